From an optimization exercise on the open Yosys and OpenROAD flow, aimed at small area; shortcuts taken in it are not production practice. The RTL was checked by simulation tests, not by an equivalence proof against the original design. Runs are listed by start time; runs that overlapped did not see each other's results, and the first one shown may already differ from the original design. Not every run is shown, and edits may drop behaviour that the tests do not exercise. Power and IR drop assume default switching activity.

==> flow/design.v <==
`timescale 1ns / 1ps
module button(
    input clk,
    input rst,
    input debounce_clk,
    input button,
    output reg pressed
    );
	reg [1:0] step;
	always @(posedge clk) begin
		if (rst) begin
			step <= 2'b0;
			pressed <= 0;
		end
		else begin
			if (debounce_clk) begin
				step <= {button, step[1]};
			end
			pressed <= step[1] & ~step[0] & debounce_clk;
		end
	end
endmodule
`timescale 1ns / 1ps
module switch(
    input clk,
    input rst,
    input debounce_clk,
    input switch,
    output reg state
    );
	reg [1:0] step;
	always @(posedge clk) begin
		if(rst) begin
			step <= 2'b0;
			state <= 0;
		end
		else begin
		if(debounce_clk) begin
			step <= {switch, step[1]};
		end
		if(step[1] && !step[0] && debounce_clk) begin
			state <= 1;
		end
		else if(!step[1] && step[0] && debounce_clk) begin
			state <= 0;
		end
		end
	end
endmodule
`timescale 1ns / 1ps
module debouncer(
    input clk,
    input rst,
    input debounce_clk,
    input increase_button,
    input decrease_button,
    input [7:0] sw,
    output increase,
    output decrease,
    output [7:0] color
    );
	 button inc(clk, rst, debounce_clk, increase_button, increase);
	 button dec(clk, rst, debounce_clk, decrease_button, decrease);
	 genvar i;
	 generate
	 for(i = 0; i < 8; i = i + 1) begin : switch_instantiation
		switch s(clk, rst, debounce_clk, sw[i], color[7-i]);
	 end
	 endgenerate
endmodule
`timescale 1ns / 1ps
module clock(
    input clk,
    input rst,
    output reg divided_clk
    );
	 parameter DIVIDER = 0;
	 reg [31:0] counter;
	always @(posedge clk) begin
		if(rst) begin
			counter <= 32'b0;
			divided_clk <= 0;
		end
		else if(counter + 32'b1 == DIVIDER) begin
			counter <= 32'b0;
			divided_clk <= 1;
		end
		else begin
			counter <= counter + 32'b1;
			divided_clk <= 0;
		end
	end
endmodule
`timescale 1ns / 1ps
module spi(
    input clk,
    input rst,
    input divided_clk,
    input miso,
    output reg ss,
    output reg mosi,
    output reg sck,
	 output reg valid,
	 output reg [39:0] data
    );
	 localparam IDLE = 3'd0;
	 localparam START = 3'd1;
	 localparam BYTE = 3'd2;
	 localparam STOP = 3'd3;
	 localparam END = 3'd4;
	 reg [2:0] state;
	 reg [2:0] byte_counter;
	 reg [4:0] counter;
	 always @(posedge clk) begin
		if(rst) begin
			ss <= 1;
			mosi <= 1;
			sck <= 0;
			valid <= 0;
			state <= IDLE;
			byte_counter <= 0;
			counter <= 0;
		end
		else if(divided_clk) begin
			case(state)
				IDLE: begin
					ss <= 0;
					sck <= 0;
					state <= START;
				end
				START: begin
					if(counter == 5'd30) begin
						state <= BYTE;
						counter <= 0;
					end
					else begin
						counter <= counter + 5'd1;
					end
				end
				BYTE: begin
					if(sck) begin
						sck <= 0;
						data <= {data[38:0], miso};
						if(counter == 5'd7) begin
							counter <= 0;
							state <= STOP;
						end
						else begin
							counter <= counter + 5'd1;
						end
					end
					else begin
						sck <= 1;
					end
				end
				STOP: begin
					if(counter == 5'd20) begin
						counter <= 0;
						if(byte_counter == 3'd4) begin
							state <= END;
							byte_counter <= 0;
							valid <= 1;
						end
						else begin
							byte_counter <= byte_counter + 3'd1;
							state <= BYTE;
						end
					end
					else begin
						counter <= counter + 5'd1;
					end
				end
				END: begin
					ss <= 1;
					state <= IDLE;
					valid <= 0;
				end
				default: begin
				end
			endcase
		end
	 end
endmodule
`timescale 1ns / 1ps
module joystick(
    input clk,
    input rst,
	 input valid,
	 input [39:0] data,
    output reg [4:0] x,
    output reg [4:0] y,
    output reg button
    );
	 parameter MAX_X = 16'd65535;
	 parameter MAX_Y = 16'd65535;
	 parameter SCREEN_WIDTH = MAX_X;
	 parameter SCREEN_HEIGHT = MAX_Y;
	 parameter SCALING_FACTOR = 0;
	 reg [9:0] x_reading;
	 reg [9:0] y_reading;
	 reg [2:0] buttons;
	 reg [9:0] v_x;
	 reg [9:0] v_y;
	 reg x_sign;
	 reg y_sign;
	 reg [17:0] internal_x;
	 reg [17:0] internal_y;
	 always @* begin
		x_reading = {data[25:24], data[39:32]};
		y_reading = {data[9:8], data[23:16]};
		buttons = data[2:0];
		v_x = (x_reading >= 10'd512) ? (x_reading - 10'd512) / 10'd128 : (10'd511 - x_reading) / 10'd128;
		v_y = (y_reading >= 10'd512) ? (y_reading - 10'd512) / 10'd128 : (10'd511 - y_reading) / 10'd128;
		x_sign = x_reading < 10'd512;
		y_sign = y_reading < 10'd512;
	 end
	 always @(posedge clk) begin
		if(rst) begin
			button <= 0;
			internal_x <= 0;
			internal_y <= 0;
			x <= 0;
			y <= 0;
		end
		else if(valid) begin
			button <= buttons[1];
			if(x_sign) begin
				internal_x <= (internal_x >= v_x) ? internal_x - v_x : 11'd0;
			end
			else begin
				internal_x <= (internal_x <= MAX_X - v_x - 4*SCALING_FACTOR) ? internal_x + v_x : MAX_X;
			end
			if(!y_sign) begin
				internal_y <= (internal_y >= v_y) ? internal_y - v_y : 11'd0;
			end
			else begin
				internal_y <= (internal_y <= MAX_Y - v_y - 4*SCALING_FACTOR) ? internal_y + v_y : MAX_Y;
			end
		end
		else begin
			x <= internal_x / (MAX_X / SCREEN_WIDTH);
			y <= internal_y / (MAX_X / SCREEN_HEIGHT);
		end
	 end
endmodule
`timescale 1ns / 1ps
module vga(
    input clk,  
    input rst,
	 input divided_clk,
	 input [2399:0] image,
    output hsync,
    output vsync,
    output reg [2:0] red,
    output reg [2:0] green,
    output reg [1:0] blue
    );
parameter hpixels = 800; 
parameter vlines = 521;  
parameter hpulse = 96; 	 
parameter vpulse = 2; 	 
parameter hbp = 144; 	 
parameter hfp = 784; 	 
parameter vbp = 31; 		 
parameter vfp = 511; 	 
localparam SCREEN_WIDTH = 20;
localparam SCALING_FACTOR = 640 / SCREEN_WIDTH;
reg [9:0] hc;
reg [9:0] vc;
always @(posedge clk)
begin
	if(rst) begin
		hc <= 0;
		vc <= 0;
	end
	else if(divided_clk) begin
		if (hc < hpixels - 1)
			hc <= hc + 10'd1;
		else
		begin
			hc <= 0;
			if (vc < vlines - 1)
				vc <= vc + 10'd1;
			else
				vc <= 0;
		end
	end
end
assign hsync = (hc < hpulse) ? 1'b0:1'b1;
assign vsync = (vc < vpulse) ? 1'b0:1'b1;
reg [7:0] pixel;
always @(*)
begin
	pixel = 8'd0;
	if (vc >= vbp && vc < vfp)
	begin
		if (hc >= hbp && hc < hfp)
		begin
			pixel = image[8*((vc-vbp)/SCALING_FACTOR*SCREEN_WIDTH+(hc-hbp)/SCALING_FACTOR)+:8];
			red = pixel[2:0];
			green = pixel[5:3];
			blue = pixel[7:6];
		end
		else
		begin
			red = 0;
			green = 0;
			blue = 0;
		end
	end
	else
	begin
		red = 0;
		green = 0;
		blue = 0;
	end
end
endmodule
`timescale 1ns / 1ps
module radius(
    input clk,
    input rst,
    input increase,
    input decrease,
    output reg [4:0] radius
    );
	 parameter MAX_RADIUS = 10;
	 always @(posedge clk) begin
		if(rst) begin
			radius <= 0;
		end
		else if(increase && !decrease && radius < MAX_RADIUS) begin
			radius <= radius + 4'd1;
		end
		else if(decrease && !increase && radius > 0) begin
			radius <= radius - 4'd1;
		end
	 end
endmodule
`timescale 1ns / 1ps
module image(
    clk,
    rst,
    draw,
    draw_image,
	 image
    );
localparam SCREEN_WIDTH = 20;
localparam SCREEN_HEIGHT = 15;
localparam SCREEN_SIZE = SCREEN_WIDTH * SCREEN_HEIGHT;
	 parameter WIDTH = SCREEN_SIZE*8;
	 input clk;
	 input rst;
	 input draw;
	 input [WIDTH-1:0] draw_image;
    output reg [WIDTH-1:0] image;
	 always @(posedge clk) begin
		if(rst) begin
			image <= 0;
		end
		else if(draw) begin
			image <= draw_image;
		end
	 end
endmodule
`timescale 1ns / 1ps
module draw(
		image,
		x,
		y,
		radius,
		color,
		output_image
    );
	 parameter WIDTH = 40;
	 parameter HEIGHT = 30;
    input [WIDTH*HEIGHT*8-1:0] image;
    input [4:0] x;
    input [4:0] y;
    input [4:0] radius;
	 input [7:0] color;
    output reg [WIDTH*HEIGHT*8-1:0] output_image;
	 reg [4:0] i;
	 reg [4:0] j;
	 reg [4:0] x_dist;
	 reg [4:0] y_dist;
	 always @* begin
		for(i = 0; i < HEIGHT; i = i + 1) begin
			for(j = 0; j < WIDTH; j = j + 1) begin
				x_dist = (x > j) ? x - j : j - x;
				y_dist = (y > i) ? y - i : i - y;
				if(x_dist <= radius && y_dist <= radius) begin
					output_image[(i*WIDTH+j)*8+:8] = color;
				end
				else begin
					output_image[(i*WIDTH+j)*8+:8] = image[(i*WIDTH+j)*8+:8];
				end
			end
		end
	 end
endmodule
`timescale 1ns / 1ps
module extra_sketchy(
    input clk,
	 input rst,
	 input [7:0] sw,
	 input btnL,
	 input btnR,
	 input MISO,
	 output SS,
	 output MOSI,
	 output SCK,
	 output Hsync,
	 output Vsync,
	 output [2:0] vgaRed,
	 output [2:0] vgaGreen,
	 output [1:0] vgaBlue
    );
localparam SCREEN_WIDTH = 20;
localparam SCREEN_HEIGHT = 15;
localparam SCREEN_SIZE = SCREEN_WIDTH * SCREEN_HEIGHT;
localparam SCALING_FACTOR = 640 / SCREEN_WIDTH;
localparam MAX_X = 1920;
localparam MAX_Y = 1080;
	 wire [39:0] data;
	 wire [4:0] x;
	 wire [4:0] y;
	 wire debounce_clk;
	 wire pixel_clk;
	 wire spi_clk;
	 wire increase;
	 wire decrease;
	 wire [7:0] color;
	 wire [4:0] radius;
	 wire [SCREEN_SIZE*8-1:0] screen;
	 wire left_button;
	 wire valid;
	 wire [SCREEN_SIZE*8-1:0] draw_image;
	clock #(32'd256) divider(clk, rst, debounce_clk);
	clock #(32'd4) vga_divider(clk, rst, pixel_clk);
	clock #(32'd4) spi_divider(clk, rst, spi_clk);
	debouncer debounce(clk, rst, debounce_clk, btnL, btnR, sw, increase, decrease, color);
	spi spi_controller(clk, rst, spi_clk, MISO, SS, MOSI, SCK, valid, data);
	joystick #(18'd1023, 18'd1023, SCREEN_WIDTH, SCREEN_HEIGHT, SCALING_FACTOR) jstk(clk, rst, valid, data, x, y, left_button);
	vga vga_controller(clk, rst, pixel_clk, draw_image, Hsync, Vsync, vgaRed, vgaGreen, vgaBlue);
	radius #(10) radius_controller(clk, rst, increase, decrease, radius);
	image #(SCREEN_SIZE*8) memory(clk, rst, left_button, draw_image, screen);
	draw #(SCREEN_WIDTH, SCREEN_HEIGHT) drawer(screen, x, y, radius, color, draw_image);
endmodule
==> flow/run.sh <==
#!/bin/bash
# synth_recipe.tcl (not shown) runs the flow's synth.tcl, then flattens the netlist and writes it again
# the make line also repeats each setting of config.mk as NAME=value (left out here)
make -C /OpenROAD-flow-scripts/flow DESIGN_CONFIG=/design/flow/config.mk WORK_HOME=/design/flow/orfs CLKGATE_MAP_FILE= SYNTH_SCRIPT=/design/flow/synth_recipe.tcl finish
==> flow/config.mk <==
export PLATFORM = sky130hd
export DESIGN_NAME = extra_sketchy
export DESIGN_NICKNAME = extra_sketchy
export VERILOG_FILES = /design/flow/design.v
export SDC_FILE = /design/flow/constraint.sdc
export NUM_CORES = 8
export LEC_CHECK = 0
export CAP_MARGIN = 20
export CORE_MARGIN = 2
export CORE_UTILIZATION = 30
export SLEW_MARGIN = 20
==> flow/constraint.sdc <==
create_clock -name core_clock -period 12.0 [get_ports {clk}]
set_input_delay 2.4000 -clock core_clock [delete_from_list [all_inputs] [get_ports {clk}]]
set_output_delay 2.4000 -clock core_clock [all_outputs]
set_load 0.01 [all_outputs]
==> results of run 1 <==
==> worst paths after layout <==
| kind | end | cells past startpoint |
|---|---|---|
| max reg2reg | jstk.x[0] | 36 |
| max | vgaRed[1] | 26 |
| min reg2reg | spi_controller.data[11] | 0 |
| min | spi_controller.data[11] | 0 |
==> logic make-up (layout without fill, tap and decap cells) <==
family	count (synthesis)	count (layout)	synth area share, %
AO/OA/AOI/OAI	5072	5072	24.7
adder cells (fa/ha/maj)	239	239	2.25
flip-flops	2655	2655	39.9
multiplexers	475	475	6.12
AND/OR/NAND/NOR	7136	7136	21.4
other	1	25	0.00279
buffers and inverters	1423	991	4.02
XOR/XNOR	252	252	1.64
==> metrics by stage <==
stage               cell area, um^2  setup slack (ns)
floorplan                    134000              3.37
global placement             141000             0.677
detailed placement           141000             0.736
CTS                          151000            0.0861
global route                 151000            0.0343
finish                       151000             0.144
==> what timing repair did <==
action | in CTS | in global routing
gates resized for setup | 1 | 4
setup endpoints to repair | 1 | 6
gates cloned | 0 | 0
==> synth_stat cells, types with 62 or more instances <==
cell type                     n
sky130_fd_sc_hd__xnor2_1    172
sky130_fd_sc_hd__a222oi_1   919
sky130_fd_sc_hd__nor3_1     135
sky130_fd_sc_hd__mux2i_1    178
sky130_fd_sc_hd__dfxtp_1   2615
sky130_fd_sc_hd__o21a_1     213
sky130_fd_sc_hd__ha_1       225
sky130_fd_sc_hd__buf_1      128
sky130_fd_sc_hd__o22ai_1    112
sky130_fd_sc_hd__nand2_1   5133
sky130_fd_sc_hd__clkbuf_1  1115
sky130_fd_sc_hd__a221oi_1   118
sky130_fd_sc_hd__mux4_2     272
sky130_fd_sc_hd__nand2b_1    63
sky130_fd_sc_hd__o221ai_1   142
sky130_fd_sc_hd__a21oi_1   2760
sky130_fd_sc_hd__inv_1      159
sky130_fd_sc_hd__o21ai_0    304
sky130_fd_sc_hd__nand3_1    328
sky130_fd_sc_hd__nand4_1     62
sky130_fd_sc_hd__nor2_1    1072
sky130_fd_sc_hd__nor2b_1     98
sky130_fd_sc_hd__a31oi_1     88
sky130_fd_sc_hd__xor2_1      80
==> routing by layer <==
| layer | GRT usage [%] | share of wire, % | up-vias |
|---|---|---|---|
| met3 | 5.69 | 12 | 1587 |
| met2 | 34.2 | 42 | 8224 |
| met5 | 0 | 0.039 | - |
| met1 | 29.7 | 39 | 63732 |
| li1 | - | - | 60888 |
| met4 | 14.1 | 6.8 | 36 |
==> area by class of cell <==
class / instances / area (um^2)
clock buffer: 408 / 8440
clock inverter: 112 / 1550
multi-input combinational: 13175 / 76200
timing repair buffer: 306 / 2940
sequential: 2655 / 53600
fill: 46132 / 295000
antenna: 24 / 60.1
inverter: 165 / 624
tap: 5928 / 7420
==> flip-flops by register name (all words and copies together) (netlist names), 3 cells and up <==
signal and cells:
jstk.x 5, jstk.internal_y 18, memory.image 2400, jstk.internal_x 18, spi_divider.counter 32, divider.counter 32, vga_controller.vc 10, spi_controller.state 3
vga_controller.hc 10, debounce.switch_instantiation.s.step 16, debounce.switch_instantiation.s.state 8, jstk.y 5, spi_controller.data 40, spi_controller.counter 5, radius_controller.radius 5, vga_divider.counter 32
spi_controller.byte_counter 3
==> impl_metrics.tcl, run 1 <==
set metrics [dict create \
    global_route.usage.total_pct 23.0 \
    worst_ep_required_time_ns 9.60 \
    detail_routed_via_count_per_cell 5.90 \
    period_minus_slack_ns 11.86 \
    cts.sinks 2655 \
    instances_no_fill 22773 \
    detail_route.first_pass.iterations 17 \
    async_flop_share_pct 0 \
    cts_setup_buffers 0 \
    grt_setup_unrepaired "false" \
    maximum_clock_path_buffer_count 4 \
    cts.root.buffer_cell "sky130_fd_sc_hd__clkbuf_16" \
    mappedNetlistArea_mm2 0.134 \
    holdCritStartpoint "spi_controller.data[10]" \
    final_util_pct 33.9 \
    cts_tree "yes" \
    ys.flop_type "sky130_fd_sc_hd__dfxtp_1" \
    timing.critical_path.slowest_cell_delay_ns 0.66 \
    setup-tns-final_ns 0 \
    synth.area.top_cells "sky130_fd_sc_hd__dfxtp_1 (39%), sky130_fd_sc_hd__nand2_1 (14%), sky130_fd_sc_hd__a21oi_1 (10%), sky130_fd_sc_hd__a222oi_1 (6.9%), sky130_fd_sc_hd__mux4_2 (4.6%)" \
    fmax_ghz 0.0843 \
    die_x_um 673 \
    layout-drive-gt1-share_pct 7.45 \
    placement_rows 245 \
    dpl.cell_count 22229 \
    dr_total_vias 134467 \
    dieHeight_um 673 \
    cts_buffers 291 \
    drc 0 \
    setup-violations-final 0 \
    timing.critical_path.max_delay_family "compound AO/OA/AOI/OAI gates" \
    routed_wirelength_um 549000 \
    synthesized_instance_count 17253 \
    clk_latency_ns 0.98 \
    skew_ns 0.0915 \
    worstSetupEndpointType "primary output" \
    count_of_routing_violations_after_the_opening_detailed_route_iteration 22546 \
    final.period_utilization_pct 98.8 \
    critPathMaxFanout 16 \
    grt_start_max_net_pins 222 \
    grt-ovfl-total 0 \
    final-hold-violation-count 0 \
    reg2reg_slack_ns 0.89 \
    worstHoldPathType "flop to flop" \
    pin_count 26 \
    ctsHtreeMaxLevel 5 \
    ys_warn_count 10 \
    ant_nets 0 \
    floorplan.initialDensity_pct 30.1 \
    status "finished clean" \
    yosys.area.top_type "sky130_fd_sc_hd__dfxtp_1" \
    hold-worst-slack_ns 0.415 \
    syn-mean-instance-area_um2 7.78 \
    setup.worst_path.class "flop to primary output" \
    buffer_ports.inserted 24 \
    wire_length_of_the_first_global_routing_pass_um 805000 \
    timing_worst_slew_pin_value_ns 1.27 \
    synth_enable_flop_cells 40 \
    max_transition_margin_pct 15.0 \
    flow.area_growth_from_synthesis_pct 12.3 \
    synth.ff_latch_count 2655 \
    synth_largest_type_area_fraction_pct 39.0 \
    dieArea_mm2 0.453 \
    synth_seq_area_share_pct 39.9 \
    drv_slew 0 \
    leading_cell_type_in_the_layout_fill_and_taps_excluded "sky130_fd_sc_hd__nand2_1" \
    critical_path_start "jstk.x[3]" \
    startpoint_type "flop" \
    core_area_mm2 0.445 \
    worst-endpoint-arrival_ns 9.46 \
    drv.max_cap_violation_count 0 \
    clock_pin_slew_worst_setup_and_hold_paths_ns 0.06 \
    dpl.hpwl_um 344000 \
    synthesis.nets 17498 \
    finalWeightedCongestion 0.946 \
    net_count_reported_at_finish 16839 \
    crit_buf_inv 5 \
    reg2reg_from "jstk.internal_x[17]" \
    post_cts_hold_buffer_count 0 \
    number_of_global_route_vias_before_repair 121409 \
    antenna_found_initial 37 \
    yosysUniqueCellTypes 117 \
    leading_cell_types_in_the_layout_fill_and_taps_excluded "sky130_fd_sc_hd__nand2_1 (5123), sky130_fd_sc_hd__a21oi_1 (2758), sky130_fd_sc_hd__dfxtp_1 (2603), sky130_fd_sc_hd__nor2_1 (1070), sky130_fd_sc_hd__a222oi_1 (919)" \
    cpMaxStageDelayCell "sky130_fd_sc_hd__clkdlybuf4s50_1" \
    average_routed_wire_per_standard_cell_um 24.1 \
]
Power of run 1 is not shown: the default activity estimate is doubtful for this run.
==> inputs of run 2 (changes only) <==
==> flow/design.v (replaced) <==
`timescale 1ns / 1ps
module extra_sketchy(
    input clk,
    input rst,
    input [7:0] sw,
    input btnL,
    input btnR,
    input MISO,
    output SS,
    output MOSI,
    output SCK,
    output Hsync,
    output Vsync,
    output [2:0] vgaRed,
    output [2:0] vgaGreen,
    output [1:0] vgaBlue
    );
    reg [7:0] c8;
    reg started;             
    reg fresh;               
    always @(posedge clk) begin
        if (rst) begin
            c8 <= 8'd0;
            started <= 1'b0;
            fresh <= 1'b1;
        end
        else begin
            c8 <= c8 + 8'd1;
            started <= 1'b1;
            if (c8 == 8'd99)
                fresh <= 1'b0;
        end
    end
    wire pix = started & (c8[1:0] == 2'd0);      
    wire db = started & (c8 == 8'd0);            
    reg [1:0] bl, br;
    reg pl, pr;
    reg [7:0] s1, s0;
    always @(posedge clk) begin
        if (rst) begin
            bl <= 2'd0;
            br <= 2'd0;
            pl <= 1'b0;
            pr <= 1'b0;
            s1 <= 8'd0;
            s0 <= 8'd0;
        end
        else begin
            if (db) begin
                bl <= {btnL, bl[1]};
                br <= {btnR, br[1]};
                s1 <= sw;
                s0 <= s1;
            end
            pl <= bl[1] & ~bl[0] & db;
            pr <= br[1] & ~br[0] & db;
        end
    end
    wire [7:0] C = {s0[0], s0[1], s0[2], s0[3], s0[4], s0[5], s0[6], s0[7]};
    reg [3:0] R;
    always @(posedge clk) begin
        if (rst)
            R <= 4'd0;
        else if (pl && !pr && R < 4'd10)
            R <= R + 4'd1;
        else if (pr && !pl && R != 4'd0)
            R <= R - 4'd1;
    end
    reg [7:0] pC;
    reg [3:0] pR;
    always @(posedge clk) begin
        if (c8 == 8'd0)
            pC <= C;
        if (c8 == 8'd1)
            pR <= R;
    end
    reg [2:0] sb;
    reg [5:0] sw6;
    always @(posedge clk) begin
        if (rst) begin
            sb <= 3'd5;
            sw6 <= 6'd0;
        end
        else if (pix) begin
            if (sb == 3'd5) begin
                if (sw6 == 6'd31) begin
                    sb <= 3'd0;
                    sw6 <= 6'd0;
                end
                else
                    sw6 <= sw6 + 6'd1;
            end
            else if ((sw6 == 6'd36 && sb != 3'd4) || sw6 == 6'd37) begin
                sb <= (sb == 3'd4) ? 3'd5 : sb + 3'd1;
                sw6 <= 6'd0;
            end
            else
                sw6 <= sw6 + 6'd1;
        end
    end
    assign SS = (sb == 3'd5) && (sw6 == 6'd0);
    assign SCK = (sb != 3'd5) && (sw6 < 6'd16) && sw6[0];
    assign MOSI = 1'b1;
    reg xb7, x1, x0, yb7, y1, y0, bt;
    always @(posedge clk) begin
        if (pix) begin
            if (sb == 3'd0 && sw6 == 6'd1) xb7 <= MISO;
            if (sb == 3'd1 && sw6 == 6'd13) x1 <= MISO;
            if (sb == 3'd1 && sw6 == 6'd15) x0 <= MISO;
            if (sb == 3'd2 && sw6 == 6'd1) yb7 <= MISO;
            if (sb == 3'd3 && sw6 == 6'd13) y1 <= MISO;
            if (sb == 3'd3 && sw6 == 6'd15) y0 <= MISO;
            if (sb == 3'd4 && sw6 == 6'd13) bt <= MISO;
        end
    end
    wire b_edge = (sb == 3'd4) && (sw6 == 6'd37) && (c8[1:0] == 2'd1);
    wire p_edge = (sb == 3'd5) && (sw6 == 6'd0) && (c8[1:0] == 2'd1) && !fresh;
    reg B, pB;
    reg [6:0] aB;            
    reg [4:0] qx, pX;
    reg [5:0] rx;
    reg [3:0] qy, pY;
    reg [6:0] ry;
    wire [1:0] vx = x1 ? {x0, xb7} : ~{x0, xb7};
    wire [1:0] vy = y1 ? {y0, yb7} : ~{y0, yb7};
    wire [5:0] stx = {2'b0, vx, 2'b0};
    wire [6:0] sty = {3'b0, vy, 2'b0};
    wire [5:0] rxs = rx + stx;
    wire [6:0] rys = ry + sty;
    always @(posedge clk) begin
        if (rst) begin
            B <= 1'b0;
            aB <= 7'd127;
            qx <= 5'd0;
            rx <= 6'd0;
            qy <= 4'd0;
            ry <= 7'd0;
        end
        else begin
            if (b_edge) begin
                B <= bt;
                aB <= 7'd0;
            end
            else if (aB != 7'd127)
                aB <= aB + 7'd1;
            if (p_edge) begin
                if (!x1) begin
                    if (rx >= stx)
                        rx <= rx - stx;
                    else if (qx != 5'd0) begin
                        qx <= qx - 5'd1;
                        rx <= rx + 6'd51 - stx;
                    end
                    else
                        rx <= 6'd0;
                end
                else begin
                    if (qx < 5'd17 || (qx == 5'd17 && rxs <= 6'd28)) begin
                        if (rxs >= 6'd51) begin
                            qx <= qx + 5'd1;
                            rx <= rxs - 6'd51;
                        end
                        else
                            rx <= rxs;
                    end
                    else begin
                        qx <= 5'd20;
                        rx <= 6'd3;
                    end
                end
                if (y1) begin
                    if (ry >= sty)
                        ry <= ry - sty;
                    else if (qy != 4'd0) begin
                        qy <= qy - 4'd1;
                        ry <= ry + 7'd68 - sty;
                    end
                    else
                        ry <= 7'd0;
                end
                else begin
                    if (qy < 4'd13 || (qy == 4'd13 && rys <= 7'd11)) begin
                        if (rys >= 7'd68) begin
                            qy <= qy + 4'd1;
                            ry <= rys - 7'd68;
                        end
                        else
                            ry <= rys;
                    end
                    else begin
                        qy <= 4'd15;
                        ry <= 7'd3;
                    end
                end
            end
        end
    end
    always @(posedge clk) begin
        if (b_edge)
            pB <= B;
        if (p_edge) begin
            pX <= qx;
            pY <= qy;
        end
    end
    wire [4:0] X = qx;
    wire [3:0] Y = qy;
    function cov;
        input [4:0] a;
        input [4:0] b;
        input [3:0] r;
        reg [5:0] d;
        begin
            d = (a > b) ? a - b : b - a;
            cov = d <= {2'b0, r};
        end
    endfunction
    reg [9:0] hc, vc;
    always @(posedge clk) begin
        if (rst) begin
            hc <= 10'd0;
            vc <= 10'd0;
        end
        else if (pix) begin
            if (hc == 10'd799) begin
                hc <= 10'd0;
                vc <= (vc == 10'd520) ? 10'd0 : vc + 10'd1;
            end
            else
                hc <= hc + 10'd1;
        end
    end
    assign Hsync = !(hc < 10'd96);
    assign Vsync = !(vc < 10'd2);
    wire active = (hc >= 10'd144) && (hc < 10'd784) && (vc >= 10'd31) && (vc < 10'd511);
    wire [9:0] hx = hc - 10'd144;
    wire [9:0] vy10 = vc - 10'd31;
    wire [4:0] cc = hx[9:5];
    wire [4:0] ncc = (hc < 10'd144) ? 5'd0 : cc + 5'd1;
    wire [3:0] dr = vy10[8:5];
    wire swev = pix && (hc[4:0] == 5'd15) && (hc >= 10'd143) && (hc <= 10'd751);
    reg [4:0] hcol;
    reg [2:0] rr;
    always @(posedge clk) begin
        if (rst) begin
            hcol <= 5'd0;
            rr <= 3'd0;
        end
        else if (hcol == 5'd19) begin
            hcol <= 5'd0;
            rr <= (rr == 3'd4) ? 3'd0 : rr + 3'd1;
        end
        else
            hcol <= hcol + 5'd1;
    end
    wire [7:0] aCf = c8 - 8'd1;
    wire [6:0] aC = aCf[7] ? 7'd127 : aCf[6:0];
    wire [7:0] aC8 = {1'b0, aC};
    wire [7:0] aB8 = {1'b0, aB};
    wire eC_in = aC <= 7'd98;
    wire eC_b = (aC8 >= aB8) ? pB : B;
    wire eC_xo = (aB >= 7'd4) && (aC8 + 8'd4 >= aB8);
    wire eC_ro = aC >= 7'd1;
    wire eR_in = (aC >= 7'd1) && (aC <= 7'd99);
    wire eR_b = (aC8 > aB8) ? pB : B;
    wire eR_xo = (aB >= 7'd4) && (aC8 + 8'd4 > aB8);
    wire eB_in = aB <= 7'd98;
    wire eB_xo = aB >= 7'd4;
    wire eB_cn = !(aB8 >= aC8);
    wire eB_ro = (aC >= 7'd1) && (aC8 <= aB8 + 8'd1);
    wire eX_in = (aB >= 7'd4) && (aB <= 7'd102);
    wire eX_cn = !(aB8 > aC8 + 8'd3);
    wire eX_ro = (aC >= 7'd1) && (aB8 > aC8 + 8'd2);
    reg [3:0] G, Gn;
    integer k;
    always @* begin
        for (k = 0; k < 4; k = k + 1) begin
            G[k] = (B && k == 0)
                || (eC_in && eC_b && k == {eC_xo, eC_ro})
                || (eR_in && eR_b && k == {eR_xo, 1'b1})
                || (eB_in && pB && k == {eB_xo, eB_ro})
                || (eX_in && B && k == {1'b1, eX_ro});
            Gn[k] = (B && k == 0)
                || (eR_in && eR_b && k == {eR_xo, 1'b1})
                || (eB_in && pB && eB_cn && k == {eB_xo, eB_ro})
                || (eX_in && B && eX_cn && k == {1'b1, eX_ro});
        end
    end
    reg [799:0] ring0, ring1, ring2;
    wire [7:0] hd0 = ring0[7:0];
    wire [7:0] hd1 = ring1[7:0];
    wire [7:0] hd2 = ring2[7:0];
    reg [3:0] colK;
    reg [3:0] rowK0, rowK1, rowK2;
    always @* begin
        for (k = 0; k < 4; k = k + 1) begin
            colK[k] = cov(k[1] ? pX : X, hcol, k[0] ? pR : R);
            rowK0[k] = cov({1'b0, k[1] ? pY : Y}, {2'b0, rr}, k[0] ? pR : R);
            rowK1[k] = cov({1'b0, k[1] ? pY : Y}, {2'b0, rr} + 5'd5, k[0] ? pR : R);
            rowK2[k] = cov({1'b0, k[1] ? pY : Y}, {2'b0, rr} + 5'd10, k[0] ? pR : R);
        end
    end
    wire any0 = |(G & colK & rowK0);
    wire any1 = |(G & colK & rowK1);
    wire any2 = |(G & colK & rowK2);
    wire nw0 = |(Gn & colK & rowK0);
    wire nw1 = |(Gn & colK & rowK1);
    wire nw2 = |(Gn & colK & rowK2);
    wire [7:0] wb0 = fresh ? 8'd0 : any0 ? (nw0 ? C : pC) : hd0;
    wire [7:0] wb1 = fresh ? 8'd0 : any1 ? (nw1 ? C : pC) : hd1;
    wire [7:0] wb2 = fresh ? 8'd0 : any2 ? (nw2 ? C : pC) : hd2;
    always @(posedge clk) begin
        ring0 <= {wb0, ring0[799:8]};
        ring1 <= {wb1, ring1[799:8]};
        ring2 <= {wb2, ring2[799:8]};
    end
    wire [1:0] di = (dr < 4'd5) ? 2'd0 : (dr < 4'd10) ? 2'd1 : (dr < 4'd15) ? 2'd2 : 2'd3;
    wire [2:0] drr = (dr < 4'd5) ? dr[2:0] : (dr < 4'd10) ? dr - 4'd5 : dr - 4'd10;
    wire pmatch = (hcol == ncc) && (rr == drr) && (di != 2'd3);
    wire [7:0] wbd = (di == 2'd0) ? wb0 : (di == 2'd1) ? wb1 : wb2;
    wire rowD = cov({1'b0, Y}, {1'b0, dr}, R);
    wire covQ = rowD && cov(X, cc, R);
    wire covP = rowD && cov(X, ncc, R);
    reg [7:0] P, Q;
    wire [7:0] Pt = (B && covP) ? C : P;
    always @(posedge clk) begin
        P <= pmatch ? wbd : Pt;
        Q <= swev ? Pt : (B && covQ) ? C : Q;
    end
    wire [7:0] pixel = active ? (covQ ? C : Q) : 8'd0;
    assign vgaRed = pixel[2:0];
    assign vgaGreen = pixel[5:3];
    assign vgaBlue = pixel[7:6];
endmodule
==> run 2 against run 1 <==
Critical path type unchanged. Setup slack improved by 2.6 ns. Global-route usage decreased by 13 points. First-iteration DRC count decreased by 92%. Maximum frequency increased by 28%.
==> impl_metrics.tcl, run 2 <==
set metrics [dict create \
    status "finished clean" \
    count_of_routing_violations_after_the_opening_detailed_route_iteration 1808 \
    synthesized_instance_count 4438 \
    global_route.usage.total_pct 9.62 \
    flow.area_growth_from_synthesis_pct 17.7 \
    dieArea_mm2 0.219 \
    cpMaxStageDelayCell "sky130_fd_sc_hd__o2111a_1" \
    post_cts.resized_instances 0 \
    dieHeight_um 468 \
    ys_warn_count 1 \
    worst_r2r_path_depth 18 \
    antenna_found_initial 1 \
    timing.critical_path.slowest_cell_delay_ns 0.73 \
    average_routed_wire_per_standard_cell_um 13.7 \
    worst-endpoint-arrival_ns 6.87 \
    finalWeightedCongestion 0.822 \
    period_minus_slack_ns 9.27 \
    ant_nets 0 \
    yosys.area.top_type "sky130_fd_sc_hd__dfxtp_1" \
    clk_latency_ns 0.89 \
    maximum_clock_path_buffer_count 3 \
    power.leakage_uw 0.0302 \
    buffer_ports.inserted 24 \
    drv_slew 0 \
    grt-ovfl-total 0 \
    cts.sinks 2547 \
    largestRegisters "ring0: 800 flops, ring1: 800 flops, ring2: 800 flops" \
    cts_tree "yes" \
    critPathMaxFanout 9 \
    synth_seq_area_share_pct 79.4 \
    dpl.hpwl_um 64800 \
    synthesis.nets 4755 \
    async_flop_share_pct 0 \
    pwr_density_cell_mw_per_mm2 216 \
    pin_count 26 \
    grt_start_max_net_pins 47 \
    holdPathStages 0 \
    grt_setup_unrepaired "false" \
    number_of_global_route_vias_before_repair 30642 \
    synth_enable_flop_cells 37 \
    layout-drive-gt1-share_pct 9.20 \
    worstHoldPathType "flop to flop" \
    syn-mean-instance-area_um2 14.6 \
    synth.ff_latch_count 2547 \
    die_x_um 468 \
    startpoint_type "flop" \
    final_util_pct 35.5 \
    drc 0 \
    net_count_reported_at_finish 4949 \
    vdd.ir_drop.worst_uv 157 \
    fillerInstances 20310 \
    setup-tns-final_ns 0 \
    ys.flop_type "sky130_fd_sc_hd__dfxtp_1" \
    floorplan.initialDensity_pct 30.2 \
    max_transition_margin_pct 27.8 \
    multi_input_comb_area_mm2 0.0125 \
    detail_route.first_pass.iterations 7 \
    regArea_mm2 0.0514 \
    path_cells "ha_1, nand2_1, nor2_1, nor2_1, xor2_1, inv_1, ha_1, o21ai_0, a21oi_1, o22a_1, mux2i_1, xor2_1, ha_1, o21ai_0, nand2b_1, a21oi_1, a41oi_1, a311oi_1, o2111a_1, mux2i_1, nor2_1, clkdlybuf4s50_1" \
    timing_worst_slew_pin_value_ns 1.08 \
    synth.most_common_cell "sky130_fd_sc_hd__dfxtp_1" \
    fmax_ghz 0.108 \
    dr_total_vias 30340 \
    post_cts_hold_buffer_count 0 \
    synth.area.top_cells "sky130_fd_sc_hd__dfxtp_1 (78%), sky130_fd_sc_hd__ha_1 (5.3%), sky130_fd_sc_hd__edfxtp_1 (1.7%), sky130_fd_sc_hd__a21oi_1 (1.2%), sky130_fd_sc_hd__nor2_1 (0.99%)" \
    drv.max_cap_violation_count 0 \
    detail_routed_via_count_per_cell 3.96 \
    final.period_utilization_pct 77.2 \
    skew_ns 0.0992 \
    cts_setup_buffers 0 \
    ctsHtreeMaxLevel 4 \
    setup.worst_path.class "flop to primary output" \
    placement_rows 170 \
    worstSetupEndpointType "primary output" \
    worst_ep_required_time_ns 9.60 \
    synth_largest_type_area_fraction_pct 77.7 \
    clock_pin_slew_worst_setup_and_hold_paths_ns 0.06 \
    cts_buffers 220 \
    core_area_mm2 0.214 \
    post_synth_most_frequent_cells "sky130_fd_sc_hd__dfxtp_1 (2510), sky130_fd_sc_hd__ha_1 (276), sky130_fd_sc_hd__nor2_1 (170)" \
    cts.root.buffer_cell "sky130_fd_sc_hd__clkbuf_16" \
    final-hold-violation-count 0 \
    yosysUniqueCellTypes 83 \
    setup-violations-final 0 \
    mappedNetlistArea_mm2 0.0647 \
    leading_cell_type_in_the_layout_fill_and_taps_excluded "sky130_fd_sc_hd__dfxtp_1" \
    leading_cell_types_in_the_layout_fill_and_taps_excluded "sky130_fd_sc_hd__dfxtp_1 (2510), sky130_fd_sc_hd__ha_1 (276), sky130_fd_sc_hd__clkbuf_16 (222), sky130_fd_sc_hd__nor2_1 (170), sky130_fd_sc_hd__nand2_1 (156)" \
    wire_length_of_the_first_global_routing_pass_um 169000 \
    total_power_uw 16500 \
    routed_wirelength_um 105000 \
]
## run 2: cell types whose count changed after synthesis, moves of 197 or more
cell,before,now
sky130_fd_sc_hd__a21oi_1,2760,154
sky130_fd_sc_hd__mux4_2,272,0
sky130_fd_sc_hd__a222oi_1,919,0
sky130_fd_sc_hd__nand2_1,5133,156
sky130_fd_sc_hd__o21a_1,213,16
sky130_fd_sc_hd__nor2_1,1072,170
sky130_fd_sc_hd__clkbuf_1,1115,48
sky130_fd_sc_hd__nand3_1,328,64
## run 2: worst paths after layout
check | startpoint | endpoint | slack [ns]
worst min-delay path | ring1[220] | ring1[212] | 0.24
worst max-delay path | vc[0] | vgaRed[2] | 2.73
worst min register to register | ring1[220] | ring1[212] | 0.24
worst max register to register | qx[1] | P[4] | 5.08
## run 2: power by group
| part | total, uW | switching [uW] | internal, uW |
|---|---|---|---|
| clock | 7260 | 3090 | 4170 |
| sequential | 8540 | 43.0 | 8500 |
| combinational | 672 | 411 | 260 |
| total | 16500 | 3540 | 12900 |
## run 2: metal layers
metal / vias up / global-route usage (%) / share of wire (%)
met3: 199 / 2.31 / 4.6
met4: 0 / 3.63 / 2.6
met1: 14416 / 13.5 / 51
li1: 15196 / - / -
met2: 529 / 14.2 / 42
met5: - / 0 / 0
## run 2: stage by stage
stage	hold WS [ns]	instances	setup slack (ns)	cell area, um^2
after global routing	0.240	7663	2.09	76100
final	0.237	7665	2.73	76100
after floorplan	0.310	4438	5.13	64700
after detailed placement	0.312	7248	3.52	68300
after CTS	0.226	7662	2.62	76100
after global placement	0.310	7248	3.64	68300
## run 2: area by class of cell
class	instances	share of cell area (%)
clock buffer	308	8.27
multi-input combinational	1673	16.4
tap	2838	4.67
antenna	3	0.00987
inverter	153	0.755
timing repair buffer	37	0.437
clock inverter	106	1.97
sequential	2547	67.5
## run 2: worst max-delay path: cells and delay by family, from the launching register on
| family | cells | cell delay [ns] |
|---|---|---|
| DFF | 1 | 0.41 |
| AOI/OAI and AO/OA | 8 | 2.19 |
| muxes | 2 | 0.43 |
| xor gates and xnor gates | 2 | 0.77 |
| and+or+nand+nor | 5 | 0.66 |
| buffers and inverters | 2 | 0.87 |
| adders and majority gates | 3 | 0.75 |
## run 2: kinds of logic after synthesis
group | Yosys count | share of synthesized area, %
compound gates | 567 | 5.77
xor+xnor | 109 | 1.48
fa+ha+maj | 304 | 6.21
buf+inv | 218 | 1.32
flops | 2547 | 79.4
mux | 56 | 0.919
other cells | 1 | 0.00580
simple gates | 636 | 4.87
==> inputs of run 3 (changes only) <==
==> flow/design.v (replaced) <==
`timescale 1ns / 1ps
module button(
    input clk,
    input rst,
    input debounce_clk,
    input button,
    output reg pressed
    );
    reg [1:0] step;
    always @(posedge clk) begin
        if (rst) begin
            step <= 2'b0;
            pressed <= 1'b0;
        end
        else begin
            if (debounce_clk)
                step <= {button, step[1]};
            pressed <= step[1] & ~step[0] & debounce_clk;
        end
    end
endmodule
`timescale 1ns / 1ps
module switch(
    input clk,
    input rst,
    input debounce_clk,
    input switch,
    output state
    );
    reg [1:0] step;
    always @(posedge clk) begin
        if (rst)
            step <= 2'b0;
        else if (debounce_clk)
            step <= {switch, step[1]};
    end
    assign state = step[0];
endmodule
`timescale 1ns / 1ps
module debouncer(
    input clk,
    input rst,
    input debounce_clk,
    input increase_button,
    input decrease_button,
    input [7:0] sw,
    output increase,
    output decrease,
    output [7:0] color
    );
    button inc(clk, rst, debounce_clk, increase_button, increase);
    button dec(clk, rst, debounce_clk, decrease_button, decrease);
    genvar i;
    generate
        for (i = 0; i < 8; i = i + 1) begin : switch_instantiation
            switch s(clk, rst, debounce_clk, sw[i], color[7-i]);
        end
    endgenerate
endmodule
`timescale 1ns / 1ps
module clock(
    input clk,
    input rst,
    output reg [7:0] c8,
    output reg fresh,         
    output pix,               
    output db                 
    );
    reg started;
    always @(posedge clk) begin
        if (rst) begin
            c8 <= 8'd0;
            started <= 1'b0;
            fresh <= 1'b1;
        end
        else begin
            c8 <= c8 + 8'd1;
            started <= 1'b1;
            if (c8 == 8'd99)
                fresh <= 1'b0;
        end
    end
    assign pix = started & (c8[1:0] == 2'd0);
    assign db = started & (c8 == 8'd0);
endmodule
`timescale 1ns / 1ps
module spi(
    input clk,
    input rst,
    input tick,
    input [1:0] phase,        
    input fresh,
    input miso,
    output ss,
    output sck,
    output reg xb7, x1, x0, yb7, y1, y0, bt,
    output b_edge,            
    output p_edge             
    );
    reg [2:0] sb;
    reg [5:0] w;
    always @(posedge clk) begin
        if (rst) begin
            sb <= 3'd5;
            w <= 6'd0;
        end
        else if (tick) begin
            if (sb == 3'd5) begin
                if (w == 6'd31) begin
                    sb <= 3'd0;
                    w <= 6'd0;
                end
                else
                    w <= w + 6'd1;
            end
            else if ((w == 6'd36 && sb != 3'd4) || w == 6'd37) begin
                sb <= (sb == 3'd4) ? 3'd5 : sb + 3'd1;
                w <= 6'd0;
            end
            else
                w <= w + 6'd1;
        end
    end
    assign ss = (sb == 3'd5) && (w == 6'd0);
    assign sck = (sb != 3'd5) && (w < 6'd16) && w[0];
    always @(posedge clk) begin
        if (tick) begin
            if (sb == 3'd0 && w == 6'd1) xb7 <= miso;
            if (sb == 3'd1 && w == 6'd13) x1 <= miso;
            if (sb == 3'd1 && w == 6'd15) x0 <= miso;
            if (sb == 3'd2 && w == 6'd1) yb7 <= miso;
            if (sb == 3'd3 && w == 6'd13) y1 <= miso;
            if (sb == 3'd3 && w == 6'd15) y0 <= miso;
            if (sb == 3'd4 && w == 6'd13) bt <= miso;
        end
    end
    assign b_edge = (sb == 3'd4) && (w == 6'd37) && (phase == 2'd1);
    assign p_edge = (sb == 3'd5) && (w == 6'd0) && (phase == 2'd1) && !fresh;
endmodule
`timescale 1ns / 1ps
module joystick(
    input clk,
    input rst,
    input b_edge,
    input p_edge,
    input xb7, x1, x0, yb7, y1, y0, bt,
    output reg [4:0] x,
    output reg [3:0] y,
    output reg button,
    output reg [4:0] px,      
    output reg [3:0] py,
    output reg pbutton,       
    output reg [6:0] bage     
    );
    reg [5:0] rx;
    reg [6:0] ry;
    wire [1:0] vx = x1 ? {x0, xb7} : ~{x0, xb7};
    wire [1:0] vy = y1 ? {y0, yb7} : ~{y0, yb7};
    wire [5:0] stx = {2'b0, vx, 2'b0};
    wire [6:0] sty = {3'b0, vy, 2'b0};
    wire [5:0] rxs = rx + stx;
    wire [6:0] rys = ry + sty;
    always @(posedge clk) begin
        if (rst) begin
            button <= 1'b0;
            bage <= 7'd127;
            x <= 5'd0;
            rx <= 6'd0;
            y <= 4'd0;
            ry <= 7'd0;
        end
        else begin
            if (b_edge) begin
                button <= bt;
                bage <= 7'd1;
            end
            else if (bage != 7'd127)
                bage <= bage + 7'd1;
            if (p_edge) begin
                if (!x1) begin
                    if (rx >= stx)
                        rx <= rx - stx;
                    else if (x != 5'd0) begin
                        x <= x - 5'd1;
                        rx <= rx + 6'd51 - stx;
                    end
                    else
                        rx <= 6'd0;
                end
                else if (x < 5'd17 || (x == 5'd17 && rxs <= 6'd28)) begin
                    if (rxs >= 6'd51) begin
                        x <= x + 5'd1;
                        rx <= rxs - 6'd51;
                    end
                    else
                        rx <= rxs;
                end
                else begin
                    x <= 5'd20;
                    rx <= 6'd3;
                end
                if (y1) begin
                    if (ry >= sty)
                        ry <= ry - sty;
                    else if (y != 4'd0) begin
                        y <= y - 4'd1;
                        ry <= ry + 7'd68 - sty;
                    end
                    else
                        ry <= 7'd0;
                end
                else if (y < 4'd13 || (y == 4'd13 && rys <= 7'd11)) begin
                    if (rys >= 7'd68) begin
                        y <= y + 4'd1;
                        ry <= rys - 7'd68;
                    end
                    else
                        ry <= rys;
                end
                else begin
                    y <= 4'd15;
                    ry <= 7'd3;
                end
            end
        end
    end
    always @(posedge clk) begin
        if (b_edge)
            pbutton <= button;
        if (p_edge) begin
            px <= x;
            py <= y;
        end
    end
endmodule
`timescale 1ns / 1ps
module vga(
    input clk,
    input rst,
    input tick,
    output hsync,
    output vsync,
    output active,
    output [4:0] col,         
    output [4:0] ncol,        
    output [3:0] row,         
    output next_cell          
    );
    reg [9:0] h, v;
    always @(posedge clk) begin
        if (rst) begin
            h <= 10'd656;
            v <= 10'd490;
        end
        else if (tick) begin
            h <= (h == 10'd799) ? 10'd0 : h + 10'd1;
            if (h == 10'd655)
                v <= (v == 10'd520) ? 10'd0 : v + 10'd1;
        end
    end
    assign hsync = !(h >= 10'd656 && h < 10'd752);
    assign vsync = !(v == 10'd490 || v == 10'd491);
    assign col = h[9:5];
    assign row = v[8:5];
    assign active = (h < 10'd640) && (v < 10'd480);
    assign ncol = (col >= 5'd20) ? 5'd0 : col + 5'd1;
    assign next_cell = tick && (h[4:0] == 5'd31) && (col < 5'd19 || col == 5'd24);
endmodule
`timescale 1ns / 1ps
module radius(
    input clk,
    input rst,
    input increase,
    input decrease,
    input capture,
    output reg [3:0] radius,
    output reg [3:0] prev
    );
    parameter MAX_RADIUS = 10;
    always @(posedge clk) begin
        if (rst)
            radius <= 4'd0;
        else if (increase && !decrease && radius < MAX_RADIUS)
            radius <= radius + 4'd1;
        else if (decrease && !increase && radius != 4'd0)
            radius <= radius - 4'd1;
    end
    always @(posedge clk)
        if (capture)
            prev <= radius;
endmodule
`timescale 1ns / 1ps
module image(
    input clk,
    input rst,
    input fresh,              
    input [7:0] c8,           
    input [4:0] x, px,
    input [3:0] y, py,
    input [3:0] r, pr,
    input b, pb,
    input [6:0] bage,
    input [7:0] color, pcolor,
    output reg [4:0] hcol,
    output reg [3:0] k3,
    output [7:0] wb0, wb1, wb2
    );
    always @(posedge clk) begin
        if (rst) begin
            hcol <= 5'd0;
            k3 <= 4'd0;
        end
        else if (hcol == 5'd19) begin
            hcol <= 5'd0;
            k3 <= (k3 == 4'd12) ? 4'd0 : k3 + 4'd3;
        end
        else
            hcol <= hcol + 5'd1;
    end
    function le;
        input [5:0] a;
        input [5:0] b;
        integer i;
        reg t;
        begin
            t = 1'b1;
            for (i = 0; i < 6; i = i + 1)
                t = (~a[i] & b[i]) | (~(a[i] & ~b[i]) & t);
            le = t;
        end
    endfunction
    function ac;
        input [5:0] d;
        input [3:0] r;
        reg [5:0] a;
        begin
            a = d[5] ? -d : d;
            ac = le(a, {2'b0, r});
        end
    endfunction
    function [2:0] rw;
        input [5:0] d;
        input [3:0] r;
        reg [6:0] lo, hi;
        begin
            lo = {d[5], d} - {3'b0, r};
            hi = {d[5], d} + {3'b0, r};
            rw[0] = lo[6] | (lo == 7'd0);
            rw[1] = (lo[6] | (lo <= 7'd1)) && !hi[6] && (hi >= 7'd1);
            rw[2] = (lo[6] | (lo <= 7'd2)) && !hi[6] && (hi >= 7'd2);
            rw[0] = rw[0] && !hi[6];
        end
    endfunction
    wire c8z = c8 == 8'd0;
    wire neg = c8z | (bage < c8);                        
    wire big = !c8z && ({2'b0, bage} > {1'b0, c8} + 9'd3);
    wire xyold = bage >= 7'd5;                           
    wire rchg = c8 != 8'd1;                              
    wire mid_on = xyold && (neg || !rchg);               
    wire sR_in = (c8 >= 8'd2) && (c8 <= 8'd100);
    wire sR_g = sR_in && (neg ? pb : b);
    wire sR_oo = xyold && !big;
    wire sB_g = (bage <= 7'd99) && pb;
    wire sB_ro = rchg && !neg;
    wire sB_oo = xyold && sB_ro;
    wire sB_nn = !xyold && !sB_ro;
    wire sX_g = xyold && (bage <= 7'd103) && b;
    wire sX_ro = rchg && !neg;
    wire [2:0] G, Gn;
    assign G[0] = b | (sB_g && sB_nn);
    assign G[1] = (sR_g && sR_oo) | (sB_g && sB_oo) | (sX_g && sX_ro);
    assign G[2] = (sR_g && !sR_oo) | (sB_g && !sB_oo && !sB_nn) | (sX_g && !sX_ro);
    assign Gn[0] = b | (sB_g && sB_nn && neg);
    assign Gn[1] = (sR_g && sR_oo) | (sB_g && sB_oo && neg) | (sX_g && sX_ro && !big);
    assign Gn[2] = (sR_g && !sR_oo) | (sB_g && !sB_oo && !sB_nn && neg) | (sX_g && !sX_ro && !big);
    wire [5:0] dxn = {1'b0, x} - {1'b0, hcol};
    wire [5:0] dxo = {1'b0, px} - {1'b0, hcol};
    wire [5:0] dyn = {2'b0, y} - {2'b0, k3};
    wire [5:0] dyo = {2'b0, py} - {2'b0, k3};
    wire [5:0] dxm = mid_on ? dxo : dxn;
    wire [5:0] dym = mid_on ? dyo : dyn;
    wire [3:0] rm = mid_on ? r : pr;
    wire [2:0] colK = {ac(dxm, rm), ac(dxo, pr), ac(dxn, r)};
    wire [2:0] rn = rw(dyn, r);
    wire [2:0] ro = rw(dyo, pr);
    wire [2:0] rmm = rw(dym, rm);
    wire [2:0] rowK0 = {rmm[0], ro[0], rn[0]};
    wire [2:0] rowK1 = {rmm[1], ro[1], rn[1]};
    wire [2:0] rowK2 = {rmm[2], ro[2], rn[2]};
    wire [2:0] h0 = colK & rowK0;
    wire [2:0] h1 = colK & rowK1;
    wire [2:0] h2 = colK & rowK2;
    reg [799:0] ring0, ring1, ring2;
    assign wb0 = fresh ? 8'd0 : |(G & h0) ? (|(Gn & h0) ? color : pcolor) : ring0[7:0];
    assign wb1 = fresh ? 8'd0 : |(G & h1) ? (|(Gn & h1) ? color : pcolor) : ring1[7:0];
    assign wb2 = fresh ? 8'd0 : |(G & h2) ? (|(Gn & h2) ? color : pcolor) : ring2[7:0];
    always @(posedge clk) begin
        ring0 <= {wb0, ring0[799:8]};
        ring1 <= {wb1, ring1[799:8]};
        ring2 <= {wb2, ring2[799:8]};
    end
endmodule
`timescale 1ns / 1ps
module draw(
    input clk,
    input active,
    input [4:0] col,
    input [4:0] ncol,
    input [3:0] row,
    input next_cell,
    input [4:0] hcol,
    input [3:0] k3,
    input [7:0] wb0, wb1, wb2,
    input [4:0] x,
    input [3:0] y,
    input [3:0] r,
    input b,
    input [7:0] color,
    output [7:0] pixel
    );
    function le;
        input [5:0] a;
        input [5:0] b;
        integer i;
        reg t;
        begin
            t = 1'b1;
            for (i = 0; i < 6; i = i + 1)
                t = (~a[i] & b[i]) | (~(a[i] & ~b[i]) & t);
            le = t;
        end
    endfunction
    function ac;
        input [5:0] d;
        input [3:0] r;
        reg [5:0] a;
        begin
            a = d[5] ? -d : d;
            ac = le(a, {2'b0, r});
        end
    endfunction
    reg [1:0] ri;
    reg [3:0] rk3;
    always @* begin
        case (row)
            4'd0, 4'd3, 4'd6, 4'd9, 4'd12: ri = 2'd0;
            4'd1, 4'd4, 4'd7, 4'd10, 4'd13: ri = 2'd1;
            4'd2, 4'd5, 4'd8, 4'd11, 4'd14: ri = 2'd2;
            default: ri = 2'd3;
        endcase
        rk3 = row - {2'b0, ri};
    end
    wire pmatch = (hcol == ncol) && (k3 == rk3) && (ri != 2'd3);
    wire [7:0] wbd = (ri == 2'd0) ? wb0 : (ri == 2'd1) ? wb1 : wb2;
    wire rowc = ac({2'b0, y} - {2'b0, row}, r);
    wire covq = rowc && ac({1'b0, x} - {1'b0, col}, r);
    wire covp = rowc && ac({1'b0, x} - {1'b0, ncol}, r);
    reg [7:0] P, Q;
    wire [7:0] pt = (b && covp) ? color : P;
    always @(posedge clk) begin
        P <= pmatch ? wbd : pt;
        Q <= next_cell ? pt : (b && covq) ? color : Q;
    end
    assign pixel = active ? (covq ? color : Q) : 8'd0;
endmodule
`timescale 1ns / 1ps
module extra_sketchy(
    input clk,
    input rst,
    input [7:0] sw,
    input btnL,
    input btnR,
    input MISO,
    output SS,
    output MOSI,
    output SCK,
    output Hsync,
    output Vsync,
    output [2:0] vgaRed,
    output [2:0] vgaGreen,
    output [1:0] vgaBlue
    );
    wire [7:0] c8;
    wire fresh, pix, db;
    wire increase, decrease;
    wire [7:0] color;
    reg [7:0] pcolor;
    wire [3:0] radius, pradius;
    wire xb7, x1, x0, yb7, y1, y0, bt, b_edge, p_edge;
    wire [4:0] x, px;
    wire [3:0] y, py;
    wire button, pbutton;
    wire [6:0] bage;
    wire active, next_cell;
    wire [4:0] col, ncol, hcol;
    wire [3:0] row, k3;
    wire [7:0] wb0, wb1, wb2, pixel;
    clock divider(clk, rst, c8, fresh, pix, db);
    debouncer debounce(clk, rst, db, btnL, btnR, sw, increase, decrease, color);
    always @(posedge clk)
        if (c8 == 8'd0)
            pcolor <= color;
    radius #(10) radius_controller(clk, rst, increase, decrease, c8 == 8'd1, radius, pradius);
    spi spi_controller(clk, rst, pix, c8[1:0], fresh, MISO, SS, SCK, xb7, x1, x0, yb7, y1, y0, bt, b_edge, p_edge);
    assign MOSI = 1'b1;
    joystick jstk(clk, rst, b_edge, p_edge, xb7, x1, x0, yb7, y1, y0, bt, x, y, button, px, py, pbutton, bage);
    vga vga_controller(clk, rst, pix, Hsync, Vsync, active, col, ncol, row, next_cell);
    image memory(clk, rst, fresh, c8, x, px, y, py, radius, pradius, button, pbutton, bage, color, pcolor, hcol, k3, wb0, wb1, wb2);
    draw drawer(clk, active, col, ncol, row, next_cell, hcol, k3, wb0, wb1, wb2, x, y, radius, button, color, pixel);
    assign vgaRed = pixel[2:0];
    assign vgaGreen = pixel[5:3];
    assign vgaBlue = pixel[7:6];
endmodule
==> run 3 against run 2 <==
Still clean. Utilization about the same. Combinational power decreased by 55%. Maximum frequency increased by 14%. Cell count decreased by 7.1%. Non-clock buffer count decreased by 4. Sequential share of layout area increased by 3.4 points. Wire length decreased by 15%. Register-to-register slack improved by 1.3 ns. Flip-flop and latch count increased by 3. Design area decreased by 4.7%. Critical path type unchanged. Largest power group unchanged. Highest routed layer unchanged.
==> impl_metrics.tcl, run 3 <==
set metrics [dict create \
    status "finished clean" \
    skew_ns 0.0503 \
    synth_seq_area_share_pct 83.2 \
    ys_warn_count 10 \
    flow.area_growth_from_synthesis_pct 17.4 \
    wire_length_of_the_first_global_routing_pass_um 146000 \
    leading_cell_types_in_the_layout_fill_and_taps_excluded "sky130_fd_sc_hd__dfxtp_1 (2513), sky130_fd_sc_hd__clkbuf_16 (211), sky130_fd_sc_hd__nor2_1 (151), sky130_fd_sc_hd__ha_1 (143), sky130_fd_sc_hd__nand2_1 (140)" \
    holdCritStartpoint "memory.ring2[273]" \
    synth.ff_latch_count 2550 \
    vdd.ir_drop.worst_uv 161 \
    worstHoldPathType "flop to flop" \
    largestRegisters "memory.ring0: 800 flops, memory.ring1: 800 flops, memory.ring2: 800 flops" \
    reg2reg_from "divider.c8[5]" \
    critPathMaxFanout 9 \
    leading_cell_type_in_the_layout_fill_and_taps_excluded "sky130_fd_sc_hd__dfxtp_1" \
    placement.setup.worst_slack_ns 4.61 \
    synthesis.nets 4251 \
    dpl.hpwl_um 52900 \
    syn-mean-instance-area_um2 15.2 \
    worstSetupEndpointType "primary output" \
    drc 0 \
    detail_routed_via_count_per_cell 3.85 \
    synth_largest_type_area_fraction_pct 81.4 \
    placement_rows 166 \
    post_synth_most_frequent_cells "sky130_fd_sc_hd__dfxtp_1 (2513), sky130_fd_sc_hd__nor2_1 (151), sky130_fd_sc_hd__ha_1 (143)" \
    cts_setup_buffers 0 \
    fmax_ghz 0.122 \
    path_cells "inv_1, ha_1, inv_1, fa_1, a21o_1, a21oi_1, mux2_2, maj3_1, maj3_1, o21ai_0, o211ai_1, nand2b_1, a21oi_2, mux2i_1, nor2_1, clkdlybuf4s50_1" \
    worst_ep_required_time_ns 9.60 \
    period_minus_slack_ns 8.17 \
    layout-drive-gt1-share_pct 9.26 \
    ys.flop_type "sky130_fd_sc_hd__dfxtp_1" \
    dieArea_mm2 0.210 \
    final.period_utilization_pct 68.1 \
    ctsHtreeMaxLevel 4 \
    global_route.usage.total_pct 8.56 \
    timing.critical_path.slowest_cell_delay_ns 0.68 \
    instances_no_fill 7118 \
    post-route-worst-setup-slack_ns 3.83 \
    power.leakage_uw 0.0285 \
    net_count_reported_at_finish 4431 \
    finalWeightedCongestion 0.813 \
    post_cts.resized_instances 0 \
    cts_buffers 208 \
    setup-violations-final 0 \
    core_area_mm2 0.205 \
    dr_total_vias 27376 \
    cpMaxStageDelayCell "sky130_fd_sc_hd__a21oi_2" \
    async_flop_share_pct 0 \
    grt-ovfl-total 0 \
    grt_setup_unrepaired "false" \
    cts.root.buffer_cell "sky130_fd_sc_hd__clkbuf_16" \
    timing_worst_slew_pin_value_ns 0.975 \
    yosysUniqueCellTypes 101 \
    clock_pin_slew_worst_setup_and_hold_paths_ns 0.07 \
    startpoint_type "flop" \
    maximum_clock_path_buffer_count 3 \
    pin_count 26 \
    setup.worst_path.class "flop to primary output" \
    synth_enable_flop_cells 37 \
    final-hold-violation-count 0 \
    pwr_density_cell_mw_per_mm2 218 \
    average_routed_wire_per_standard_cell_um 12.6 \
    worst-endpoint-arrival_ns 5.77 \
    ant_nets 0 \
    mappedNetlistArea_mm2 0.0618 \
    drv_slew 0 \
    routed_wirelength_um 89600 \
    floorplan.initialDensity_pct 30.2 \
    dieHeight_um 458 \
    antenna_found_initial 3 \
    cts.sinks 2550 \
    drv.max_cap_violation_count 0 \
    number_of_global_route_vias_before_repair 27188 \
    cts_tree "yes" \
    die_x_um 458 \
    post_cts_hold_buffer_count 0 \
    grt_start_max_net_pins 75 \
    clk_latency_ns 0.81 \
    setup-tns-final_ns 0 \
    dpl.cell_count 6733 \
    critical_path_start "jstk.y[0]" \
    synthesized_instance_count 4075 \
    count_of_routing_violations_after_the_opening_detailed_route_iteration 1341 \
    synth.area.top_cells "sky130_fd_sc_hd__dfxtp_1 (81%), sky130_fd_sc_hd__ha_1 (2.9%), sky130_fd_sc_hd__edfxtp_1 (1.8%), sky130_fd_sc_hd__xnor2_1 (1.1%), sky130_fd_sc_hd__nor2_1 (0.92%)" \
    buffer_ports.inserted 24 \
    detail_route.first_pass.iterations 6 \
    synth.most_common_cell "sky130_fd_sc_hd__dfxtp_1" \
    max_transition_margin_pct 35.0 \
    yosys.area.top_type "sky130_fd_sc_hd__dfxtp_1" \
]
## run 3: where the power goes
part           internal [uW]  leakage (uW)  switching [uW]
Sequential              8500        0.0206            29.0
Clock                   4010       0.00361            2980
Combinational            121       0.00434             184
Total                  12600        0.0285            3190
## run 3: stage by stage
step | area [um^2] | util (%) | hold WS (ns) | total power (uW)
floorplan | 61800 | - | 0.310 | 8940
global placement | 65100 | 31.8 | 0.309 | 9020
detailed placement | 65100 | 31.8 | 0.312 | 9020
CTS | 72500 | 35.4 | 0.299 | 16000
global route | 72500 | 35.5 | 0.314 | 16400
finish | 72500 | 35.5 | 0.298 | 15800
## run 3: critical path, delay by kind of cell, from the launching register on
kind	cells	cell delay [ns]
flops	1	0.39
simple gates	2	0.36
mux	2	0.55
buf+inv	3	0.82
compound gates	5	1.53
fa+ha+maj	4	1.31
## run 3: cells by family after synthesis
logic type                 Yosys count  share of synthesized area [%]
buffers and inverters              207                           1.39
adders and majority gates          167                           3.61
muxes                               32                          0.593
other                                1                        0.00607
and+or+nand+nor                    539                           4.28
xor gates and xnor gates           102                           1.46
AOI/OAI and AO/OA                  477                           5.44
DFF                               2550                           83.2
## run 3: layout make-up
cell class	count	area [um^2]
diodes	2	5.00
clock buffers	291	6020
multi-input cells	1318	9520
flip-flops and latches	2550	51400
inverters	144	541
well taps	2688	3360
clock inverters	92	1370
fillers	19159	132000
repair buffers	33	303
## run 3: routing by layer
metal | GRT usage [%] | vias up | share of wire, %
met5 | 0 | - | 0
met4 | 4.06 | 0 | 3.1
met3 | 1.80 | 165 | 3.9
met2 | 12.6 | 437 | 42
met1 | 12.0 | 12910 | 51
li1 | - | 13864 | -
## run 3: final timing paths
kind	slack [ns]	end	cells past startpoint
worst max register to register	6.33	drawer.P[3]	20
worst min register to register	0.30	memory.ring2[265]	0
worst max-delay path	3.83	vgaRed[1]	16
worst min-delay path	0.30	memory.ring2[265]	0
==> inputs of run 4 (changes only) <==
--- a/flow/design.v
+++ b/flow/design.v
@@ -97,3 +97,7 @@
     output b_edge,            
-    output p_edge             
+    output p_edge,            
+    output age_ge4,
+    output age_ge5,
+    output age_le99,
+    output age_le103
     );
@@ -138,2 +142,7 @@
     assign p_edge = (sb == 3'd5) && (w == 6'd0) && (phase == 2'd1) && !fresh;
+    wire young = (sb == 3'd4) && (w == 6'd37) && (phase != 2'd1);
+    assign age_ge4 = !young;
+    assign age_ge5 = !young && !((sb == 3'd5) && (w == 6'd0) && (phase == 2'd1));
+    assign age_le99 = young || ((sb == 3'd5) && (w <= 6'd23));
+    assign age_le103 = young || ((sb == 3'd5) && (w <= 6'd24));
 endmodule
@@ -151,4 +160,3 @@
     output reg [3:0] py,
-    output reg pbutton,       
-    output reg [6:0] bage     
+    output reg pbutton        
     );
@@ -158,6 +166,14 @@
     wire [1:0] vy = y1 ? {y0, yb7} : ~{y0, yb7};
-    wire [5:0] stx = {2'b0, vx, 2'b0};
-    wire [6:0] sty = {3'b0, vy, 2'b0};
-    wire [5:0] rxs = rx + stx;
-    wire [6:0] rys = ry + sty;
+    wire xup = x1;
+    wire [6:0] tx = xup ? {1'b0, rx} + {3'b0, vx, 2'b0} : {1'b0, rx} - {3'b0, vx, 2'b0};
+    wire xover = !tx[6] && tx[5:0] >= 6'd51;
+    wire xunder = tx[6];
+    wire xclamp = xup && (x > 5'd17 || (x == 5'd17 && tx[5:0] > 6'd28));
+    wire [5:0] txc = tx[5:0] + (xover ? 6'd13 : xunder ? 6'd51 : 6'd0);
+    wire yup = !y1;
+    wire [7:0] ty = yup ? {1'b0, ry} + {4'b0, vy, 2'b0} : {1'b0, ry} - {4'b0, vy, 2'b0};
+    wire yover = !ty[7] && ty[6:0] >= 7'd68;
+    wire yunder = ty[7];
+    wire yclamp = yup && (y > 4'd13 || (y == 4'd13 && ty[6:0] > 7'd11));
+    wire [6:0] tyc = ty[6:0] + (yover ? 7'd60 : yunder ? 7'd68 : 7'd0);
     always @(posedge clk) begin
@@ -165,3 +181,2 @@
             button <= 1'b0;
-            bage <= 7'd127;
             x <= 5'd0;
@@ -172,28 +187,6 @@
         else begin
-            if (b_edge) begin
+            if (b_edge)
                 button <= bt;
-                bage <= 7'd1;
-            end
-            else if (bage != 7'd127)
-                bage <= bage + 7'd1;
             if (p_edge) begin
-                if (!x1) begin
-                    if (rx >= stx)
-                        rx <= rx - stx;
-                    else if (x != 5'd0) begin
-                        x <= x - 5'd1;
-                        rx <= rx + 6'd51 - stx;
-                    end
-                    else
-                        rx <= 6'd0;
-                end
-                else if (x < 5'd17 || (x == 5'd17 && rxs <= 6'd28)) begin
-                    if (rxs >= 6'd51) begin
-                        x <= x + 5'd1;
-                        rx <= rxs - 6'd51;
-                    end
-                    else
-                        rx <= rxs;
-                end
-                else begin
+                if (xclamp) begin
                     x <= 5'd20;
@@ -201,21 +194,12 @@
                 end
-                if (y1) begin
-                    if (ry >= sty)
-                        ry <= ry - sty;
-                    else if (y != 4'd0) begin
-                        y <= y - 4'd1;
-                        ry <= ry + 7'd68 - sty;
-                    end
-                    else
-                        ry <= 7'd0;
-                end
-                else if (y < 4'd13 || (y == 4'd13 && rys <= 7'd11)) begin
-                    if (rys >= 7'd68) begin
-                        y <= y + 4'd1;
-                        ry <= rys - 7'd68;
-                    end
-                    else
-                        ry <= rys;
-                end
+                else if (xunder && x == 5'd0)
+                    rx <= 6'd0;
                 else begin
+                    rx <= txc;
+                    if (xover)
+                        x <= x + 5'd1;
+                    else if (xunder)
+                        x <= x - 5'd1;
+                end
+                if (yclamp) begin
                     y <= 4'd15;
@@ -223,2 +207,11 @@
                 end
+                else if (yunder && y == 4'd0)
+                    ry <= 7'd0;
+                else begin
+                    ry <= tyc;
+                    if (yover)
+                        y <= y + 4'd1;
+                    else if (yunder)
+                        y <= y - 4'd1;
+                end
             end
@@ -243,4 +236,4 @@
     output active,
+    output blank,             
     output [4:0] col,         
-    output [4:0] ncol,        
     output [3:0] row,         
@@ -264,5 +257,5 @@
     assign row = v[8:5];
-    assign active = (h < 10'd640) && (v < 10'd480);
-    assign ncol = (col >= 5'd20) ? 5'd0 : col + 5'd1;
-    assign next_cell = tick && (h[4:0] == 5'd31) && (col < 5'd19 || col == 5'd24);
+    assign blank = h >= 10'd640;
+    assign active = !blank && (v < 10'd480);
+    assign next_cell = tick && (h[4:0] == 5'd31) && (col < 5'd19);
 endmodule
@@ -301,3 +294,4 @@
     input b, pb,
-    input [6:0] bage,
+    input b_edge,             
+    input age_ge4, age_ge5, age_le99, age_le103,    
     input [7:0] color, pcolor,
@@ -353,6 +347,18 @@
     endfunction
-    wire c8z = c8 == 8'd0;
-    wire neg = c8z | (bage < c8);                        
-    wire big = !c8z && ({2'b0, bage} > {1'b0, c8} + 9'd3);
-    wire xyold = bage >= 7'd5;                           
+    reg neg, big;
+    always @(posedge clk) begin
+        if (rst) begin
+            neg <= 1'b0;
+            big <= 1'b0;
+        end
+        else if (b_edge) begin
+            neg <= 1'b1;
+            big <= 1'b0;
+        end
+        else if (c8 == 8'd0) begin
+            neg <= 1'b0;
+            big <= age_ge4;
+        end
+    end
+    wire xyold = age_ge5;                                
     wire rchg = c8 != 8'd1;                              
@@ -362,3 +368,3 @@
     wire sR_oo = xyold && !big;
-    wire sB_g = (bage <= 7'd99) && pb;
+    wire sB_g = age_le99 && pb;
     wire sB_ro = rchg && !neg;
@@ -366,3 +372,3 @@
     wire sB_nn = !xyold && !sB_ro;
-    wire sX_g = xyold && (bage <= 7'd103) && b;
+    wire sX_g = xyold && age_le103 && b;
     wire sX_ro = rchg && !neg;
@@ -379,6 +385,8 @@
     wire [5:0] dyo = {2'b0, py} - {2'b0, k3};
-    wire [5:0] dxm = mid_on ? dxo : dxn;
     wire [5:0] dym = mid_on ? dyo : dyn;
     wire [3:0] rm = mid_on ? r : pr;
-    wire [2:0] colK = {ac(dxm, rm), ac(dxo, pr), ac(dxn, r)};
+    wire [5:0] axn = dxn[5] ? -dxn : dxn;
+    wire [5:0] axo = dxo[5] ? -dxo : dxo;
+    wire [5:0] axm = mid_on ? axo : axn;
+    wire [2:0] colK = {le(axm, {2'b0, rm}), le(axo, {2'b0, pr}), le(axn, {2'b0, r})};
     wire [2:0] rn = rw(dyn, r);
@@ -406,4 +414,4 @@
     input active,
+    input blank,
     input [4:0] col,
-    input [4:0] ncol,
     input [3:0] row,
@@ -420,23 +428,2 @@
     );
-    function le;
-        input [5:0] a;
-        input [5:0] b;
-        integer i;
-        reg t;
-        begin
-            t = 1'b1;
-            for (i = 0; i < 6; i = i + 1)
-                t = (~a[i] & b[i]) | (~(a[i] & ~b[i]) & t);
-            le = t;
-        end
-    endfunction
-    function ac;
-        input [5:0] d;
-        input [3:0] r;
-        reg [5:0] a;
-        begin
-            a = d[5] ? -d : d;
-            ac = le(a, {2'b0, r});
-        end
-    endfunction
     reg [1:0] ri;
@@ -452,7 +439,14 @@
     end
-    wire pmatch = (hcol == ncol) && (k3 == rk3) && (ri != 2'd3);
+    wire [4:0] qcol = blank ? 5'd0 : col;
+    wire [4:0] tcol = blank ? 5'd0 : col + 5'd1;
+    wire match = (hcol == tcol) && (k3 == rk3) && (ri != 2'd3);
     wire [7:0] wbd = (ri == 2'd0) ? wb0 : (ri == 2'd1) ? wb1 : wb2;
-    wire rowc = ac({2'b0, y} - {2'b0, row}, r);
-    wire covq = rowc && ac({1'b0, x} - {1'b0, col}, r);
-    wire covp = rowc && ac({1'b0, x} - {1'b0, ncol}, r);
+    wire [6:0] d = {2'b0, x} - {2'b0, qcol};
+    wire [6:0] lo = d + {3'b0, r};           
+    wire [6:0] hi = {3'b0, r} - d;           
+    wire [5:0] dy = {2'b0, y} - {2'b0, row};
+    wire [5:0] ay = dy[5] ? -dy : dy;
+    wire rowc = ay <= {2'b0, r};
+    wire covq = rowc && !lo[6] && !hi[6];
+    wire covp = rowc && !lo[6] && (lo != 7'd0) && (!hi[6] || hi == 7'h7f);
     reg [7:0] P, Q;
@@ -460,4 +454,4 @@
     always @(posedge clk) begin
-        P <= pmatch ? wbd : pt;
-        Q <= next_cell ? pt : (b && covq) ? color : Q;
+        P <= (match && !blank) ? wbd : pt;
+        Q <= (match && blank) ? wbd : next_cell ? pt : (b && covq) ? color : Q;
     end
@@ -492,5 +486,6 @@
     wire button, pbutton;
-    wire [6:0] bage;
+    wire age_ge4, age_ge5, age_le99, age_le103;
     wire active, next_cell;
-    wire [4:0] col, ncol, hcol;
+    wire [4:0] col, hcol;
+    wire blank;
     wire [3:0] row, k3;
@@ -503,8 +498,8 @@
     radius #(10) radius_controller(clk, rst, increase, decrease, c8 == 8'd1, radius, pradius);
-    spi spi_controller(clk, rst, pix, c8[1:0], fresh, MISO, SS, SCK, xb7, x1, x0, yb7, y1, y0, bt, b_edge, p_edge);
+    spi spi_controller(clk, rst, pix, c8[1:0], fresh, MISO, SS, SCK, xb7, x1, x0, yb7, y1, y0, bt, b_edge, p_edge, age_ge4, age_ge5, age_le99, age_le103);
     assign MOSI = 1'b1;
-    joystick jstk(clk, rst, b_edge, p_edge, xb7, x1, x0, yb7, y1, y0, bt, x, y, button, px, py, pbutton, bage);
-    vga vga_controller(clk, rst, pix, Hsync, Vsync, active, col, ncol, row, next_cell);
-    image memory(clk, rst, fresh, c8, x, px, y, py, radius, pradius, button, pbutton, bage, color, pcolor, hcol, k3, wb0, wb1, wb2);
-    draw drawer(clk, active, col, ncol, row, next_cell, hcol, k3, wb0, wb1, wb2, x, y, radius, button, color, pixel);
+    joystick jstk(clk, rst, b_edge, p_edge, xb7, x1, x0, yb7, y1, y0, bt, x, y, button, px, py, pbutton);
+    vga vga_controller(clk, rst, pix, Hsync, Vsync, active, blank, col, row, next_cell);
+    image memory(clk, rst, fresh, c8, x, px, y, py, radius, pradius, button, pbutton, b_edge, age_ge4, age_ge5, age_le99, age_le103, color, pcolor, hcol, k3, wb0, wb1, wb2);
+    draw drawer(clk, active, blank, col, row, next_cell, hcol, k3, wb0, wb1, wb2, x, y, radius, button, color, pixel);
     assign vgaRed = pixel[2:0];
--- a/flow/config.mk
+++ b/flow/config.mk
@@ -9,3 +9,6 @@
 export CORE_MARGIN = 2
-export CORE_UTILIZATION = 30
+export CORE_UTILIZATION = 50
+export CTS_BUF_LIST = sky130_fd_sc_hd__clkbuf_8
+export CTS_CLUSTER_DIAMETER = 60
+export CTS_CLUSTER_SIZE = 20
 export SLEW_MARGIN = 20
==> run 4 against run 3 <==
Still clean on timing, DRC and antenna. Die area decreased by 41%. Global-route usage increased by 4.7 points. Register-to-register slack got worse by 0.29 ns. Largest cell class unchanged.
==> impl_metrics.tcl, run 4 <==
set metrics [dict create \
    grt_start_max_net_pins 40 \
    synth.most_common_cell "sky130_fd_sc_hd__dfxtp_1" \
    buffer_ports.inserted 24 \
    cts_setup_buffers 0 \
    dr_total_vias 25226 \
    worst_ep_required_time_ns 9.60 \
    startpoint_type "flop" \
    synthesis.nets 4043 \
    timing_worst_slew_pin_value_ns 0.944 \
    leading_cell_type_in_the_layout_fill_and_taps_excluded "sky130_fd_sc_hd__dfxtp_1" \
    synth_largest_type_area_fraction_pct 83.3 \
    post_cts.resized_instances 0 \
    grt-ovfl-total 0 \
    critPathMaxFanout 11 \
    die_x_um 351 \
    maximum_clock_path_buffer_count 3 \
    worst_r2r_path_depth 21 \
    dieHeight_um 351 \
    synth_enable_flop_cells 37 \
    worstSetupEndpointType "primary output" \
    detail_route.first_pass.iterations 5 \
    total_power_uw 12400 \
    flow.area_growth_from_synthesis_pct 7.76 \
    reg2reg_slack_ns 6.04 \
    leading_cell_types_in_the_layout_fill_and_taps_excluded "sky130_fd_sc_hd__dfxtp_1 (2507), sky130_fd_sc_hd__clkbuf_8 (162), sky130_fd_sc_hd__inv_1 (143), sky130_fd_sc_hd__nor2_1 (134), sky130_fd_sc_hd__nand2_1 (130)" \
    wire_length_of_the_first_global_routing_pass_um 129000 \
    largestRegisters "memory.ring0: 800 flops, memory.ring1: 800 flops, memory.ring2: 800 flops" \
    pin_count 26 \
    vdd.ir_drop.worst_uv 133 \
    drv.max_cap_violation_count 0 \
    pwr_density_cell_mw_per_mm2 191 \
    cts_buffers 155 \
    synth.ff_latch_count 2544 \
    status "finished clean" \
    fillerInstances 9707 \
    ant_nets 0 \
    post_synth_most_frequent_cells "sky130_fd_sc_hd__dfxtp_1 (2507), sky130_fd_sc_hd__inv_1 (141), sky130_fd_sc_hd__nor2_1 (134)" \
    final.period_utilization_pct 66.2 \
    net_count_reported_at_finish 4173 \
    detail_routed_via_count_per_cell 4.45 \
    max_transition_margin_pct 36.9 \
    clk_latency_ns 0.89 \
    ys_warn_count 10 \
    final-hold-violation-count 0 \
    yosys.area.top_type "sky130_fd_sc_hd__dfxtp_1" \
    core_area_mm2 0.120 \
    dieArea_mm2 0.123 \
    routed_wirelength_um 79700 \
    ctsHtreeMaxLevel 4 \
    clock_pin_slew_worst_setup_and_hold_paths_ns 0.10 \
    setup-tns-final_ns 0 \
    crit-reg2reg-capture "drawer.Q[4]" \
    worstHoldPathType "flop to flop" \
    setup-violations-final 0 \
    drv_slew 0 \
    drc 0 \
    dpl.hpwl_um 47900 \
    floorplan.initialDensity_pct 50.3 \
    yosysUniqueCellTypes 88 \
    post_cts_hold_buffer_count 0 \
    async_flop_share_pct 0 \
    synth.area.top_cells "sky130_fd_sc_hd__dfxtp_1 (83%), sky130_fd_sc_hd__ha_1 (2.4%), sky130_fd_sc_hd__edfxtp_1 (1.8%), sky130_fd_sc_hd__a21oi_1 (1.0%), sky130_fd_sc_hd__xnor2_1 (0.90%)" \
    syn-mean-instance-area_um2 15.5 \
    layout-drive-gt1-share_pct 5.62 \
    worst-endpoint-arrival_ns 5.54 \
    fmax_ghz 0.126 \
    count_of_routing_violations_after_the_opening_detailed_route_iteration 1313 \
    worst_hold_path.endpoint "memory.ring1[442]" \
    ys.flop_type "sky130_fd_sc_hd__dfxtp_1" \
    global_route.usage.total_pct 13.3 \
    cts.sinks 2544 \
    synthesized_instance_count 3891 \
    antenna_found_initial 1 \
    synth_seq_area_share_pct 85.2 \
    cts.root.buffer_cell "sky130_fd_sc_hd__clkbuf_8" \
    setup.worst_path.class "flop to primary output" \
    holdPathStages 0 \
    placement_rows 127 \
    period_minus_slack_ns 7.94 \
    grt_setup_unrepaired "false" \
    reg2reg_from "spi_controller.sb[1]" \
    average_routed_wire_per_standard_cell_um 14.1 \
    mappedNetlistArea_mm2 0.0602 \
    power.leakage_uw 0.0256 \
    holdCritStartpoint "memory.ring1[450]" \
    finalWeightedCongestion 0.824 \
    number_of_global_route_vias_before_repair 24363 \
    skew_ns 0.0326 \
    cts_tree "yes" \
]
[run 4: worst max-delay path, stage by stage, from the launching register on]
cell	delay, ns
sky130_fd_sc_hd__dfxtp_1	0.42
sky130_fd_sc_hd__o21ai_1	0.54
sky130_fd_sc_hd__and2_1	0.25
sky130_fd_sc_hd__ha_1	0.18
sky130_fd_sc_hd__inv_1	0.06
sky130_fd_sc_hd__fa_1	0.43
sky130_fd_sc_hd__xor2_1	0.27
sky130_fd_sc_hd__ha_1	0.36
sky130_fd_sc_hd__a21o_1	0.21
sky130_fd_sc_hd__nand2_1	0.12
sky130_fd_sc_hd__a21oi_1	0.10
sky130_fd_sc_hd__o221a_2	0.28
sky130_fd_sc_hd__nor2b_1	0.13
sky130_fd_sc_hd__buf_4	0.21
sky130_fd_sc_hd__mux2i_1	0.14
sky130_fd_sc_hd__nor2_1	0.36
sky130_fd_sc_hd__clkdlybuf4s50_1	0.62
[run 4: cell type report]
cell class / count / area (um^2) / share of cell area [%]
multi-input cells: 1149 / 8150 / 12.6
flip-flops and latches: 2544 / 51300 / 79.1
well taps: 1612 / 2020 / 3.11
clock inverters: 28 / 375 / 0.578
diodes: 1 / 2.50 / 0.00386
clock buffers: 162 / 2230 / 3.44
repair buffers: 30 / 280 / 0.432
inverters: 141 / 529 / 0.816
[run 4: kinds of logic after synthesis]
group / count (synthesis) / share of synthesized area, %
buffers and inverters: 198 / 1.26
other: 1 / 0.00623
DFF: 2544 / 85.2
AOI/OAI and AO/OA: 403 / 4.49
adders and majority gates: 141 / 3.20
xor gates and xnor gates: 93 / 1.35
muxes: 26 / 0.443
and+or+nand+nor: 485 / 4.05
[run 4: power by group]
group | switching [uW] | total (uW) | leakage, uW | internal (uW)
logic | 118 | 190 | 0.00375 | 71.5
registers | 14.7 | 8490 | 0.0205 | 8470
clock network | 2400 | 3710 | 0.00134 | 1300
[run 4: metrics by stage]
| step | hold WS [ns] | utilization (%) | cells | worst slack (ns) | cell area [um^2] |
|---|---|---|---|---|---|
| after global placement | 0.310 | 52.0 | 5475 | 5.03 | 62300 |
| after floorplan | 0.310 | - | 3891 | 5.84 | 60200 |
| final | 0.314 | 54.2 | 5667 | 4.06 | 64900 |
| after global routing | 0.306 | 54.2 | 5667 | 3.65 | 64900 |
| after CTS | 0.307 | 54.2 | 5666 | 3.92 | 64900 |
| after detailed placement | 0.312 | 52.1 | 5476 | 4.98 | 62300 |
[run 4: per-layer routing]
metal  global-route usage (%)  vias to the layer above  wire length [um]
met5                        0                        -                 0
met3                     3.34                      167              3950
met1                     20.3                    11858             42900
li1                         -                    12832                 -
met4                     5.68                        0              2480
met2                     17.6                      369             30300
[run 4: worst max path at each step]
stage                             start    endpoint  slack [ns]
finish              vga_controller.h[7]   vgaRed[0]        4.06
global route        vga_controller.h[7]   vgaRed[0]        3.65
CTS                 vga_controller.h[7]   vgaRed[0]        3.92
detailed placement  vga_controller.h[7]   vgaRed[0]        4.98
global placement    vga_controller.h[7]   vgaRed[0]        5.03
floorplan           vga_controller.h[7]  vgaBlue[0]        5.84
==> inputs of run 5 (changes only) <==
==> flow/flow/run.sh (new file) <==
#!/bin/bash
# The standard ORFS flow (standard.sh, all steps) with two changes:
# the clock tree is built from clkbuf_8 cells in clusters of up to 20 sinks
# and without dummy loads, and the port buffers are buf_1 cells.
# make's full output goes to flow.log; ORFS keeps each step's log under orfs/logs.
set -euo pipefail
bash standard.sh \
  "CTS_ARGS=-sink_clustering_enable -repair_clock_nets -sink_clustering_size 20 -sink_clustering_max_diameter 60 -buf_list sky130_fd_sc_hd__clkbuf_8 -dont_use_dummy_load" \
  "BUFFER_PORTS_ARGS=-buffer_cell sky130_fd_sc_hd__buf_1" \
  finish > flow.log 2>&1
==> flow/standard.sh (new file) <==
#!/bin/bash
# synth_recipe.tcl (not shown) runs the flow's synth.tcl, then flattens the netlist and writes it again
# the make line also repeats each setting of config.mk as NAME=value (left out here)
make -C /OpenROAD-flow-scripts/flow DESIGN_CONFIG=/design/flow/config.mk WORK_HOME=/design/flow/orfs CLKGATE_MAP_FILE= SYNTH_SCRIPT=/design/flow/synth_recipe.tcl "${@:-finish}"
--- a/flow/config.mk
+++ b/flow/config.mk
@@ -10,5 +10,2 @@
 export CORE_UTILIZATION = 50
-export CTS_BUF_LIST = sky130_fd_sc_hd__clkbuf_8
-export CTS_CLUSTER_DIAMETER = 60
-export CTS_CLUSTER_SIZE = 20
 export SLEW_MARGIN = 20
removed: flow/run.sh
==> run 5 against run 4 <==
First-iteration DRC count decreased by 8.5%. Critical path depth unchanged. Maximum frequency increased by 6.1%. Clock-buffer cell count decreased by 2. Worst hold slack got worse by 0.055 ns. Total power decreased by 1.8%. Wire length increased by 0.82%.
==> impl_metrics.tcl, run 5 <==
set metrics [dict create \
    crit_buf_inv 3 \
    setup-violations-final 0 \
    worst_r2r_path_depth 19 \
    switching_share_pct 19.9 \
    intPower_uw 9740 \
    leading_cell_types_in_the_layout_fill_and_taps_excluded "sky130_fd_sc_hd__dfxtp_1 (2507), sky130_fd_sc_hd__clkbuf_8 (160), sky130_fd_sc_hd__inv_1 (141), sky130_fd_sc_hd__nor2_1 (134), sky130_fd_sc_hd__nand2_1 (130)" \
    ys_warn_count 10 \
    placement.setup.worst_slack_ns 5.40 \
    dieArea_mm2 0.123 \
    global_route.usage.total_pct 13.3 \
    worstSetupEndpointType "primary output" \
    power_share_of_the_combinational_group_pct 1.5 \
    cts_setup_buffers 0 \
    final-hold-violation-count 0 \
    yosys.area_share.xor_xnor_pct 1.35 \
    cts_tree "yes" \
    detail_routed_via_count_per_cell 4.45 \
    leading_cell_type_in_the_layout_fill_and_taps_excluded "sky130_fd_sc_hd__dfxtp_1" \
    synth.most_common_cell "sky130_fd_sc_hd__dfxtp_1" \
    power.share.sequential_pct 69.8 \
    cpMaxStageDelayCell "sky130_fd_sc_hd__o21ai_1" \
    synth_largest_type_area_fraction_pct 83.3 \
    core_area_mm2 0.120 \
    post-route-worst-setup-slack_ns 4.51 \
    synth_top_family_by_area "compound AO/OA/AOI/OAI gates" \
    setup.worst_path.class "flop to primary output" \
    cts_buffers 160 \
    post_cts_hold_buffer_count 0 \
    count_of_routing_violations_after_the_opening_detailed_route_iteration 1201 \
    drc 0 \
    power_switching_uw 2420 \
    cts.sinks 2544 \
    routed_wirelength_um 80300 \
    fmax_ghz 0.134 \
    ctsHtreeMaxLevel 4 \
    period_minus_slack_ns 7.49 \
    largestRegisters "memory.ring0: 800 flops, memory.ring1: 800 flops, memory.ring2: 800 flops" \
    synth_enable_flop_cells 37 \
    dr_total_vias 25083 \
    antenna_found_initial 1 \
    layout-drive-gt1-share_pct 4.97 \
    drv.max_cap_violation_count 0 \
    synth.area.top_cells "sky130_fd_sc_hd__dfxtp_1 (83%), sky130_fd_sc_hd__ha_1 (2.4%), sky130_fd_sc_hd__edfxtp_1 (1.8%), sky130_fd_sc_hd__a21oi_1 (1.0%), sky130_fd_sc_hd__xnor2_1 (0.90%)" \
    startpoint_type "flop" \
    async_flop_share_pct 0 \
    average_routed_wire_per_standard_cell_um 14.3 \
    detail_route.first_pass.iterations 5 \
    synth_seq_area_share_pct 85.2 \
    worst-endpoint-arrival_ns 5.09 \
    timing_worst_slew_pin_value_ns 0.943 \
    die_x_um 351 \
    timing.critical_path.slowest_cell_delay_ns 0.53 \
    grt_start_max_net_pins 40 \
    status "finished clean" \
    path_common_cell "sky130_fd_sc_hd__ha_1" \
    yosysUniqueCellTypes 88 \
    synth.ff_latch_count 2544 \
    synth-compound-area-share_pct 4.49 \
    finalWeightedCongestion 0.815 \
    total_power_uw 12200 \
    ant_nets 0 \
    timing.critical_path.depth 16 \
    clk_latency_ns 0.87 \
    synthAdderAreaFrac_pct 3.20 \
    floorplan.initialDensity_pct 50.3 \
    number_of_global_route_vias_before_repair 24306 \
    synthesized_instance_count 3891 \
    synth_simple_gate_area_share_pct 4.05 \
    mappedNetlistArea_mm2 0.0602 \
    setup-tns-final_ns 0 \
    wire_length_of_the_first_global_routing_pass_um 129000 \
    post_cts.resized_instances 0 \
    skew_ns 0.101 \
    hold-worst-slack_ns 0.259 \
    holdPathStages 0 \
    vdd.ir_drop.worst_uv 135 \
    critPathMaxFanout 11 \
    yosys.area.top_type "sky130_fd_sc_hd__dfxtp_1" \
    timing.critical_path.max_delay_family "compound AO/OA/AOI/OAI gates" \
    synth_mux_area_share_pct 0.443 \
    dieHeight_um 351 \
    pin_count 26 \
    power.leakage_uw 0.0254 \
    path_cells "o21ai_1, and2_1, ha_1, inv_1, fa_1, xor2_1, ha_1, a21o_1, nand2_1, a21oi_1, o221a_2, nor2b_1, buf_4, mux2i_1, nor2_1, buf_1" \
    dpl.hpwl_um 47800 \
    max_transition_margin_pct 37.0 \
    grt_setup_unrepaired "false" \
    placement_rows 127 \
    final.period_utilization_pct 62.4 \
    synthesis.nets 4043 \
    cts.root.buffer_cell "sky130_fd_sc_hd__clkbuf_8" \
    pwr_density_cell_mw_per_mm2 189 \
    maximum_clock_path_buffer_count 3 \
    ys.flop_type "sky130_fd_sc_hd__dfxtp_1" \
    power.share.clock_pct 28.7 \
    buffer_ports.inserted 24 \
    clock_pin_slew_worst_setup_and_hold_paths_ns 0.11 \
    net_count_reported_at_finish 4177 \
    grt-ovfl-total 0 \
    post_synth_most_frequent_cells "sky130_fd_sc_hd__dfxtp_1 (2507), sky130_fd_sc_hd__inv_1 (141), sky130_fd_sc_hd__nor2_1 (134)" \
    worstHoldPathType "flop to flop" \
    drv_slew 0 \
    syn-mean-instance-area_um2 15.5 \
    worst_ep_required_time_ns 9.60 \
    flow.area_growth_from_synthesis_pct 6.85 \
]
-- run 5: cell counts after synthesis --
No cell type changed its count.
-- run 5: through the flow --
step | util (%) | cells | instance area (um^2)
5_1_grt | 53.8 | 5636 | 64300
3_3_place_gp | 51.9 | 5474 | 62100
3_5_place_dp | 51.9 | 5475 | 62100
2_1_floorplan | - | 3891 | 60200
6_report | 53.8 | 5637 | 64300
4_1_cts | 53.8 | 5635 | 64300
-- run 5: worst register-to-register path: stages, from the launching register on --
cell and delay (ns):
sky130_fd_sc_hd__dfxtp_1 0.38, sky130_fd_sc_hd__inv_1 0.08, sky130_fd_sc_hd__ha_1 0.23, sky130_fd_sc_hd__and2_1 0.19, sky130_fd_sc_hd__and4_1 0.30, sky130_fd_sc_hd__nor3_4 0.70, sky130_fd_sc_hd__nor2_1 0.10, sky130_fd_sc_hd__a21oi_1 0.45
sky130_fd_sc_hd__ha_1 0.33, sky130_fd_sc_hd__nor2b_1 0.15, sky130_fd_sc_hd__a2111o_1 0.37, sky130_fd_sc_hd__a31oi_1 0.21, sky130_fd_sc_hd__or2_2 0.16, sky130_fd_sc_hd__o211a_1 0.17, sky130_fd_sc_hd__nor2_1 0.05, sky130_fd_sc_hd__nand3_1 0.33
sky130_fd_sc_hd__nor2b_1 0.76, sky130_fd_sc_hd__o221ai_1 0.26, sky130_fd_sc_hd__a32oi_2 0.26, sky130_fd_sc_hd__o21ai_1 0.10
-- run 5: layout make-up --
type                    count  area [um^2]
fillers                  9758        55300
inverters                 141          529
diodes                      2         5.00
flip-flops and latches   2544        51300
repair buffers             29          126
multi-input cells        1149         8160
clock buffers             160         2200
well taps                1612         2020
-- run 5: per-layer routing --
| layer | global-route usage (%) | vias up | share of wire, % |
|---|---|---|---|
| met4 | 5.49 | 0 | 3.3 |
| met1 | 20.2 | 11718 | 54 |
| met2 | 17.6 | 396 | 37 |
| met5 | 0 | - | 0 |
| li1 | - | 12781 | - |
| met3 | 3.53 | 188 | 5.1 |
-- run 5: kinds of logic after synthesis --
kind of cell	Yosys count
compound gates	403
xor+xnor	93
fa+ha+maj	141
buf+inv	198
flops	2544
mux	26
other cells	1
simple gates	485
-- run 5: final timing paths --
path / slack [ns] / to / from
min: 0.26 / memory.ring1[80] / memory.ring1[88]
min reg2reg: 0.26 / memory.ring1[80] / memory.ring1[88]
max reg2reg: 6.08 / drawer.Q[0] / spi_controller.sb[1]
max: 4.51 / vgaGreen[2] / vga_controller.h[7]
-- run 5: power by group through the flow --
stage / Clock, uW / Sequential [uW] / Combinational (uW)
after floorplan: 0 / 8670 / 138
after global placement: 0 / 8680 / 180
after detailed placement: 0 / 8680 / 183
after CTS: 3670 / 8490 / 184
after global routing: 3960 / 8490 / 205
final: 3480 / 8490 / 185
==> inputs of run 6 (changes only) <==
==> flow/flow/run.sh (replaced) <==
#!/bin/bash
# The standard ORFS flow (standard.sh, all steps) with two changes:
# the clock tree is built from clkbuf_8 cells in clusters of up to 22 sinks
# and without dummy loads, and the port buffers are buf_1 cells.
# make's full output goes to flow.log; ORFS keeps each step's log under orfs/logs.
set -euo pipefail
bash standard.sh \
  "CTS_ARGS=-sink_clustering_enable -repair_clock_nets -sink_clustering_size 22 -sink_clustering_max_diameter 70 -buf_list sky130_fd_sc_hd__clkbuf_8 -dont_use_dummy_load" \
  "BUFFER_PORTS_ARGS=-buffer_cell sky130_fd_sc_hd__buf_1" \
  finish > flow.log 2>&1
==> run 6 against run 5 <==
Combinational power hardly changed. Sequential share of layout area is 0.33 points higher. Highest routed layer unchanged. First-iteration DRC count is 12% higher. Largest power group unchanged. Total power is 1.6% lower. Non-clock buffer count stayed put. Still clean on timing, DRC and antenna.
==> impl_metrics.tcl, run 6 <==
set metrics [dict create \
    final.period_utilization_pct 61.8 \
    dieArea_mm2 0.123 \
    grt_start_max_net_pins 40 \
    setup-violations-final 0 \
    pin_count 26 \
    synthesized_instance_count 3891 \
    critPathMaxFanout 11 \
    setup.worst_path.class "flop to primary output" \
    synth.most_common_cell "sky130_fd_sc_hd__dfxtp_1" \
    skew_ns 0.0644 \
    global_route.usage.total_pct 13.1 \
    max_transition_margin_pct 36.2 \
    layout-drive-gt1-share_pct 4.52 \
    wire_length_of_the_first_global_routing_pass_um 128000 \
    flow.area_growth_from_synthesis_pct 6.42 \
    timing_worst_slew_pin_value_ns 0.956 \
    fillerInstances 9797 \
    drv_slew 0 \
    final-hold-violation-count 0 \
    cts.sinks 2544 \
    yosys.area.top_type "sky130_fd_sc_hd__dfxtp_1" \
    regArea_mm2 0.0513 \
    ant_nets 0 \
    period_minus_slack_ns 7.41 \
    synthesis.nets 4043 \
    leading_cell_types_in_the_layout_fill_and_taps_excluded "sky130_fd_sc_hd__dfxtp_1 (2507), sky130_fd_sc_hd__inv_1 (141), sky130_fd_sc_hd__clkbuf_8 (141), sky130_fd_sc_hd__nor2_1 (134), sky130_fd_sc_hd__nand2_1 (130)" \
    ys_warn_count 10 \
    clock_pin_slew_worst_setup_and_hold_paths_ns 0.11 \
    ys.flop_type "sky130_fd_sc_hd__dfxtp_1" \
    fmax_ghz 0.135 \
    placement_rows 127 \
    detail_routed_via_count_per_cell 4.45 \
    mappedNetlistArea_mm2 0.0602 \
    status "finished clean" \
    buffer_ports.inserted 24 \
    reg2reg_slack_ns 6.02 \
    worst-endpoint-arrival_ns 5.01 \
    synth_seq_area_share_pct 85.2 \
    routed_wirelength_um 79400 \
    vdd.ir_drop.worst_uv 131 \
    dpl.hpwl_um 47800 \
    async_flop_share_pct 0 \
    core_area_mm2 0.120 \
    finalWeightedCongestion 0.815 \
    syn-mean-instance-area_um2 15.5 \
    clk_latency_ns 0.81 \
    power.leakage_uw 0.0252 \
    multi_input_comb_area_mm2 0.00816 \
    placement.setup.worst_slack_ns 5.40 \
    synth.area.top_cells "sky130_fd_sc_hd__dfxtp_1 (83%), sky130_fd_sc_hd__ha_1 (2.4%), sky130_fd_sc_hd__edfxtp_1 (1.8%), sky130_fd_sc_hd__a21oi_1 (1.0%), sky130_fd_sc_hd__xnor2_1 (0.90%)" \
    average_routed_wire_per_standard_cell_um 14.1 \
    maximum_clock_path_buffer_count 3 \
    leading_cell_type_in_the_layout_fill_and_taps_excluded "sky130_fd_sc_hd__dfxtp_1" \
    cts_setup_buffers 0 \
    floorplan.initialDensity_pct 50.3 \
    worstHoldPathType "flop to flop" \
    worst_r2r_path_depth 19 \
    dieHeight_um 351 \
    synth.ff_latch_count 2544 \
    startpoint_type "flop" \
    cts_buffers 141 \
    detail_route.first_pass.iterations 5 \
    number_of_global_route_vias_before_repair 24160 \
    cts.root.buffer_cell "sky130_fd_sc_hd__clkbuf_8" \
    grt_setup_unrepaired "false" \
    antenna_found_initial 2 \
    synth_largest_type_area_fraction_pct 83.3 \
    drv.max_cap_violation_count 0 \
    post_cts_hold_buffer_count 0 \
    ctsHtreeMaxLevel 4 \
    cts_tree "yes" \
    net_count_reported_at_finish 4158 \
    worst_ep_required_time_ns 9.60 \
    dr_total_vias 25005 \
    yosysUniqueCellTypes 88 \
    drc 0 \
    post_cts.resized_instances 0 \
    dpl.cell_count 5475 \
    instances_no_fill 5618 \
    holdCritStartpoint "memory.ring1[72]" \
    setup-tns-final_ns 0 \
    holdPathStages 0 \
    post-route-worst-setup-slack_ns 4.59 \
    synth_enable_flop_cells 37 \
    post_synth_most_frequent_cells "sky130_fd_sc_hd__dfxtp_1 (2507), sky130_fd_sc_hd__inv_1 (141), sky130_fd_sc_hd__nor2_1 (134)" \
    count_of_routing_violations_after_the_opening_detailed_route_iteration 1347 \
    reg2reg_from "spi_controller.sb[1]" \
    worst_hold_path.endpoint "memory.ring1[64]" \
    worstSetupEndpointType "primary output" \
    largestRegisters "memory.ring0: 800 flops, memory.ring1: 800 flops, memory.ring2: 800 flops" \
    crit-reg2reg-capture "drawer.Q[3]" \
    die_x_um 351 \
    grt-ovfl-total 0 \
    total_power_uw 12000 \
    pwr_density_cell_mw_per_mm2 187 \
]
## run 6: cell counts after synthesis
Identical to the previous run, type by type.
## run 6: cells by family (layout without fill, tap and decap cells)
family	Yosys count	in the layout	share of synthesized area, %
flops	2544	2544	85.2
simple gates	485	485	4.05
compound gates	403	403	4.49
buf+inv	198	311	1.26
fa+ha+maj	141	141	3.20
xor+xnor	93	93	1.35
mux	26	26	0.443
other cells	1	3	0.00623
## run 6: per-stage QoR
stage / util, % / hold WS, ns / cell area, um^2
2_1_floorplan: - / 0.310 / 60200
3_3_place_gp: 51.9 / 0.310 / 62100
3_5_place_dp: 51.9 / 0.312 / 62100
4_1_cts: 53.5 / 0.250 / 64100
5_1_grt: 53.6 / 0.250 / 64100
6_report: 53.6 / 0.252 / 64100
## run 6: worst max path at each step
stage | cells past startpoint | slack [ns] | startpoint | endpoint
finish | 16 | 4.59 | vga_controller.h[7] | vgaGreen[2]
global route | 16 | 4.16 | vga_controller.h[7] | vgaGreen[2]
CTS | 16 | 4.44 | vga_controller.h[7] | vgaGreen[2]
detailed placement | 16 | 5.40 | vga_controller.h[7] | vgaGreen[2]
global placement | 15 | 5.51 | vga_controller.h[7] | vgaRed[0]
floorplan | 17 | 5.84 | vga_controller.h[7] | vgaBlue[0]
## run 6: area by class of cell
type                    instances  area share, %
diodes                          2        0.00781
clock buffers                 141           3.03
inverters                     141          0.826
multi-input cells            1149           12.7
flip-flops and latches       2544           80.1
well taps                    1612           3.15
repair buffers                 29          0.197
## run 6: metal layers
layer,track usage [%],part of all wire [%],up-vias
met1,20.2,54,11709
met5,0,0,-
met3,3.09,4.6,161
met4,5.17,3.1,0
met2,17.6,38,385
li1,-,-,12750
## run 6: report_power, final
| part | internal, uW | total, uW | switching (uW) |
|---|---|---|---|
| Combinational | 68.4 | 184 | 116 |
| Clock | 1070 | 3290 | 2220 |
| Sequential | 8470 | 8490 | 15.1 |
| Total | 9610 | 12000 | 2360 |
## run 6: critical path, cell delays in order (launching register included)
cell                      delay (ns)
sky130_fd_sc_hd__dfxtp_1        0.43
sky130_fd_sc_hd__o21ai_1        0.53
sky130_fd_sc_hd__and2_1         0.26
sky130_fd_sc_hd__ha_1           0.18
sky130_fd_sc_hd__inv_1          0.06
sky130_fd_sc_hd__fa_1           0.42
sky130_fd_sc_hd__xor2_1         0.20
sky130_fd_sc_hd__ha_1           0.43
sky130_fd_sc_hd__a21o_1         0.15
sky130_fd_sc_hd__nand2_1        0.09
sky130_fd_sc_hd__a21oi_1        0.22
sky130_fd_sc_hd__o221a_2        0.25
sky130_fd_sc_hd__nor2b_1        0.28
sky130_fd_sc_hd__buf_4          0.26
sky130_fd_sc_hd__mux2i_1        0.24
sky130_fd_sc_hd__nor2_1         0.06
sky130_fd_sc_hd__buf_1          0.14
==> inputs of run 7 (changes only) <==
--- a/flow/design.v
+++ b/flow/design.v
@@ -162,2 +162,17 @@
     );
+    function [7:0] addsub;
+        input [7:0] a;
+        input [7:0] b;
+        input sub;
+        integer i;
+        reg c, bb;
+        begin
+            c = sub;
+            for (i = 0; i < 8; i = i + 1) begin
+                bb = b[i] ^ sub;
+                addsub[i] = a[i] ^ bb ^ c;
+                c = (a[i] & bb) | (a[i] & c) | (bb & c);
+            end
+        end
+    endfunction
     reg [5:0] rx;
@@ -167,3 +182,4 @@
     wire xup = x1;
-    wire [6:0] tx = xup ? {1'b0, rx} + {3'b0, vx, 2'b0} : {1'b0, rx} - {3'b0, vx, 2'b0};
+    wire [7:0] tx8 = addsub({2'b0, rx}, {4'b0, vx, 2'b0}, !xup);
+    wire [6:0] tx = tx8[6:0];
     wire xover = !tx[6] && tx[5:0] >= 6'd51;
@@ -171,5 +187,6 @@
     wire xclamp = xup && (x > 5'd17 || (x == 5'd17 && tx[5:0] > 6'd28));
-    wire [5:0] txc = tx[5:0] + (xover ? 6'd13 : xunder ? 6'd51 : 6'd0);
+    wire [7:0] txc8 = addsub({2'b0, tx[5:0]}, xover ? 8'd13 : xunder ? 8'd51 : 8'd0, 1'b0);
+    wire [5:0] txc = txc8[5:0];
     wire yup = !y1;
-    wire [7:0] ty = yup ? {1'b0, ry} + {4'b0, vy, 2'b0} : {1'b0, ry} - {4'b0, vy, 2'b0};
+    wire [7:0] ty = addsub({1'b0, ry}, {5'b0, vy, 2'b0}, !yup);
     wire yover = !ty[7] && ty[6:0] >= 7'd68;
@@ -177,3 +194,6 @@
     wire yclamp = yup && (y > 4'd13 || (y == 4'd13 && ty[6:0] > 7'd11));
-    wire [6:0] tyc = ty[6:0] + (yover ? 7'd60 : yunder ? 7'd68 : 7'd0);
+    wire [7:0] tyc8 = addsub({1'b0, ty[6:0]}, yover ? 8'd60 : yunder ? 8'd68 : 8'd0, 1'b0);
+    wire [6:0] tyc = tyc8[6:0];
+    wire [7:0] xpm = addsub({3'b0, x}, 8'd1, xunder);
+    wire [7:0] ypm = addsub({4'b0, y}, 8'd1, yunder);
     always @(posedge clk) begin
@@ -198,6 +218,4 @@
                     rx <= txc;
-                    if (xover)
-                        x <= x + 5'd1;
-                    else if (xunder)
-                        x <= x - 5'd1;
+                    if (xover || xunder)
+                        x <= xpm[4:0];
                 end
@@ -211,6 +229,4 @@
                     ry <= tyc;
-                    if (yover)
-                        y <= y + 4'd1;
-                    else if (yunder)
-                        y <= y - 4'd1;
+                    if (yover || yunder)
+                        y <= ypm[3:0];
                 end
@@ -313,2 +329,53 @@
     end
+    function [5:0] sub6;
+        input [5:0] a;
+        input [5:0] b;
+        integer i;
+        reg c;
+        begin
+            c = 1'b1;
+            for (i = 0; i < 6; i = i + 1) begin
+                sub6[i] = a[i] ^ ~b[i] ^ c;
+                c = (a[i] & ~b[i]) | (a[i] & c) | (~b[i] & c);
+            end
+        end
+    endfunction
+    function [6:0] add7;
+        input [6:0] a;
+        input [6:0] b;
+        integer i;
+        reg c;
+        begin
+            c = 1'b0;
+            for (i = 0; i < 7; i = i + 1) begin
+                add7[i] = a[i] ^ b[i] ^ c;
+                c = (a[i] & b[i]) | (a[i] & c) | (b[i] & c);
+            end
+        end
+    endfunction
+    function [6:0] sub7;
+        input [6:0] a;
+        input [6:0] b;
+        integer i;
+        reg c;
+        begin
+            c = 1'b1;
+            for (i = 0; i < 7; i = i + 1) begin
+                sub7[i] = a[i] ^ ~b[i] ^ c;
+                c = (a[i] & ~b[i]) | (a[i] & c) | (~b[i] & c);
+            end
+        end
+    endfunction
+    function [5:0] neg6;
+        input [5:0] a;
+        integer i;
+        reg c;
+        begin
+            c = 1'b1;
+            for (i = 0; i < 6; i = i + 1) begin
+                neg6[i] = ~a[i] ^ c;
+                c = ~a[i] & c;
+            end
+        end
+    endfunction
     function le;
@@ -325,11 +392,2 @@
     endfunction
-    function ac;
-        input [5:0] d;
-        input [3:0] r;
-        reg [5:0] a;
-        begin
-            a = d[5] ? -d : d;
-            ac = le(a, {2'b0, r});
-        end
-    endfunction
     function [2:0] rw;
@@ -339,4 +397,4 @@
         begin
-            lo = {d[5], d} - {3'b0, r};
-            hi = {d[5], d} + {3'b0, r};
+            lo = sub7({d[5], d}, {3'b0, r});
+            hi = add7({d[5], d}, {3'b0, r});
             rw[0] = lo[6] | (lo == 7'd0);
@@ -381,10 +439,10 @@
     assign Gn[2] = (sR_g && !sR_oo) | (sB_g && !sB_oo && !sB_nn && neg) | (sX_g && !sX_ro && !big);
-    wire [5:0] dxn = {1'b0, x} - {1'b0, hcol};
-    wire [5:0] dxo = {1'b0, px} - {1'b0, hcol};
-    wire [5:0] dyn = {2'b0, y} - {2'b0, k3};
-    wire [5:0] dyo = {2'b0, py} - {2'b0, k3};
+    wire [5:0] dxn = sub6({1'b0, x}, {1'b0, hcol});
+    wire [5:0] dxo = sub6({1'b0, px}, {1'b0, hcol});
+    wire [5:0] dyn = sub6({2'b0, y}, {2'b0, k3});
+    wire [5:0] dyo = sub6({2'b0, py}, {2'b0, k3});
     wire [5:0] dym = mid_on ? dyo : dyn;
     wire [3:0] rm = mid_on ? r : pr;
-    wire [5:0] axn = dxn[5] ? -dxn : dxn;
-    wire [5:0] axo = dxo[5] ? -dxo : dxo;
+    wire [5:0] axn = dxn[5] ? neg6(dxn) : dxn;
+    wire [5:0] axo = dxo[5] ? neg6(dxo) : dxo;
     wire [5:0] axm = mid_on ? axo : axn;
@@ -443,8 +501,58 @@
     wire [7:0] wbd = (ri == 2'd0) ? wb0 : (ri == 2'd1) ? wb1 : wb2;
-    wire [6:0] d = {2'b0, x} - {2'b0, qcol};
-    wire [6:0] lo = d + {3'b0, r};           
-    wire [6:0] hi = {3'b0, r} - d;           
-    wire [5:0] dy = {2'b0, y} - {2'b0, row};
-    wire [5:0] ay = dy[5] ? -dy : dy;
-    wire rowc = ay <= {2'b0, r};
+    function [6:0] add7;
+        input [6:0] a;
+        input [6:0] b;
+        integer i;
+        reg c;
+        begin
+            c = 1'b0;
+            for (i = 0; i < 7; i = i + 1) begin
+                add7[i] = a[i] ^ b[i] ^ c;
+                c = (a[i] & b[i]) | (a[i] & c) | (b[i] & c);
+            end
+        end
+    endfunction
+    function [6:0] sub7;
+        input [6:0] a;
+        input [6:0] b;
+        integer i;
+        reg c;
+        begin
+            c = 1'b1;
+            for (i = 0; i < 7; i = i + 1) begin
+                sub7[i] = a[i] ^ ~b[i] ^ c;
+                c = (a[i] & ~b[i]) | (a[i] & c) | (~b[i] & c);
+            end
+        end
+    endfunction
+    function [5:0] neg6;
+        input [5:0] a;
+        integer i;
+        reg c;
+        begin
+            c = 1'b1;
+            for (i = 0; i < 6; i = i + 1) begin
+                neg6[i] = ~a[i] ^ c;
+                c = ~a[i] & c;
+            end
+        end
+    endfunction
+    function le;
+        input [5:0] a;
+        input [5:0] b;
+        integer i;
+        reg t;
+        begin
+            t = 1'b1;
+            for (i = 0; i < 6; i = i + 1)
+                t = (~a[i] & b[i]) | (~(a[i] & ~b[i]) & t);
+            le = t;
+        end
+    endfunction
+    wire [6:0] d = sub7({2'b0, x}, {2'b0, qcol});
+    wire [6:0] lo = add7(d, {3'b0, r});           
+    wire [6:0] hi = sub7({3'b0, r}, d);           
+    wire [5:0] dy = sub7({3'b0, y}, {3'b0, row});
+    wire [5:0] ay = dy[5] ? neg6(dy) : dy;
+    wire rowc = le(ay, {2'b0, r});
     wire covq = rowc && !lo[6] && !hi[6];
==> run 7 against run 6 <==
Still clean on timing, DRC and antenna. Sequential share of layout area is 1.1 points higher. Combinational power is 11% lower. Setup slack lost 0.35 ns. Clock skew is 0.0095 ns higher. Critical endpoint unchanged. Largest cell class unchanged.
==> impl_metrics.tcl, run 7 <==
set metrics [dict create \
    synth.area.top_cells "sky130_fd_sc_hd__dfxtp_1 (85%), sky130_fd_sc_hd__fa_1 (2.2%), sky130_fd_sc_hd__edfxtp_1 (1.9%), sky130_fd_sc_hd__ha_1 (1.6%), sky130_fd_sc_hd__mux2i_1 (0.91%)" \
    finalWeightedCongestion 0.854 \
    path_cells "o21ai_1, and2_1, ha_1, inv_1, fa_1, inv_1, fa_1, fa_1, fa_1, inv_1, ha_1, inv_1, ha_1, a21oi_1, nand2_1, or2_2, mux2i_1, nor2_1, buf_1" \
    status "finished clean" \
    clock_pin_slew_worst_setup_and_hold_paths_ns 0.11 \
    timing.critical_path.slowest_cell_delay_ns 0.55 \
    largestRegisters "memory.ring0: 800 flops, memory.ring1: 800 flops, memory.ring2: 800 flops" \
    dpl.hpwl_um 44500 \
    post-route-worst-setup-slack_ns 4.24 \
    worstSetupEndpointType "primary output" \
    cts_tree "yes" \
    layout-drive-gt1-share_pct 4.61 \
    synth_seq_area_share_pct 86.4 \
    pin_count 26 \
    drv_slew 0 \
    post_cts_hold_buffer_count 0 \
    reg2reg_from "divider.c8[0]" \
    ys_warn_count 10 \
    net_count_reported_at_finish 3974 \
    ys.flop_type "sky130_fd_sc_hd__dfxtp_1" \
    power.leakage_uw 0.0249 \
    max_transition_margin_pct 35.1 \
    worst_r2r_path_depth 22 \
    buffer_ports.inserted 24 \
    synth.most_common_cell "sky130_fd_sc_hd__dfxtp_1" \
    dr_total_vias 23576 \
    setup-tns-final_ns 0 \
    synth-compound-area-share_pct 3.03 \
    flow.area_growth_from_synthesis_pct 6.41 \
    critical_path.endpoint "vgaGreen[2]" \
    final-hold-violation-count 0 \
    crit_buf_inv 5 \
    cts.root.buffer_cell "sky130_fd_sc_hd__clkbuf_8" \
    synth_enable_flop_cells 37 \
    post_synth_most_frequent_cells "sky130_fd_sc_hd__dfxtp_1 (2509), sky130_fd_sc_hd__inv_1 (136), sky130_fd_sc_hd__nand2_1 (120)" \
    dieArea_mm2 0.122 \
    cts_buffers 141 \
    timing.critical_path.depth 19 \
    timing.critical_path.max_delay_family "adder cells" \
    core_area_mm2 0.118 \
    placement.setup.worst_slack_ns 5.01 \
    dpl.cell_count 5211 \
    timing_worst_slew_pin_value_ns 0.972 \
    total_power_uw 11900 \
    cts_setup_buffers 0 \
    wire_length_of_the_first_global_routing_pass_um 121000 \
    average_routed_wire_per_standard_cell_um 13.9 \
    yosys.area.top_type "sky130_fd_sc_hd__dfxtp_1" \
    grt_start_max_net_pins 49 \
    drv.max_cap_violation_count 0 \
    skew_ns 0.0739 \
    cpMaxStageDelayCell "sky130_fd_sc_hd__fa_1" \
    synthAdderAreaFrac_pct 3.91 \
    synthesized_instance_count 3699 \
    worst-endpoint-arrival_ns 5.36 \
    global_route.usage.total_pct 12.5 \
    async_flop_share_pct 0 \
    routed_wirelength_um 74300 \
    leading_cell_types_in_the_layout_fill_and_taps_excluded "sky130_fd_sc_hd__dfxtp_1 (2509), sky130_fd_sc_hd__clkbuf_8 (141), sky130_fd_sc_hd__inv_1 (136), sky130_fd_sc_hd__nand2_1 (120), sky130_fd_sc_hd__nor2_1 (109)" \
    setup.worst_path.class "flop to primary output" \
    synth_largest_type_area_fraction_pct 84.5 \
    drc 0 \
    floorplan.initialDensity_pct 50.4 \
    maximum_clock_path_buffer_count 3 \
    syn-mean-instance-area_um2 16.1 \
    synth.ff_latch_count 2546 \
    worstHoldPathType "flop to flop" \
    post_cts.resized_instances 0 \
    fillerInstances 9577 \
    setup-violations-final 0 \
    yosysUniqueCellTypes 80 \
    startpoint_type "flop" \
    instances_no_fill 5355 \
    cts.sinks 2546 \
    dieHeight_um 349 \
    ant_nets 0 \
    grt-ovfl-total 0 \
    reg2reg_slack_ns 5.67 \
    worst_ep_required_time_ns 9.60 \
    fmax_ghz 0.129 \
    die_x_um 349 \
    synth_top_family_by_area "adder cells" \
    crit-reg2reg-capture "drawer.Q[7]" \
    clk_latency_ns 0.82 \
    yosys.area_share.xor_xnor_pct 0.796 \
    antenna_found_initial 3 \
    period_minus_slack_ns 7.76 \
    vdd.ir_drop.worst_uv 130 \
    leading_cell_type_in_the_layout_fill_and_taps_excluded "sky130_fd_sc_hd__dfxtp_1" \
    number_of_global_route_vias_before_repair 22927 \
    critPathMaxFanout 10 \
    synth_mux_area_share_pct 1.10 \
    detail_route.first_pass.iterations 5 \
    mappedNetlistArea_mm2 0.0594 \
    count_of_routing_violations_after_the_opening_detailed_route_iteration 1317 \
    synth_simple_gate_area_share_pct 3.52 \
    ctsHtreeMaxLevel 4 \
    final.period_utilization_pct 64.7 \
    synthesis.nets 3855 \
    pwr_density_cell_mw_per_mm2 189 \
    grt_setup_unrepaired "false" \
    critical_path_start "vga_controller.h[7]" \
    placement_rows 126 \
    detail_routed_via_count_per_cell 4.40 \
]
## run 7: cell types whose count changed in the layout (fill, tap and decap cells not counted), sizes merged, moves of 18 or more
| cell | delta |
|---|---|
| a21o | -18 |
| a21oi | -35 |
| fa | +44 |
| ha | -40 |
| mux2i | +35 |
| nor2 | -24 |
| xnor2 | -28 |
## run 7: cells by family (layout without fill, tap and decap cells)
logic type | after synthesis | after routing
and+or+nand+nor | 418 | 418
other | 1 | 4
xor gates and xnor gates | 54 | 54
adders and majority gates | 147 | 147
buffers and inverters | 192 | 309
DFF | 2546 | 2546
muxes | 62 | 62
AOI/OAI and AO/OA | 279 | 279
## run 7: how the worst min path moves through the flow
stage                      startpoint                end  slack, ns  cells after the start
detailed placement  memory.ring0[130]  memory.ring0[122]       0.31                      0
floorplan             memory.ring0[8]    memory.ring0[0]       0.31                      0
finish              memory.ring2[432]  memory.ring2[424]       0.26                      0
global placement    memory.ring2[690]  memory.ring2[682]       0.31                      0
global route        memory.ring2[297]  memory.ring2[289]       0.25                      0
CTS                 memory.ring2[432]  memory.ring2[424]       0.26                      0
## run 7: metal layers
layer	track usage, %	share of wire, %
met5	0	0
met4	5.30	3.3
met3	2.90	4.7
met2	16.8	38
met1	19.3	54
## run 7: power by group
part           leakage, uW  switching, uW  internal (uW)
combinational      0.00331            103           61.1
sequential          0.0206           15.7           8480
clock              0.00101           2210           1070
total               0.0249           2330           9610
## run 7: area by class of cell
class / instances / area, um^2 / area share, %
Antenna cell: 3 / 7.51 / 0.0119
Sequential cell: 2546 / 51300 / 81.2
Inverter: 137 / 514 / 0.813
Timing Repair Buffer: 31 / 144 / 0.228
Clock buffer: 141 / 1940 / 3.07
Multi-Input combinational cell: 961 / 7360 / 11.6
Tap cell: 1536 / 1920 / 3.04
## run 7: metrics by stage
stage	area, um^2	utilization (%)	hold WS [ns]
after floorplan	59400	-	0.310
after global routing	63200	53.6	0.253
final	63200	53.6	0.256
after CTS	63200	53.6	0.259
after detailed placement	61300	52.0	0.312
after global placement	61300	52.0	0.310
==> inputs of run 8 (changes only) <==
==> flow/run.sh (new file) <==
#!/bin/bash
# synth_recipe.tcl (not shown) runs the flow's synth.tcl, then flattens the netlist and writes it again
# the make line also repeats each setting of config.mk as NAME=value (left out here)
make -C /OpenROAD-flow-scripts/flow DESIGN_CONFIG=/design/flow/config.mk WORK_HOME=/design/flow/orfs CLKGATE_MAP_FILE= SYNTH_SCRIPT=/design/flow/synth_recipe.tcl finish
--- a/flow/config.mk
+++ b/flow/config.mk
@@ -10,2 +10,5 @@
 export CORE_UTILIZATION = 50
+export CTS_BUF_LIST = sky130_fd_sc_hd__clkbuf_8
+export CTS_CLUSTER_DIAMETER = 60
+export CTS_CLUSTER_SIZE = 20
 export SLEW_MARGIN = 20
removed: flow/flow/run.sh
removed: flow/standard.sh
==> run 8 against run 7 <==
Worst hold slack better by 0.045 ns. Synthesized cell count unchanged. Combinational power is essentially flat. Highest routed layer unchanged.
==> impl_metrics.tcl, run 8 <==
set metrics [dict create \
    met3_usage_pct 3.09 \
    worst-endpoint-arrival_ns 5.77 \
    dpl.hpwl_um 44400 \
    cts.root.buffer_cell "sky130_fd_sc_hd__clkbuf_8" \
    period_minus_slack_ns 8.17 \
    routed_wirelength_um 74700 \
    reg2reg_from "divider.c8[0]" \
    net_count_reported_at_finish 3988 \
    cts_tree "yes" \
    dieArea_mm2 0.122 \
    synthesis.nets 3855 \
    power.leakage_uw 0.0253 \
    grt_start_max_net_pins 42 \
    global_route.usage.total_pct 12.7 \
    critPathMaxFanout 10 \
    grt_setup_unrepaired "false" \
    synth_seq_area_share_pct 86.4 \
    worstHoldPathType "flop to flop" \
    post_cts.resized_instances 0 \
    ys_warn_count 10 \
    pwr_density_cell_mw_per_mm2 193 \
    ys.flop_type "sky130_fd_sc_hd__dfxtp_1" \
    vdd.ir_drop.worst_uv 119 \
    holdCritStartpoint "memory.ring0[725]" \
    skew_ns 0.0476 \
    cts.sinks 2546 \
    cts_buffers 156 \
    grt-ovfl-total 0 \
    post_synth_most_frequent_cells "sky130_fd_sc_hd__dfxtp_1 (2509), sky130_fd_sc_hd__inv_1 (136), sky130_fd_sc_hd__nand2_1 (120)" \
    synth_simple_gate_area_share_pct 3.52 \
    worstSetupEndpointType "primary output" \
    synthAdderAreaFrac_pct 3.91 \
    yosys.area.top_type "sky130_fd_sc_hd__dfxtp_1" \
    reg2reg_slack_ns 5.46 \
    dieHeight_um 349 \
    detail_route.first_pass.iterations 7 \
    synthesized_instance_count 3699 \
    final.period_utilization_pct 68.1 \
    flow.area_growth_from_synthesis_pct 7.70 \
    core_area_mm2 0.118 \
    synth_enable_flop_cells 37 \
    maximum_clock_path_buffer_count 3 \
    worst_ep_required_time_ns 9.60 \
    setup.worst_path.class "flop to primary output" \
    mappedNetlistArea_mm2 0.0594 \
    max_transition_margin_pct 34.6 \
    routing_usage_on_met2_pct 17.0 \
    startpoint_type "flop" \
    final-hold-violation-count 0 \
    finalWeightedCongestion 0.847 \
    cts_setup_buffers 0 \
    async_flop_share_pct 0 \
    synth.ff_latch_count 2546 \
    ctsHtreeMaxLevel 4 \
    leading_cell_type_in_the_layout_fill_and_taps_excluded "sky130_fd_sc_hd__dfxtp_1" \
    pin_count 26 \
    number_of_global_route_vias_before_repair 23687 \
    yosys.area_share.xor_xnor_pct 0.796 \
    setup-violations-final 0 \
    ant_nets 0 \
    clock_pin_slew_worst_setup_and_hold_paths_ns 0.11 \
    placement_rows 126 \
    largestRegisters "memory.ring0: 800 flops, memory.ring1: 800 flops, memory.ring2: 800 flops" \
    total_power_uw 12300 \
    drv_slew 0 \
    critical_path_start "vga_controller.h[7]" \
    dr_total_vias 23684 \
    post_cts_hold_buffer_count 0 \
    synth_top_family_by_area "adder cells" \
    timing_worst_slew_pin_value_ns 0.980 \
    yosysUniqueCellTypes 80 \
    average_routed_wire_per_standard_cell_um 13.8 \
    setup-tns-final_ns 0 \
    synth.most_common_cell "sky130_fd_sc_hd__dfxtp_1" \
    status "finished clean" \
    count_of_routing_violations_after_the_opening_detailed_route_iteration 1260 \
    drc 0 \
    fmax_ghz 0.122 \
    layout-drive-gt1-share_pct 5.79 \
    floorplan.initialDensity_pct 50.4 \
    die_x_um 349 \
    drv.max_cap_violation_count 0 \
    synth_largest_type_area_fraction_pct 84.5 \
    synth.area.top_cells "sky130_fd_sc_hd__dfxtp_1 (85%), sky130_fd_sc_hd__fa_1 (2.2%), sky130_fd_sc_hd__edfxtp_1 (1.9%), sky130_fd_sc_hd__ha_1 (1.6%), sky130_fd_sc_hd__mux2i_1 (0.91%)" \
    detail_routed_via_count_per_cell 4.38 \
    syn-mean-instance-area_um2 16.1 \
    antenna_found_initial 2 \
    fillerInstances 9558 \
    clk_latency_ns 0.84 \
    buffer_ports.inserted 24 \
    wire_length_of_the_first_global_routing_pass_um 124000 \
    synth_mux_area_share_pct 1.10 \
    synth-compound-area-share_pct 3.03 \
    gr-usage-met1_pct 19.4 \
    grt_most_used_layer "met1" \
    leading_cell_types_in_the_layout_fill_and_taps_excluded "sky130_fd_sc_hd__dfxtp_1 (2509), sky130_fd_sc_hd__clkbuf_8 (162), sky130_fd_sc_hd__inv_1 (142), sky130_fd_sc_hd__nand2_1 (120), sky130_fd_sc_hd__nor2_1 (109)" \
]
==> run 8: cell families (layout without fill, tap and decap cells) <==
logic type,count (synthesis),count (layout)
flip-flops,2546,2546
AND/OR/NAND/NOR,418,418
AO/OA/AOI/OAI,279,279
buffers and inverters,192,363
adder cells (fa/ha/maj),147,147
multiplexers,62,62
XOR/XNOR,54,54
other,1,3
==> run 8: layout make-up <==
class                      count  area (um^2)  area share, %
clock inverter                34          342          0.534
inverter                     137          514          0.804
tap                         1536         1920           3.00
timing repair buffer          30          280          0.438
clock buffer                 162         2230           3.48
multi-input combinational    961         7360           11.5
antenna                        2         5.00        0.00782
sequential                  2546        51300           80.2
==> run 8: per-layer routing <==
layer	vias to the layer above	part of all wire, %
li1	12027	-
met1	11181	55
met3	159	4.2
met4	0	3.1
met2	317	38
met5	-	0
==> run 8: final timing paths <==
| check | end | depth (start not counted) |
|---|---|---|
| worst min register to register | memory.ring0[717] | 0 |
| worst min-delay path | memory.ring0[717] | 0 |
| worst max-delay path | vgaBlue[1] | 19 |
| worst max register to register | drawer.Q[6] | 21 |
==> run 8: worst max-delay path: stages (launching register included) <==
cell                              delay (ns)
sky130_fd_sc_hd__dfxtp_1                0.41
sky130_fd_sc_hd__o21ai_1                0.32
sky130_fd_sc_hd__and2_1                 0.19
sky130_fd_sc_hd__ha_1                   0.14
sky130_fd_sc_hd__inv_1                  0.05
sky130_fd_sc_hd__fa_1                   0.55
sky130_fd_sc_hd__inv_1                  0.08
sky130_fd_sc_hd__fa_1                   0.45
sky130_fd_sc_hd__fa_1                   0.42
sky130_fd_sc_hd__fa_1                   0.39
sky130_fd_sc_hd__inv_1                  0.06
sky130_fd_sc_hd__ha_1                   0.13
sky130_fd_sc_hd__inv_1                  0.04
sky130_fd_sc_hd__ha_1                   0.16
sky130_fd_sc_hd__a21oi_1                0.11
sky130_fd_sc_hd__nand2_1                0.08
sky130_fd_sc_hd__or2_2                  0.47
sky130_fd_sc_hd__mux2i_1                0.18
sky130_fd_sc_hd__nor2_1                 0.14
sky130_fd_sc_hd__clkdlybuf4s50_1        0.55
==> run 8: metrics by stage <==
stage,util [%],cell area [um^2],cells,setup slack [ns],hold slack [ns]
after global routing,54.3,64000,5408,3.41,0.308
after floorplan,-,59400,3699,5.32,0.310
after CTS,54.3,64000,5406,3.65,0.300
after global placement,52.1,61400,5210,4.67,0.310
final,54.3,64000,5408,3.83,0.300
after detailed placement,52.1,61400,5210,4.63,0.312
==> run 8: power breakdown <==
part / switching (uW) / leakage (uW) / internal (uW)
Sequential: 16.2 / 0.0206 / 8480
Clock: 2360 / 0.00135 / 1310
Combinational: 103 / 0.00336 / 64.0
Total: 2480 / 0.0253 / 9850
==> inputs of run 9 (changes only) <==
==> flow/flow/run.sh (new file) <==
#!/bin/bash
# The standard ORFS flow (standard.sh, all steps) with two changes:
# the clock tree is built from clkbuf_8 cells in clusters of up to 20 sinks
# and without dummy loads, and the port buffers are buf_1 cells.
# make's full output goes to flow.log; ORFS keeps each step's log under orfs/logs.
set -euo pipefail
bash standard.sh \
  "CTS_ARGS=-sink_clustering_enable -repair_clock_nets -sink_clustering_size 20 -sink_clustering_max_diameter 60 -buf_list sky130_fd_sc_hd__clkbuf_8 -dont_use_dummy_load" \
  "BUFFER_PORTS_ARGS=-buffer_cell sky130_fd_sc_hd__buf_1" \
  finish > flow.log 2>&1
==> flow/standard.sh (new file) <==
#!/bin/bash
# synth_recipe.tcl (not shown) runs the flow's synth.tcl, then flattens the netlist and writes it again
# the make line also repeats each setting of config.mk as NAME=value (left out here)
make -C /OpenROAD-flow-scripts/flow DESIGN_CONFIG=/design/flow/config.mk WORK_HOME=/design/flow/orfs CLKGATE_MAP_FILE= SYNTH_SCRIPT=/design/flow/synth_recipe.tcl "${@:-finish}"
--- a/flow/config.mk
+++ b/flow/config.mk
@@ -10,5 +10,2 @@
 export CORE_UTILIZATION = 50
-export CTS_BUF_LIST = sky130_fd_sc_hd__clkbuf_8
-export CTS_CLUSTER_DIAMETER = 60
-export CTS_CLUSTER_SIZE = 20
 export SLEW_MARGIN = 20
removed: flow/run.sh
==> run 9 against run 8 <==
Worst hold slack lost 0.051 ns. Critical path depth is the same. Wire length shrank 0.23%. Critical endpoint is now vgaGreen[2]. Sequential power is essentially flat. Clock power shrank 7.6%. Via count shrank 0.44%. Synthesized cell count is the same. Sequential share of layout area grew 0.75 points. Clock skew grew 0.054 ns. Critical path type unchanged. Combinational power is essentially flat. Design area shrank 0.92%.
==> impl_metrics.tcl, run 9 <==
set metrics [dict create \
    dieHeight_um 349 \
    post_cts.resized_instances 0 \
    synth_seq_area_share_pct 86.4 \
    cts_setup_buffers 0 \
    detail_routed_via_count_per_cell 4.39 \
    setup-violations-final 0 \
    dpl-instance-area_mm2 0.0613 \
    drv_slew 0 \
    flow.area_growth_from_synthesis_pct 6.71 \
    dr_total_vias 23580 \
    placement.setup.worst_slack_ns 5.01 \
    cts.sinks 2546 \
    max_transition_margin_pct 34.9 \
    largestRegisters "memory.ring0: 800 flops, memory.ring1: 800 flops, memory.ring2: 800 flops" \
    post-route-worst-setup-slack_ns 4.22 \
    ys.flop_type "sky130_fd_sc_hd__dfxtp_1" \
    period_minus_slack_ns 7.78 \
    setup-tns-final_ns 0 \
    worstSetupEndpointType "primary output" \
    layout-drive-gt1-share_pct 4.94 \
    synthesized_instance_count 3699 \
    synth.ff_latch_count 2546 \
    yosys.area.top_type "sky130_fd_sc_hd__dfxtp_1" \
    setup.worst_path.class "flop to primary output" \
    post_cts_hold_buffer_count 0 \
    pwr_density_cell_mw_per_mm2 190 \
    vdd.ir_drop.worst_uv 123 \
    post_synth_most_frequent_cells "sky130_fd_sc_hd__dfxtp_1 (2509), sky130_fd_sc_hd__inv_1 (136), sky130_fd_sc_hd__nand2_1 (120)" \
    routed_wirelength_um 74500 \
    worst_r2r_path_depth 22 \
    status "finished clean" \
    async_flop_share_pct 0 \
    clk_latency_ns 0.82 \
    holdPathStages 0 \
    maximum_clock_path_buffer_count 3 \
    cts_buffers 154 \
    power.leakage_uw 0.0250 \
    count_of_routing_violations_after_the_opening_detailed_route_iteration 1355 \
    synth.most_common_cell "sky130_fd_sc_hd__dfxtp_1" \
    average_routed_wire_per_standard_cell_um 13.9 \
    synthesis.nets 3855 \
    dpl.cell_count 5211 \
    buffer_ports.inserted 24 \
    mappedNetlistArea_mm2 0.0594 \
    cts.root.buffer_cell "sky130_fd_sc_hd__clkbuf_8" \
    ant_nets 0 \
    synth.area.top_cells "sky130_fd_sc_hd__dfxtp_1 (85%), sky130_fd_sc_hd__fa_1 (2.2%), sky130_fd_sc_hd__edfxtp_1 (1.9%), sky130_fd_sc_hd__ha_1 (1.6%), sky130_fd_sc_hd__mux2i_1 (0.91%)" \
    dieArea_mm2 0.122 \
    total_power_uw 12000 \
    antenna_found_initial 3 \
    leading_cell_types_in_the_layout_fill_and_taps_excluded "sky130_fd_sc_hd__dfxtp_1 (2509), sky130_fd_sc_hd__clkbuf_8 (154), sky130_fd_sc_hd__inv_1 (136), sky130_fd_sc_hd__nand2_1 (120), sky130_fd_sc_hd__nor2_1 (109)" \
    final.period_utilization_pct 64.8 \
    yosysUniqueCellTypes 80 \
    worstHoldPathType "flop to flop" \
    skew_ns 0.101 \
    dpl.hpwl_um 44500 \
    clock_pin_slew_worst_setup_and_hold_paths_ns 0.11 \
    startpoint_type "flop" \
    wire_length_of_the_first_global_routing_pass_um 122000 \
    floorplan.initialDensity_pct 50.4 \
    detail_route.first_pass.iterations 5 \
    pin_count 26 \
    worst-endpoint-arrival_ns 5.38 \
    fin_area_mm2 0.0634 \
    ys_warn_count 10 \
    grt-ovfl-total 0 \
    placement_rows 126 \
    fmax_ghz 0.129 \
    number_of_global_route_vias_before_repair 23082 \
    core_area_mm2 0.118 \
    instances_no_fill 5366 \
    net_count_reported_at_finish 3987 \
    global_route.usage.total_pct 12.6 \
    finalWeightedCongestion 0.854 \
    die_x_um 349 \
    worst_ep_required_time_ns 9.60 \
    ctsHtreeMaxLevel 4 \
    timing_worst_slew_pin_value_ns 0.975 \
    critPathMaxFanout 10 \
    leading_cell_type_in_the_layout_fill_and_taps_excluded "sky130_fd_sc_hd__dfxtp_1" \
    syn-mean-instance-area_um2 16.1 \
    drv.max_cap_violation_count 0 \
    synth_enable_flop_cells 37 \
    drc 0 \
    synth_largest_type_area_fraction_pct 84.5 \
    cts_tree "yes" \
    grt_start_max_net_pins 49 \
    grt_setup_unrepaired "false" \
    final-hold-violation-count 0 \
]
-- run 9: cell counts after synthesis --
No cell type changed its count.
-- run 9: worst max-delay path: stages, from the launching register on --
cell and delay, ns:
sky130_fd_sc_hd__dfxtp_1 0.41, sky130_fd_sc_hd__o21ai_1 0.32, sky130_fd_sc_hd__and2_1 0.21, sky130_fd_sc_hd__ha_1 0.15
sky130_fd_sc_hd__inv_1 0.05, sky130_fd_sc_hd__fa_1 0.55, sky130_fd_sc_hd__inv_1 0.07, sky130_fd_sc_hd__fa_1 0.45
sky130_fd_sc_hd__fa_1 0.42, sky130_fd_sc_hd__fa_1 0.39, sky130_fd_sc_hd__inv_1 0.06, sky130_fd_sc_hd__ha_1 0.13
sky130_fd_sc_hd__inv_1 0.04, sky130_fd_sc_hd__ha_1 0.17, sky130_fd_sc_hd__a21oi_1 0.11, sky130_fd_sc_hd__nand2_1 0.07
sky130_fd_sc_hd__or2_2 0.48, sky130_fd_sc_hd__mux2i_1 0.19, sky130_fd_sc_hd__nor2_1 0.13, sky130_fd_sc_hd__buf_1 0.17
-- run 9: power by group --
group	switching, uW	internal (uW)
registers	15.8	8480
clock network	2230	1160
logic	103	61.1
total	2350	9700
-- run 9: through the flow --
step	util, %	hold slack [ns]
after floorplan	-	0.310
after global placement	52.0	0.310
after detailed placement	52.0	0.312
after CTS	53.8	0.243
after global routing	53.8	0.233
final	53.8	0.249
-- run 9: final cells by class --
type                    instances  area, um^2
diodes                          1        2.50
fillers                      9580       54500
clock buffers                 154        2120
repair buffers                 31         144
inverters                     137         514
well taps                    1536        1920
multi-input cells             961        7360
flip-flops and latches       2546       51300
-- run 9: cell families after synthesis --
group	synth area share [%]
other cells	0.00631
simple gates	3.52
fa+ha+maj	3.91
buf+inv	1.24
flops	86.4
mux	1.10
xor+xnor	0.796
compound gates	3.03
-- run 9: worst paths after layout --
check,start,slack [ns],endpoint
setup / recovery,vga_controller.h[7],4.22,vgaGreen[2]
hold / removal,memory.ring0[93],0.25,memory.ring0[85]
setup reg to reg,divider.c8[0],5.62,drawer.Q[3]
hold reg to reg,memory.ring0[93],0.25,memory.ring0[85]
-- run 9: metal layers --
layer | wire [um] | GRT usage, %
met5 | 0 | 0
met2 | 27800 | 16.7
met1 | 40600 | 19.3
met3 | 3580 | 2.97
met4 | 2500 | 5.48

-- port drivers added, routing unchanged --
How much do the figures lean on ideal ports? The routed layouts below were timed once more, with nothing changed but the port constraints.
Step 1 sets driving cells, clkbuf_16 on the clock port and buf_2 on the other inputs (assumed; they add their load-dependent delay and slew).
Step 2 times the ports against the registers' clock, not the clock port: input delays grow and output delays shrink by t, the midpoint of the rising clock arrivals with the driver on.
Slacks: ideal ports / drivers / drivers and shift; pairs: ideal ports / drivers.
run	t, ns	setup slack, ns	worst setup path after step 2	clock arrival spread, ns
run 1	1.042	0.144 / 0.034 / 0.890	register to register	0.092 / 0.091
run 2	0.910	2.731 / 2.652 / 3.562	register to output	0.112 / 0.113
run 3	0.863	3.833 / 3.761 / 4.625	register to output	0.060 / 0.061
run 4	0.936	4.059 / 3.989 / 4.925	register to output	0.047 / 0.047
run 5	0.896	4.513 / 4.444 / 5.340	register to output	0.110 / 0.110
run 6	0.861	4.587 / 4.515 / 5.376	register to output	0.089 / 0.090
run 7	0.853	4.238 / 4.171 / 5.024	register to output	0.089 / 0.089
run 8	0.887	3.833 / 3.768 / 4.654	register to output	0.055 / 0.055
run 9	0.842	4.220 / 4.153 / 4.995	register to output	0.108 / 0.108
After both steps every run listed still meets setup and hold.
